Background: an optimization exercise with open tools, aiming at small area. Do not read the settings as production practice. Where RTL was checked, it was by simulation tests only, not by an equivalence proof against the original. Order is by start time. A run may have started before the one above it ended, and the first run may already hold edits. Not every run is shown, and edits may drop behaviour that the tests do not exercise. For run 11, only the layout was checked, not whether the RTL still works. The clock port is modelled as an ideal driver; clocking choices that lean on that would not hold on a real chip. Power is estimated from default activity; no workload was simulated.

## design/flow/design.v

```verilog
`timescale 1ns / 1ps
module vga(
input clk,
input reset,
input [9:0] l_pos,
input [9:0] r_pos,
input [9:0] x_ball_pos,
input [9:0] y_ball_pos,
output reg hsync,
output reg vsync,
output reg [11:0] out
    );
    reg [20:0] counter;
    always @(posedge clk) begin
        if(reset) begin
            counter <= 0;
            hsync <= 0;
            vsync <= 0;
            out <= 0;
        end else begin
            if(counter[0]==0) begin
                hsync <= counter%(1040*2) >= 1712 && counter%(1040*2) < 1952;
                vsync <= counter >= 1324960 && counter < 1337440;
                if(counter%(1040*2) >= 112 && counter%(1040*2) < 1712
                && counter >= 76960 && counter < 1324960) begin
                    out <=  
                    ((counter%(1040*2)-112)/2 < 20)&&((counter-76960)/(1040*2)>=l_pos)&&
                    ((counter-76960)/(1040*2)<l_pos+150) ||
                    ((counter%(1040*2)-112)/2 >= 780)&&((counter-76960)/(1040*2)>=r_pos)&&
                    ((counter-76960)/(1040*2)<r_pos+150) ||
                    counter%(1040*2) == 912 && ((counter-76960)/(1040*2*8))%2 ||
                    (counter%(1040*2)/2-56 >= x_ball_pos && counter%(1040*2)/2-56 < x_ball_pos + 10 &&
                    (counter-76960)/(1040*2) >= y_ball_pos && (counter-76960)/(1040*2) < y_ball_pos + 10)
                    ?8191:0;
                end else begin
                    out <= 0;
                end
            end
            counter <= (counter + 1)%(1040*666*2);
        end
    end
endmodule
`timescale 1ns / 1ps
module pong(
input clk,
input reset,
input l_up,
input l_down,
input r_up,
input r_down,
output reg [9:0] l_pos,
output reg [9:0] r_pos,
output reg [9:0] x_ball_pos,
output reg [9:0] y_ball_pos
    );
    reg [16:0] l_up_c, l_down_c, r_up_c, r_down_c, ball_c;
    reg move_x, move_y;
    always @(posedge clk) begin
        if(reset) begin
            l_up_c <= 0;
            l_down_c <= 0;
            r_up_c <= 0;
            r_down_c <= 0;
            ball_c <= 0;
            l_pos <= 225;
            r_pos <= 225;
            x_ball_pos <= 395;
            y_ball_pos <= 295;
            move_x <= 0;
            move_y <= 0;
        end else begin
            if(l_down&&~l_up)
                l_down_c <= l_down_c + 1;
            else if(l_up&&~l_down)
                l_up_c <= l_up_c + 1;
            if(r_down&&~r_up)
                r_down_c <= r_down_c + 1;
            else if(r_up&&~r_down)
                r_up_c <= r_up_c + 1;
            if(&l_up_c)
                l_pos <= l_pos == 0 ? 0 : l_pos - 1;
            if(&l_down_c)
                l_pos <= l_pos == 449 ? 449 : l_pos + 1;
            if(&r_up_c)
                r_pos <= r_pos == 0 ? 0 : r_pos - 1;
            if(&r_down_c)
                r_pos <= r_pos == 449 ? 449 : r_pos + 1;
            ball_c = ball_c + 1;
            if(&ball_c) begin
                if(x_ball_pos == 20 || x_ball_pos == 769)
                    move_x=~move_x;
                if(y_ball_pos == 0 || y_ball_pos == 589)
                    move_y=~move_y;
                if(x_ball_pos == 20 && (y_ball_pos >= l_pos + 160 || y_ball_pos + 10 < l_pos)) begin
                    x_ball_pos <= 395;
                    y_ball_pos <= 295;
                end else if(x_ball_pos == 769 && (y_ball_pos >= r_pos + 160 || y_ball_pos + 10 < r_pos)) begin
                    x_ball_pos <= 395;
                    y_ball_pos <= 295;
                end else begin
                    x_ball_pos = x_ball_pos + (move_x ? 1 : -1);
                    y_ball_pos = y_ball_pos + (move_y ? 1 : -1);
                end
            end
        end
    end
endmodule
`timescale 1ns / 1ps
module Top(
input clk,
input reset,
input l_down,
input l_up,
input r_down,
input r_up,
output hsync,
output vsync,
output red0,
output red1,
output red2,
output red3,
output grn0,
output grn1,
output grn2,
output grn3,
output blu0,
output blu1,
output blu2,
output blu3
    );
    wire [11:0] out;
    assign red0=out[0];
    assign red1=out[1];
    assign red2=out[2];
    assign red3=out[3];
    assign grn0=out[4];
    assign grn1=out[5];
    assign grn2=out[6];
    assign grn3=out[7];
    assign blu0=out[8];
    assign blu1=out[9];
    assign blu2=out[10];
    assign blu3=out[11];
    wire [9:0] l_pos, r_pos, x_ball_pos, y_ball_pos;
    vga vga_inst(
    .clk(clk),
    .reset(reset),
    .l_pos(l_pos),
    .r_pos(r_pos),
    .x_ball_pos(x_ball_pos),
    .y_ball_pos(y_ball_pos),
    .hsync(hsync),
    .vsync(vsync),
    .out(out)
    );
    pong pong_inst(
    .clk(clk),
    .reset(reset),
    .l_up(l_up),
    .l_down(l_down),
    .r_up(r_up),
    .r_down(r_down),
    .x_ball_pos(x_ball_pos),
    .y_ball_pos(y_ball_pos),
    .l_pos(l_pos),
    .r_pos(r_pos)
    );
endmodule
```

## design/flow/run.sh

```bash
#!/bin/bash
# synth_recipe.tcl (not shown) runs the flow's synth.tcl, then flattens the netlist and writes it again
# the make line also repeats each setting of config.mk as NAME=value (left out here)
make -C /OpenROAD-flow-scripts/flow DESIGN_CONFIG=/design/flow/config.mk WORK_HOME=/design/flow/orfs CLKGATE_MAP_FILE= SYNTH_SCRIPT=/design/flow/synth_recipe.tcl finish
```

## design/flow/config.mk

```make
export PLATFORM = sky130hd
export DESIGN_NAME = Top
export DESIGN_NICKNAME = Top
export VERILOG_FILES = /design/flow/design.v
export SDC_FILE = /design/flow/constraint.sdc
export NUM_CORES = 4
export LEC_CHECK = 0
export CAP_MARGIN = 20
export CORE_MARGIN = 2
export CORE_UTILIZATION = 40
export SLEW_MARGIN = 20
```

## design/flow/constraint.sdc

```tcl
create_clock -name core_clock -period 12.0 [get_ports {clk}]
set_input_delay 2.4000 -clock core_clock [delete_from_list [all_inputs] [get_ports {clk}]]
set_output_delay 2.4000 -clock core_clock [all_outputs]
set_load 0.01 [all_outputs]
```

==> out/qor.yml, run 1 <==
timing:
  min_period_over_period: 0.9305
  clock_skew_ns: 0.01246
  fin_ws_ns: 0.8338
  setup_violations: 0
  slew_viol_final: 0
  slew_headroom: 0.3910
  period_needed_ns: 11.17
  worst_slew_pin_slew_ns: 0.9134
  fmax_mhz: 89.56
  finalHoldViolations: 0
die:
  die_area_um2: 44580
  start_util: 0.4073
  placeableCoreArea_um2: 42130
  die_x_um: 211.1
  ioPinCount: 20
  fp.dieH_um: 211.1
  row_count: 75
logic_synthesis:
  netlist_area_um2: 17160
  synth_cells: 2294
  async_flop_share: 0
  seq_area_frac_synth: 0.1761
  synth_cell_types: 131
  synth_nets: 2474
  avgSynthCellArea_um2: 7.481
  synth_ff_type: "dfxtp_1"
  yosys_register_bits: 151
  yosysWarnings: 2
  synth_edf_count: 0
route:
  antenna_left: 0
  wl_per_cell_um: 16.35
  wirelength_um: 45980
  vias: 16220
  drc: 0
  drt_first_pass_iters: 9
  drtIter0Drc: 1197
  viasPerCell: 5.764
worst_hold_path:
  min_to: "pong_inst.move_x"
  hp-class: "flop to flop"
  worstHoldPathCells: 2
  hp-start: "pong_inst.move_x"
placement:
  place_congestion: 0.8993
  place_ws_ns: 0.2337
  port-buffer-count: 19
  dpl-instance-area_um2: 17730
  place.detailed.hpwl_um: 34810
clock_tree:
  cts.path.max_buffers: 2
  cts.reportedPaths.clkPinSlew_ns: 0.07
  htree_levels: 4
  insertion_delay_ns: 0.46
  cts_buffers: 17
  root_buffer: "clkbuf_16"
  cts_tree: "built"
  cts_sinks: 151
worst_setup_path:
  r2r.worst_path.cells: 42
  critPathSlowestCell: "or4b_4"
  critPathLaunch: "vga_inst.counter[5]"
  cp.arrival_ns: 11.55
  end_kind: "flop"
  r2r_slack_ns: 0.83
  critPathMaxStageDelay_ns: 0.48
  reg2reg_to: "vga_inst.out[10]"
  crit_type: "flop to flop"
  critPathLaunchType: "flop"
  r2r_start: "vga_inst.counter[5]"
  worstPathRequired_ns: 12.39
  path_max_fanout: 16
global_route:
  grt_overflow: 0
  grt_max_degree: 84
  grt_pass1_wl_um: 76980
  grtUsageTotal: 0.2080
  antenna_found_initial: 0
  grt_pass1_vias: 15490
cells_and_area:
  diodes: 0
  stdcell_area_um2: 18520
  nNetsFinal: 2441
  layout-drive-gt1-share: 0.08135
  area_delta_synth_final_pct: 7.896
flow_run:
  cap_violations: 0
run_status:
  outcome: "no timing/DRC/antenna violations"
## kinds of logic after synthesis
| family | Yosys count | share of synthesized area |
|---|---|---|
| mux | 25 | 0.01589 |
| buf+inv | 203 | 0.04914 |
| fa+ha+maj | 179 | 0.1307 |
| simple gates | 938 | 0.2854 |
| flops | 151 | 0.1761 |
| compound gates | 587 | 0.2311 |
| xor+xnor | 211 | 0.1116 |
## per-stage QoR
stage	utilization	hold WS (ns)	TNS [ns]	std cells
floorplan	-	0.4411	0	2294
global placement	0.4208	0.4523	0	2775
detailed placement	0.4208	0.4650	0	2775
CTS	0.4349	0.4754	0	2807
global route	0.4395	0.5007	-0.1406	2813
finish	0.4395	0.4711	0	2813
## metal layers
layer,track usage,vias to the layer above,part of all wire,wire length (um)
li1,-,8211,-,-
met5,0,-,0,0
met1,0.2797,7570,0.47,21820
met4,0.06387,0,0.020,931
met3,0.03375,65,0.044,2007
met2,0.3405,369,0.46,21230
## how the worst max path moves through the flow
stage                     depth (start not counted)          endpoint
after floorplan                                  53  vga_inst.out[10]
after global placement                           49  vga_inst.out[10]
after detailed placement                         49  vga_inst.out[10]
after CTS                                        49  vga_inst.out[10]
after global routing                             53  vga_inst.out[10]
final                                            42  vga_inst.out[10]
## timing repair
item | in CTS | in global routing
hold buffers | 0 | 0
buffers inserted | 0 | 6
gates resized for setup | 0 | 35
endpoints found under the setup margin | 0 | 1
## critical path, delay by kind of cell, from the launching register on
family          cells  cell delay, ns
buf+inv             3            0.42
flops               1            0.34
compound gates     13            3.58
fa+ha+maj           3            0.82
mux                 2            0.57
simple gates       17            4.29
xor+xnor            4            1.07
## layout make-up
class                      count  area (um2)
sequential                   151        3027
tap                          539       674.4
fill                        4217       23620
multi-input combinational   1940       13440
timing repair buffer          45       382.9
inverter                     106       397.9
clock inverter                14       156.4
clock buffer                  18       439.2
## Yosys cell counts (15+ instances only)
| cell | count | area share |
|---|---|---|
| nand2_1 | 187 | 0.041 |
| a211oi_1 | 15 | 0.0066 |
| dfxtp_1 | 151 | 0.18 |
| nand4_1 | 38 | 0.014 |
| ha_1 | 172 | 0.13 |
| o21ai_0 | 123 | 0.036 |
| xnor2_1 | 127 | 0.065 |
| clkbuf_1 | 62 | 0.014 |
| xor2_1 | 78 | 0.040 |
| nor2b_1 | 53 | 0.019 |
| o21a_1 | 18 | 0.0079 |
| or2_2 | 20 | 0.0073 |
| inv_1 | 100 | 0.022 |
| mux2i_1 | 18 | 0.010 |
| and2_1 | 22 | 0.0080 |
| nor4_1 | 19 | 0.0069 |
| nand3_1 | 93 | 0.027 |
| nor3_1 | 71 | 0.021 |
| o211ai_1 | 15 | 0.0066 |
| and3_1 | 33 | 0.012 |
| nor2_1 | 230 | 0.050 |
| or3_1 | 35 | 0.013 |
| nand2b_1 | 60 | 0.022 |
| a21o_1 | 28 | 0.012 |
| a21oi_1 | 168 | 0.049 |
## placed cells by master, fill, tap and decap left out, types with 21 or more instances in the layout
master	instances
a21o_1	28
a21oi_1	166
and2_1	21
and3_1	33
buf_4	27
dfxtp_1	148
ha_1	172
inv_1	100
nand2_1	187
nand2b_1	60
nand3_1	93
nand4_1	38
nor2_1	229
nor2b_1	53
nor3_1	66
o21ai_0	121
or3_1	35
xnor2_1	125
xor2_1	78
## sequential cells by signal, summed over array words and instances, names as in the netlist, 17 cells and up
signal / count
pong_inst.r_up_c: 17
vga_inst.counter: 21
pong_inst.l_down_c: 17
pong_inst.ball_c: 17
pong_inst.l_up_c: 17
pong_inst.r_down_c: 17
Power of run 1 is not shown: the default activity estimate is doubtful for this run.
==> run 2: changes to the inputs <==
==> design/flow/design.v (replaced) <==
module vga(
input clk,
input reset,
input [8:0] l_pos,
input [8:0] r_pos,
input [9:0] x_ball_n,
input [9:0] y_ball_n,
output step,
output reg hsync,
output reg vsync,
output reg col
    );
    function [10:0] sub;
        input [9:0] a;
        input [9:0] b;
        reg c;
        integer i;
        begin
            c = 1'b1;
            for (i = 0; i < 10; i = i + 1) begin
                sub[i] = a[i] ^ b[i] ^ c;
                c = (a[i] & b[i]) | (a[i] & c) | (b[i] & c);
            end
            sub[10] = c;
        end
    endfunction
    reg [11:0] h;
    reg [9:0] v;
    wire [10:0] h2 = h[11:1];
    wire p = h[0];
    wire hend = h == 12'd2079;
    wire vend = v == 10'd665;
    balltimer bt(.clk(clk), .reset(reset), .step(step));
    wire [8:0] pad_n = h2[9] ? ~r_pos : ~l_pos;
    wire [10:0] dp = sub(v, {1'b1, pad_n});           
    wire on_pad = (h2 < 11'd76 || h2 >= 11'd836) && dp[10] && dp[9:0] < 10'd150;
    wire [10:0] dx = sub(h2[9:0], x_ball_n);           
    wire [10:0] dy = sub(v, y_ball_n);                 
    wire on_ball = dx[10] && dx[9:0] < 10'd10 && dy[10] && dy[9:0] < 10'd10;
    wire [9:0] y = v - 10'd37;
    wire on_line = h2 == 11'd456 && y[3];
    wire visible = h2 >= 11'd56 && h2 < 11'd856 && v >= 10'd37 && v < 10'd637;
    always @(posedge clk) begin
        if (reset || hend)
            h <= 12'd0;
        else
            h <= h + 1'b1;
        if (reset || (hend && vend))
            v <= 10'd0;
        else if (hend)
            v <= v + 1'b1;
        if (reset) begin
            hsync <= 1'b0;
            vsync <= 1'b0;
            col <= 1'b0;
        end else if (!p) begin
            hsync <= h2 >= 11'd856 && h2 < 11'd976;
            vsync <= v >= 10'd637 && v < 10'd643;
            col <= visible && (on_pad || on_line || on_ball);
        end
    end
endmodule
module balltimer(
input clk,
input reset,
output step
    );
    reg [16:0] s;
    wire [16:0] q = s ^ 17'h0aaaa;     
    wire z = ~|q[15:0];
    wire fb = q[16] ^ q[13] ^ z;
    assign step = q[16] & z;
    always @(posedge clk)
        s <= reset ? 17'h0aaaa ^ 17'd1 : ({q[15:0], fb} ^ 17'h0aaaa);
endmodule
module pong(
input clk,
input reset,
input l_up,
input l_down,
input r_up,
input r_down,
input step,
output reg [9:0] x_ball_n,
output reg [9:0] y_ball_n,
output [8:0] l_pos,
output [8:0] r_pos
    );
    wire l_up_f, l_down_f, r_up_f, r_down_f;
    stepc l_down_s(.clk(clk), .reset(reset), .en(l_down && ~l_up), .full(l_down_f));
    stepc l_up_s(.clk(clk), .reset(reset), .en(l_up && ~l_down), .full(l_up_f));
    stepc r_down_s(.clk(clk), .reset(reset), .en(r_down && ~r_up), .full(r_down_f));
    stepc r_up_s(.clk(clk), .reset(reset), .en(r_up && ~r_down), .full(r_up_f));
    paddle l_p(.clk(clk), .reset(reset), .dn(l_down_f), .up(l_up_f), .pos(l_pos));
    paddle r_p(.clk(clk), .reset(reset), .dn(r_down_f), .up(r_up_f), .pos(r_pos));
    function [10:0] sub;
        input [9:0] a;
        input [9:0] b;
        reg c;
        integer i;
        begin
            c = 1'b1;
            for (i = 0; i < 10; i = i + 1) begin
                sub[i] = a[i] ^ b[i] ^ c;
                c = (a[i] & b[i]) | (a[i] & c) | (b[i] & c);
            end
            sub[10] = c;
        end
    endfunction
    reg move_x, move_y;
    wire at_l = x_ball_n == ~10'd76;
    wire at_r = x_ball_n == ~10'd825;
    wire at_x = at_l || at_r;
    wire mx = move_x ^ at_x;
    wire my = move_y ^ (y_ball_n == ~10'd37 || y_ball_n == ~10'd626);
    wire [8:0] pad = at_r ? r_pos : l_pos;
    wire [10:0] e = sub({1'b0, pad}, y_ball_n);
    wire hit = e[10] ? e[9:0] <= 10'd10 : e[9:0] > 10'd864;
    wire miss = at_x && !hit;
    function [9:0] step1;
        input [9:0] a;
        input dn;
        reg t;
        integer i;
        begin
            t = 1'b1;
            for (i = 0; i < 10; i = i + 1) begin
                step1[i] = a[i] ^ t;
                t = t & (a[i] ^ dn);
            end
        end
    endfunction
    always @(posedge clk) begin
        if (reset) begin
            x_ball_n <= ~10'd451;
            y_ball_n <= ~10'd332;
            move_x <= 1'b0;
            move_y <= 1'b0;
        end else if (step) begin
            move_x <= mx;
            move_y <= my;
            if (miss) begin
                x_ball_n <= ~10'd451;
                y_ball_n <= ~10'd332;
            end else begin
                x_ball_n <= step1(x_ball_n, mx);
                y_ball_n <= step1(y_ball_n, my);
            end
        end
    end
endmodule
module paddle(
input clk,
input reset,
input dn,
input up,
output reg [8:0] pos
    );
    wire inc = dn && pos != 9'd486;
    wire dec = !dn && up && pos != 9'd37;
    reg [8:0] nx;
    reg t;
    integer i;
    always @(*) begin
        t = inc | dec;
        for (i = 0; i < 9; i = i + 1) begin
            nx[i] = pos[i] ^ t;
            t = t & (pos[i] ^ dec);
        end
    end
    always @(posedge clk)
        if (reset) pos <= 9'd262;
        else pos <= nx;
endmodule
module stepc(
input clk,
input reset,
input en,
output full
    );
    reg [16:0] q;
    wire z = ~|q[15:0];
    wire fb = q[16] ^ q[13] ^ z;
    assign full = z & ~q[16];
    always @(posedge clk)
        if (reset) q <= 17'd1;
        else if (en) q <= {q[15:0], fb};
endmodule
module Top(
input clk,
input reset,
input l_down,
input l_up,
input r_down,
input r_up,
output hsync,
output vsync,
output red0,
output red1,
output red2,
output red3,
output grn0,
output grn1,
output grn2,
output grn3,
output blu0,
output blu1,
output blu2,
output blu3
    );
    wire col;
    assign red0=col;
    assign red1=col;
    assign red2=col;
    assign red3=col;
    assign grn0=col;
    assign grn1=col;
    assign grn2=col;
    assign grn3=col;
    assign blu0=col;
    assign blu1=col;
    assign blu2=col;
    assign blu3=col;
    wire [8:0] l_pos, r_pos;
    wire [9:0] x_ball_pos, y_ball_pos;
    wire step;
    vga vga_inst(
    .clk(clk),
    .reset(reset),
    .l_pos(l_pos),
    .r_pos(r_pos),
    .x_ball_n(x_ball_pos),
    .y_ball_n(y_ball_pos),
    .step(step),
    .hsync(hsync),
    .vsync(vsync),
    .col(col)
    );
    pong pong_inst(
    .clk(clk),
    .reset(reset),
    .l_up(l_up),
    .l_down(l_down),
    .r_up(r_up),
    .r_down(r_down),
    .step(step),
    .x_ball_n(x_ball_pos),
    .y_ball_n(y_ball_pos),
    .l_pos(l_pos),
    .r_pos(r_pos)
    );
endmodule
==> run 2 against run 1 <==
Compared with the run above:
- still clean on timing, DRC and antenna
- first-iteration DRC count down 71%
- routed wire length down 64%
- fmax up 75%
- count of clock-buffer cells in the layout unchanged
- cell area down 52%
- via count down 62%
- sequential share of layout area up 17 points
- hold slack worse by 0.080 ns
- worst setup slack better by 4.8 ns
- synthesized cell count down 58%
==> out/qor.yml, run 2 <==
worst_setup_path:
  reg2reg_to: "pong_inst.x_ball_n[9]"
  r2r_slack_ns: 5.60  # +4.77 ns
  path_max_fanout: 20  # +4
  crit_type: "flop to flop"
  cp.arrival_ns: 6.71  # -4.84 ns
  r2r_start: "pong_inst.x_ball_n[4]"
  worstPathRequired_ns: 12.32  # -0.07 ns
  critPathLaunch: "pong_inst.x_ball_n[4]"
  r2r.worst_path.cells: 27  # -36%
  end_kind: "flop"
  critPathLaunchType: "flop"
  endpoint: "pong_inst.x_ball_n[9]"
logic_synthesis:
  synth_cells: 962  # -58%
  yosysMostFrequentCell: "nand2_1"
  synth_cell_types: 62  # -53%
  netlist_area_um2: 8045  # -53%
  yosysWarnings: 5  # +3
  synth_ff_type: "dfxtp_1"
  avgSynthCellArea_um2: 8.363  # +12%
  yosys-top-cells-area: "dfxtp_1 (37%), fa_1 (8.5%), nand2_1 (7.8%)"
  seq_area_frac_synth: 0.3733  # +0.1971
  yosys_register_bits: 150  # -0.66%
  synth_nets: 1010  # -59%
  synth_top_cell_by_area: "dfxtp_1"
  synth_edf_count: 0  # unchanged
  async_flop_share: 0  # unchanged
  post-synth-top-area-fraction: 0.3733  # +0.1971
  synth_commonest_cells: "nand2_1 (167), dfxtp_1 (150), a21oi_1 (96), nor2_1 (70), inv_1 (57)"
timing:
  slew_viol_final: 0  # unchanged
  period_needed_ns: 6.397  # -4.769 ns
  final.setup.tns_ns: 0  # unchanged
  hold_ws_ns: 0.3907  # -0.08038 ns
  min_period_over_period: 0.5331  # -0.3974
  fmax_mhz: 156.3  # +75%
  finalHoldViolations: 0  # unchanged
  setup_violations: 0  # unchanged
  slew_headroom: 0.2860  # -0.1051
  rsz0062_at_grt: "no"
  worst_slew_pin_slew_ns: 1.069  # +0.1554 ns
  clock_skew_ns: 0.01275  # +0.0002884 ns
power:
  power_density_nw_per_um2: 127.6
  power.leakage_nw: 3.116
  peakVddDrop_mv: 0.09160
global_route:
  grtUsageTotal: 0.1609  # -0.04710
  grt_pass1_vias: 5808  # -63%
  grt_max_degree: 104  # +24%
  grt_pass1_wl_um: 28320  # -63%
  grt_overflow: 0  # unchanged
  antenna_found_initial: 0  # unchanged
clock_tree:
  cts_sinks: 150  # -0.66%
  insertion_delay_ns: 0.43  # -0.03 ns
  htree_levels: 4  # unchanged
  root_buffer: "clkbuf_16"
  cts.repair_timing.setup_buffer_count: 0  # unchanged
  cts_tree: "built"
  cts_buffers: 17  # unchanged
  cts.path.max_buffers: 2  # unchanged
  holdBufCountCts: 0  # unchanged
  cts.reportedPaths.clkPinSlew_ns: 0.07  # about the same
  cts_resized: 0  # unchanged
die:
  fp.dieH_um: 145.8  # -31%
  row_count: 51  # -32%
  die_x_um: 145.8  # -31%
  placeableCoreArea_um2: 19590  # -54%
  start_util: 0.4107  # +0.003374
  ioPinCount: 20  # unchanged
  die_area_um2: 21260  # -52%
route:
  vias: 6227  # -62%
  drt_first_pass_iters: 5  # -4
  wl_per_cell_um: 13.59  # -17%
  drc: 0  # unchanged
  drtIter0Drc: 345  # -71%
  viasPerCell: 5.125  # -11%
  wirelength_um: 16510  # -64%
  antenna_left: 0  # unchanged
placement:
  port-buffer-count: 19  # unchanged
  place_congestion: 0.8502  # -5.5%
  place.detailed.hpwl_um: 11450  # -67%
cells_and_area:
  layout-drive-gt1-share: 0.06316  # -0.01820
  nNetsFinal: 985  # -60%
  area_delta_synth_final_pct: 10.75
  layout_commonest_cell: "nand2_1"
  diodes: 0  # unchanged
  mostFrequentLayoutCells: "nand2_1 (167), dfxtp_1 (150), a21oi_1 (96)"
worst_hold_path:
  hp-class: "flop to flop"
flow_run:
  cap_violations: 0  # unchanged
run_status:
  outcome: "no timing/DRC/antenna violations"
run 2: cell count changes after synthesis, sizes merged, moves of 67 or more:
cell | previous run | this run
nand3 | 95 | 17
ha | 172 | 8
xnor2 | 131 | 44
a21oi | 173 | 96
xor2 | 80 | 13
o21ai | 137 | 25
nor2 | 233 | 70
run 2: metal layers:
layer / GRT usage / vias up / routed length, um / share of wire
met5: 0 / - / 0 / 0
met4: 0.05245 / 0 / 197 / 0.012
met3: 0.03793 / 12 / 421 / 0.026
met2: 0.2486 / 61 / 7632 / 0.46
met1: 0.2222 / 2961 / 8254 / 0.50
li1: - / 3193 / - / -
run 2: stage by stage:
stage	power, mW	utilization	cell area [um2]	instances	setup slack [ns]
floorplan	0.5703	-	8045	962	5.956
global placement	0.5837	0.4230	8287	1183	5.850
detailed placement	0.5844	0.4230	8287	1183	5.693
CTS	1.151	0.4548	8910	1215	5.660
global route	1.183	0.4548	8910	1215	5.037
finish	1.137	0.4548	8910	1215	5.603
run 2: worst max-delay path, stage by stage, from the launching register on:
cell and delay, ns:
dfxtp_1 0.40, or2_1 0.29, nor3_1 0.24, nand2_1 0.34, mux2i_1 0.26, ha_1 0.17
inv_1 0.05, fa_1 0.39, fa_1 0.40, fa_1 0.36, inv_1 0.07, fa_1 0.15
inv_1 0.05, fa_1 0.35, inv_1 0.07, fa_1 0.15, inv_1 0.05, fa_1 0.38
fa_1 0.41, ha_1 0.33, nor2b_1 0.17, nand2_1 0.08, a21oi_1 0.15, nand4b_1 0.12
a41oi_1 0.24, buf_4 0.28, nand2_1 0.07, mux2_2 0.26
run 2: cell type report:
type | count | area [um2]
fillers | 1955 | 10680
multi-input cells | 687 | 4521
flip-flops and latches | 150 | 3003
clock buffers | 18 | 439.2
well taps | 265 | 331.6
inverters | 59 | 221.5
repair buffers | 22 | 210.2
clock inverters | 14 | 183.9
run 2: where the power goes:
| group | internal [mW] | switching, mW | leakage, nW |
|---|---|---|---|
| logic | 0.0216 | 0.0334 | 1.60 |
| registers | 0.505 | 0.0120 | 1.21 |
| clock network | 0.323 | 0.241 | 0.304 |
| total | 0.850 | 0.287 | 3.12 |
run 2: kinds of logic after synthesis:
| logic type | synth area share |
|---|---|
| DFF | 0.3733 |
| AOI/OAI and AO/OA | 0.1142 |
| and+or+nand+nor | 0.2434 |
| adders and majority gates | 0.09705 |
| muxes | 0.03919 |
| xor gates and xnor gates | 0.06812 |
| buffers and inverters | 0.06485 |
run 2: how the worst min path moves through the flow:
stage,start,endpoint,slack [ns],cells past startpoint
6_report,vga_inst.bt.s[12],vga_inst.bt.s[13],0.39,1
5_1_grt,vga_inst.bt.s[8],vga_inst.bt.s[9],0.41,1
4_1_cts,vga_inst.bt.s[12],vga_inst.bt.s[13],0.39,1
3_5_place_dp,vga_inst.bt.s[12],vga_inst.bt.s[13],0.38,1
3_3_place_gp,vga_inst.bt.s[8],vga_inst.bt.s[9],0.37,1
2_1_floorplan,vga_inst.bt.s[14],vga_inst.bt.s[15],0.36,1
==> run 3: changes to the inputs <==
--- a/design/flow/design.v
+++ b/design/flow/design.v
@@ -6,6 +6,6 @@
 input [9:0] x_ball_n,
-input [9:0] y_ball_n,
+input [9:0] y_ball_pos,
 output step,
-output reg hsync,
-output reg vsync,
+output hsync,
+output vsync,
 output reg col
@@ -19,6 +19,4 @@
             c = 1'b1;
-            for (i = 0; i < 10; i = i + 1) begin
-                sub[i] = a[i] ^ b[i] ^ c;
-                c = (a[i] & b[i]) | (a[i] & c) | (b[i] & c);
-            end
+            for (i = 0; i < 10; i = i + 1)
+                {c, sub[i]} = a[i] + b[i] + c;
             sub[10] = c;
@@ -28,2 +26,3 @@
     reg [9:0] v;
+    reg ball_v;
     wire [10:0] h2 = h[11:1];
@@ -33,8 +32,7 @@
     balltimer bt(.clk(clk), .reset(reset), .step(step));
-    wire [8:0] pad_n = h2[9] ? ~r_pos : ~l_pos;
-    wire [10:0] dp = sub(v, {1'b1, pad_n});           
-    wire on_pad = (h2 < 11'd76 || h2 >= 11'd836) && dp[10] && dp[9:0] < 10'd150;
+    wire [9:0] b = p ? y_ball_pos : {1'b0, h2[9] ? r_pos : l_pos};
+    wire [10:0] d = sub(v, ~b);                        
+    wire on_pad = (h2 < 11'd76 || h2 >= 11'd836) && d[10] && d[9:0] < 10'd150;
     wire [10:0] dx = sub(h2[9:0], x_ball_n);           
-    wire [10:0] dy = sub(v, y_ball_n);                 
-    wire on_ball = dx[10] && dx[9:0] < 10'd10 && dy[10] && dy[9:0] < 10'd10;
+    wire on_ball = dx[10] && dx[9:0] < 10'd10 && ball_v;
     wire [9:0] y = v - 10'd37;
@@ -42,2 +40,5 @@
     wire visible = h2 >= 11'd56 && h2 < 11'd856 && v >= 10'd37 && v < 10'd637;
+    assign hsync = h >= 12'd1713 && h <= 12'd1952;
+    assign vsync = (v >= 10'd637 && v < 10'd643 && !(v == 10'd637 && h == 12'd0)) ||
+                   (v == 10'd643 && h == 12'd0);
     always @(posedge clk) begin
@@ -51,11 +52,7 @@
             v <= v + 1'b1;
-        if (reset) begin
-            hsync <= 1'b0;
-            vsync <= 1'b0;
+        ball_v <= d[10] && d[9:0] < 10'd10;
+        if (reset)
             col <= 1'b0;
-        end else if (!p) begin
-            hsync <= h2 >= 11'd856 && h2 < 11'd976;
-            vsync <= v >= 10'd637 && v < 10'd643;
+        else if (!p)
             col <= visible && (on_pad || on_line || on_ball);
-        end
     end
@@ -84,3 +81,3 @@
 output reg [9:0] x_ball_n,
-output reg [9:0] y_ball_n,
+output reg [9:0] y_ball_pos,
 output [8:0] l_pos,
@@ -102,6 +99,4 @@
             c = 1'b1;
-            for (i = 0; i < 10; i = i + 1) begin
-                sub[i] = a[i] ^ b[i] ^ c;
-                c = (a[i] & b[i]) | (a[i] & c) | (b[i] & c);
-            end
+            for (i = 0; i < 10; i = i + 1)
+                {c, sub[i]} = a[i] + b[i] + c;
             sub[10] = c;
@@ -114,6 +109,6 @@
     wire mx = move_x ^ at_x;
-    wire my = move_y ^ (y_ball_n == ~10'd37 || y_ball_n == ~10'd626);
+    wire my = move_y ^ (y_ball_pos == 10'd37 || y_ball_pos == 10'd626);
     wire [8:0] pad = at_r ? r_pos : l_pos;
-    wire [10:0] e = sub({1'b0, pad}, y_ball_n);
-    wire hit = e[10] ? e[9:0] <= 10'd10 : e[9:0] > 10'd864;
+    wire [10:0] e = sub(y_ball_pos, ~{1'b0, pad});
+    wire hit = e[10] ? e[9:0] < 10'd160 : e[9:0] >= 10'd1014;
     wire miss = at_x && !hit;
@@ -135,3 +130,3 @@
             x_ball_n <= ~10'd451;
-            y_ball_n <= ~10'd332;
+            y_ball_pos <= 10'd332;
             move_x <= 1'b0;
@@ -143,6 +138,6 @@
                 x_ball_n <= ~10'd451;
-                y_ball_n <= ~10'd332;
+                y_ball_pos <= 10'd332;
             end else begin
                 x_ball_n <= step1(x_ball_n, mx);
-                y_ball_n <= step1(y_ball_n, my);
+                y_ball_pos <= step1(y_ball_pos, !my);
             end
@@ -232,3 +227,3 @@
     .x_ball_n(x_ball_pos),
-    .y_ball_n(y_ball_pos),
+    .y_ball_pos(y_ball_pos),
     .step(step),
@@ -247,3 +242,3 @@
     .x_ball_n(x_ball_pos),
-    .y_ball_n(y_ball_pos),
+    .y_ball_pos(y_ball_pos),
     .l_pos(l_pos),
==> design/flow/flow/run.sh (new file) <==
#!/bin/bash
# Own flow: the standard layout (standard.sh), except that ABC maps the
# combinational logic with an area-oriented script (area.abc) instead of
# ORFS's speed script. The synthesis is otherwise ORFS's synth.tcl as
# synth_recipe.tcl runs it, so registers, their names and cell types are the
# standard synthesis's.
set -euo pipefail
here=$(pwd)
mkdir -p "$here/mysynth"
# ORFS's synth.tcl with the ABC script swapped after synth_preamble.tcl
python3 - "$FLOW_HOME/scripts/synth.tcl" "$here/mysynth/synth_mod.tcl" "$here/flow/area.abc" <<'PY'
import sys
src, dst, abc = sys.argv[1:4]
s = open(src).read()
anchor = "source $::env(SCRIPTS_DIR)/synth_preamble.tcl\n"
assert s.count(anchor) == 1
s = s.replace(anchor, anchor + (
    "set abc_args [list -script {%s} {*}$lib_args {*}$lib_dont_use_args"
    " -constr $::env(OBJECTS_DIR)/abc.constr]\n" % abc), 1)
open(dst, "w").write(s)
PY
# synth_recipe.tcl, sourcing the patched synth.tcl
sed "s#source \$::env(SCRIPTS_DIR)/synth.tcl#source $here/mysynth/synth_mod.tcl#" \
    "$here/synth_recipe.tcl" > "$here/mysynth/synth_own.tcl"
grep -q "mysynth/synth_mod.tcl" "$here/mysynth/synth_own.tcl"
bash "$here/standard.sh" SYNTH_SCRIPT="$here/mysynth/synth_own.tcl" finish > "$here/flow_make.log" 2>&1
==> design/flow/flow/area.abc (new file) <==
strash
dch -f
amap
topo
stime -c
==> design/flow/standard.sh (new file) <==
#!/bin/bash
# synth_recipe.tcl (not shown) runs the flow's synth.tcl, then flattens the netlist and writes it again
# the make line also repeats each setting of config.mk as NAME=value (left out here)
make -C /OpenROAD-flow-scripts/flow DESIGN_CONFIG=/design/flow/config.mk WORK_HOME=/design/flow/orfs CLKGATE_MAP_FILE= SYNTH_SCRIPT=/design/flow/synth_recipe.tcl "${@:-finish}"
removed: design/flow/run.sh
==> run 3 against run 2 <==
Compared with the run above:
- still clean
- count of clock-buffer cells in the layout increased by 2
- worst setup slack improved by 0.14 ns
- fmax rose by 2.2%
- cell count is 6.5% lower
- flip-flop and latch count decreased by 1
- synthesized area is 10% lower
- via count is 1.8% higher
- synthesized cell count shrank 10%
- core utilization is 0.47 points higher
- sequential power fell by 1%
- die area is 10% lower
- hold slack worse by 0.015 ns
==> out/qor.yml, run 3 <==
timing:
  fmax_mhz: 159.7  # +2.2%
  finalHoldViolations: 0  # unchanged
  worst_slew_pin_slew_ns: 0.9232  # -0.1456 ns
  slew_viol_final: 0  # unchanged
  clock_skew_ns: 0.008538  # -0.004213 ns
  period_needed_ns: 6.261  # -0.1364 ns
  slew_headroom: 0.3807  # +0.09473
  min_period_over_period: 0.5217  # -0.01137
  rsz0062_at_grt: "no"
  final.setup.tns_ns: 0  # unchanged
  setup_violations: 0  # unchanged
power:
  pwr-share-clk: 0.463  # -0.034
  p_switching_mw: 0.2635  # -8.0%
  power.leakage_nw: 2.788  # -11%
  finalPower_mw: 1.081  # -4.9%
  peakVddDrop_mv: 0.09423  # +2.9%
  swShare: 0.2436  # -0.008460
  power_density_nw_per_um2: 131.9  # +3.4%
  power_frac_seq: 0.473  # +0.018
  comb_power_share: 0.063  # +0.015
  p_int_mw: 0.8179  # -3.8%
logic_synthesis:
  async_flop_share: 0  # unchanged
  yosysWarnings: 5  # unchanged
  post-synth-top-area-fraction: 0.4135  # +0.04021
  synth_edf_count: 0  # unchanged
  synth_nets: 903  # -11%
  seq_area_frac_synth: 0.4135  # +0.04021
  synth_ff_type: "dfxtp_1"
  yosysMostFrequentCell: "dfxtp_1"
  synth_commonest_cells: "dfxtp_1 (149), nor2_1 (143), clkinv_1 (121), a22oi_1 (69), nand2_1 (49)"
  synth_top_cell_by_area: "dfxtp_1"
  yosys-top-cells-area: "dfxtp_1 (41%), nor2_1 (7.4%), fa_1 (7.2%)"
  yosys_register_bits: 149  # -0.67%
  synth_cells: 863  # -10%
  avgSynthCellArea_um2: 8.360  # about the same
  synth_cell_types: 41  # -34%
  netlist_area_um2: 7214  # -10%
clock_tree:
  root_buffer: "clkbuf_16"
  cts_sinks: 149  # -0.67%
  cts_buffers: 17  # unchanged
  cts_resized: 0  # unchanged
  cts.reportedPaths.clkPinSlew_ns: 0.06  # about the same
  cts_tree: "built"
  cts.repair_timing.setup_buffer_count: 0  # unchanged
  htree_levels: 4  # unchanged
  cts.path.max_buffers: 2  # unchanged
  insertion_delay_ns: 0.42  # about the same
  holdBufCountCts: 0  # unchanged
worst_setup_path:
  critPathLaunchType: "flop"
  worstPathRequired_ns: 12.35  # +0.03 ns
  cp.arrival_ns: 6.61  # -0.10 ns
  end_kind: "flop"
  r2r.worst_path.cells: 26  # -3.7%
  crit_type: "flop to flop"
  path_max_fanout: 14  # -30%
placement:
  place_congestion: 0.8469  # -0.39%
  port-buffer-count: 19  # unchanged
  dpl-instance-area_um2: 7641  # -7.8%
  place.detailed.hpwl_um: 11680  # +2.0%
die:
  die_area_um2: 19130  # -10%
  ioPinCount: 20  # unchanged
  row_count: 49  # -3.9%
  placeableCoreArea_um2: 17840  # -8.9%
  start_util: 0.4044  # -0.006303
  die_x_um: 138.3  # -5.2%
  fp.dieH_um: 138.3  # -5.2%
cells_and_area:
  nNetsFinal: 936  # -5.0%
  layout_commonest_cell: "dfxtp_1"
  diodes: 0  # unchanged
  stdcell_area_um2: 8198  # -8.0%
  area_delta_synth_final_pct: 13.63
  layout-drive-gt1-share: 0.03969  # -0.02347
  mostFrequentLayoutCells: "dfxtp_1 (149), nor2_1 (142), clkinv_1 (121)"
route:
  wl_per_cell_um: 14.62  # +7.6%
  viasPerCell: 5.580  # +8.9%
  drt-met1-wl_um: 8080  # -2.1%
  vias: 6339  # +1.8%
  wirelength_um: 16610  # +0.60%
  drtIter0Drc: 434  # +26%
  top_layer: "met4"
  antenna_left: 0  # unchanged
  drc: 0  # unchanged
  wl_met2_um: 7503  # -1.7%
  dr_wl_met3_um: 702  # +67%
  drt_first_pass_iters: 5  # unchanged
worst_hold_path:
  worstHoldPathCells: 1  # unchanged
  hp-class: "flop to flop"
global_route:
  grt_max_degree: 63  # -39%
  grtUsageTotal: 0.1756  # +0.01474
  antenna_found_initial: 0  # unchanged
  grt_pass1_wl_um: 27760  # -2.0%
  grt_pass1_vias: 5691  # -2.0%
  grt_overflow: 0  # unchanged
run_status:
  outcome: "no timing/DRC/antenna violations"
flow_run:
  cap_violations: 0  # unchanged
## run 3: cell types whose count changed after synthesis, moves of 50 or more
cell / change
clkinv_1: +119
nand2_1: -118
nor2_1: +73
a22oi_1: +68
inv_1: -57
a21oi_1: -50
## run 3: per-stage QoR
step | setup WS (ns) | cells | hold WS, ns | utilization
finish | 5.739 | 1136 | 0.3759 | 0.4595
detailed placement | 5.753 | 1105 | 0.3632 | 0.4283
global placement | 5.891 | 1105 | 0.3609 | 0.4283
CTS | 5.710 | 1135 | 0.3804 | 0.4589
floorplan | 5.145 | 863 | 0.3529 | -
global route | 5.246 | 1136 | 0.3905 | 0.4595
## run 3: critical path, cell delays in order, from the launching register on
cell and delay, ns:
dfxtp_1 0.59, clkinv_1 0.42, o221ai_1 0.35, fa_1 0.22
clkinv_1 0.08, fa_1 0.41, fa_1 0.39, clkinv_1 0.07
fa_1 0.16, clkinv_1 0.08, fa_1 0.41, fa_1 0.44
fa_1 0.41, clkinv_1 0.08, fa_1 0.16, clkinv_1 0.08
fa_1 0.45, nand2b_1 0.09, nand2b_1 0.13, nor3_1 0.05
o21ai_0 0.14, a31oi_1 0.09, or4_1 0.41, o311a_1 0.14
nor3_1 0.15, a22oi_1 0.09, nor2_1 0.10
## run 3: path summary, 6_finish.rpt
path | slack [ns] | from | to
max reg2reg | 5.74 | vga_inst.h[0] | vga_inst.col
min | 0.38 | vga_inst.bt.s[0] | vga_inst.bt.s[1]
min reg2reg | 0.38 | vga_inst.bt.s[0] | vga_inst.bt.s[1]
max | 5.74 | vga_inst.h[0] | vga_inst.col
## run 3: cells by family (layout without fill, tap and decap cells)
group                      count (synthesis)  after routing  share of synthesized area
AOI/OAI and AO/OA                        261            261                     0.2432
adders and majority gates                 34             34                    0.08602
and+or+nand+nor                          287            287                     0.1830
buffers and inverters                    132            176                    0.07440
DFF                                      149            149                     0.4135
## run 3: cell type report
cell class / instances / area, um2
well taps: 229 / 286.5
multi-input cells: 582 / 3697
flip-flops and latches: 149 / 2983
repair buffers: 25 / 230.2
inverters: 121 / 454.2
clock buffers: 20 / 446.7
clock inverters: 10 / 100.1
fillers: 1762 / 9643
## run 3: power groups by stage
stage	Sequential, mW	Clock, mW	Combinational, mW
6_report	0.512	0.501	0.0684
5_1_grt	0.513	0.536	0.0783
4_1_cts	0.512	0.514	0.0682
3_5_place_dp	0.523	0	0.0678
3_3_place_gp	0.523	0	0.0671
2_1_floorplan	0.520	0	0.0475
## run 3: layer usage
metal / vias to the layer above / global-route usage
li1: 3218 / -
met1: 2950 / 0.2396
met2: 144 / 0.2762
met3: 27 / 0.03845
met4: 0 / 0.06176
met5: - / 0
==> run 4: changes to the inputs <==
--- a/design/flow/config.mk
+++ b/design/flow/config.mk
@@ -9,3 +9,5 @@
 export CORE_MARGIN = 2
-export CORE_UTILIZATION = 40
+export CORE_UTILIZATION = 60
+export CTS_BUF_LIST = sky130_fd_sc_hd__clkbuf_8
+export CTS_CLUSTER_SIZE = 50
 export SLEW_MARGIN = 20
==> run 4 against run 3 <==
Compared with the run above:
- still clean on timing, DRC and antenna
- sequential share of layout area rose by 0.92 points
- flip-flop and latch count unchanged
- largest power group unchanged
- routed wire length shrank 1.8%
- hold slack better by 0.014 ns
- highest routed layer unchanged
- synthesized cell count unchanged
==> out/qor.yml, run 4 <==
die:
  start_util: 0.6082  # +0.2039
  die_x_um: 113.7  # -18%
  die_area_um2: 12920  # -32%
  row_count: 40  # -18%
  ioPinCount: 20  # unchanged
  fp.dieH_um: 113.7  # -18%
  placeableCoreArea_um2: 11860  # -34%
route:
  viasPerCell: 6.194  # +11%
  wirelength_um: 16300  # -1.8%
  drt_first_pass_iters: 5  # unchanged
  drc: 0  # unchanged
  vias: 6535  # +3.1%
  drtIter0Drc: 626  # +44%
  wl_per_cell_um: 15.45  # +5.7%
  antenna_left: 0  # unchanged
clock_tree:
  cts_resized: 0  # unchanged
  cts_buffers: 17  # unchanged
  cts.repair_timing.setup_buffer_count: 0  # unchanged
  root_buffer: "clkbuf_8"
  htree_levels: 4  # unchanged
  cts_sinks: 149  # unchanged
  cts.path.max_buffers: 2  # unchanged
  holdBufCountCts: 0  # unchanged
  insertion_delay_ns: 0.45  # +0.03 ns
  cts_tree: "built"
  cts.reportedPaths.clkPinSlew_ns: 0.08  # +0.02 ns
logic_synthesis:
  synth_cells: 863  # unchanged
  async_flop_share: 0  # unchanged
  netlist_area_um2: 7214  # unchanged
  synth_ff_type: "dfxtp_1"
  yosysWarnings: 5  # unchanged
  yosysMostFrequentCell: "dfxtp_1"
  yosys-top-cells-area: "dfxtp_1 (41%), nor2_1 (7.4%), fa_1 (7.2%)"
  post-synth-top-area-fraction: 0.4135  # unchanged
  yosys_register_bits: 149  # unchanged
  synth_commonest_cells: "dfxtp_1 (149), nor2_1 (143), clkinv_1 (121), a22oi_1 (69), nand2_1 (49)"
  synth_cell_types: 41  # unchanged
  synth_top_cell_by_area: "dfxtp_1"
  synth_nets: 903  # unchanged
  synth_edf_count: 0  # unchanged
  seq_area_frac_synth: 0.4135  # unchanged
  avgSynthCellArea_um2: 8.360  # unchanged
worst_setup_path:
  critPathLaunchType: "flop"
  reg2reg_to: "vga_inst.col"
  crit_type: "flop to flop"
  r2r_start: "vga_inst.h[0]"
  path_max_fanout: 14  # unchanged
  r2r_slack_ns: 5.65  # -0.09 ns
  end_kind: "flop"
  r2r.worst_path.cells: 26  # unchanged
  worstPathRequired_ns: 12.38  # +0.03 ns
  cp.arrival_ns: 6.74  # +0.13 ns
timing:
  min_period_over_period: 0.5295  # +0.007788
  final.setup.tns_ns: 0  # unchanged
  fmax_mhz: 157.4  # -1.5%
  worst_slew_pin_slew_ns: 0.7161  # -0.2071 ns
  rsz0062_at_grt: "no"
  fin_ws_ns: 5.646  # -0.09345 ns
  clock_skew_ns: 0.01126  # +0.002718 ns
  period_needed_ns: 6.354  # +0.09345 ns
  setup_violations: 0  # unchanged
  slew_viol_final: 0  # unchanged
  finalHoldViolations: 0  # unchanged
  slew_headroom: 0.5175  # +0.1368
global_route:
  grt_max_degree: 64  # +1.6%
  grt_overflow: 0  # unchanged
  grt_pass1_vias: 6111  # +7.4%
  antenna_found_initial: 0  # unchanged
  grtUsageTotal: 0.2640  # +0.08839
  grt_pass1_wl_um: 27640  # -0.42%
placement:
  place_congestion: 0.9658  # +14%
  place.detailed.hpwl_um: 11770  # +0.78%
  place_ws_ns: 5.684  # -0.06895 ns
  port-buffer-count: 19  # unchanged
power:
  peakVddDrop_mv: 0.1266  # +34%
  power.leakage_nw: 2.747  # -1.5%
  power_density_nw_per_um2: 125.8  # -4.6%
cells_and_area:
  layout_commonest_cell: "dfxtp_1"
  final_util: 0.6741  # +0.2146
  mostFrequentLayoutCells: "dfxtp_1 (149), nor2_1 (142), clkinv_1 (121)"
  multiInputGateArea_um2: 3704  # +0.17%
  area_delta_synth_final_pct: 10.82
  nFillCells: 1009  # -43%
  nNetsFinal: 936  # unchanged
  ff_latch_area_um2: 2983  # unchanged
  diodes: 0  # unchanged
  layout-drive-gt1-share: 0.04185  # +0.002159
worst_hold_path:
  hp-start: "vga_inst.bt.s[6]"
  hp-class: "flop to flop"
  min_to: "vga_inst.bt.s[7]"
  worstHoldPathCells: 1  # unchanged
flow_run:
  cap_violations: 0  # unchanged
run_status:
  outcome: "no timing/DRC/antenna violations"
## run 4: changes by cell type in the layout (fill, tap and decap cells not counted)
cell,change
clkbuf_8,+18
clkbuf_16,-17
bufinv_16,+3
clkbuf_1,-2
clkinv_2,-2
inv_1,+2
inv_6,-2
a311oi_1,-1
a311oi_2,+1
clkinv_4,+1
## run 4: worst max-delay path, cell delays in order, from the launching register on
cell and delay (ns):
dfxtp_1 0.61, clkinv_1 0.44, o221ai_1 0.37, fa_1 0.22
clkinv_1 0.09, fa_1 0.42, fa_1 0.40, clkinv_1 0.07
fa_1 0.16, clkinv_1 0.08, fa_1 0.42, fa_1 0.43
fa_1 0.40, clkinv_1 0.07, fa_1 0.17, clkinv_1 0.08
fa_1 0.46, nand2b_1 0.09, nand2b_1 0.13, nor3_1 0.06
o21ai_0 0.15, a31oi_1 0.10, or4_1 0.42, o311a_1 0.14
nor3_1 0.14, a22oi_1 0.09, nor2_1 0.10
## run 4: per-stage QoR
stage | cell area, um2 | power [mW] | cells | hold slack, ns
finish | 7995 | 1.006 | 1055 | 0.3902
global route | 7995 | 1.047 | 1055 | 0.4018
CTS | 7985 | 1.014 | 1054 | 0.3928
detailed placement | 7545 | 0.5902 | 1023 | 0.3692
global placement | 7538 | 0.5865 | 1023 | 0.3655
floorplan | 7214 | 0.5678 | 863 | 0.3529
## run 4: power by group
part / switching, mW / internal, mW
clock: 0.189 / 0.237
sequential: 0.00815 / 0.503
combinational: 0.0450 / 0.0235
total: 0.242 / 0.764
## run 4: cell families (layout without fill, tap and decap cells)
group / Yosys count / count (layout) / share of synthesized area
simple gates: 287 / 287 / 0.1830
compound gates: 261 / 261 / 0.2432
flops: 149 / 149 / 0.4135
buf+inv: 132 / 177 / 0.07440
fa+ha+maj: 34 / 34 / 0.08602
## run 4: cell type report
cell class / instances / share of cell area
clock buffers: 19 / 0.03271
clock inverters: 12 / 0.02238
inverters: 121 / 0.05681
multi-input cells: 582 / 0.4632
flip-flops and latches: 149 / 0.3731
well taps: 147 / 0.02300
repair buffers: 25 / 0.02880
## run 4: how the worst max path moves through the flow
| stage | startpoint | endpoint | slack, ns | cells past startpoint |
|---|---|---|---|---|
| after floorplan | pong_inst.x_ball_n[2] | pong_inst.y_ball_pos[9] | 5.15 | 24 |
| after global placement | vga_inst.h[0] | vga_inst.col | 5.96 | 26 |
| after detailed placement | vga_inst.h[0] | vga_inst.col | 5.68 | 26 |
| after CTS | vga_inst.h[0] | vga_inst.col | 5.66 | 26 |
| after global routing | vga_inst.h[0] | vga_inst.col | 5.20 | 26 |
| final | vga_inst.h[0] | vga_inst.col | 5.65 | 26 |
## run 4: metal layers
layer	track usage	part of all wire	wire length, um
met5	0	0	0
met4	0.1049	0.020	320
met3	0.06323	0.049	791
met2	0.4559	0.50	8117
met1	0.3187	0.43	7072
==> run 5: changes to the inputs <==
--- a/design/flow/config.mk
+++ b/design/flow/config.mk
@@ -10,4 +10,5 @@
 export CORE_UTILIZATION = 60
-export CTS_BUF_LIST = sky130_fd_sc_hd__clkbuf_8
-export CTS_CLUSTER_SIZE = 50
+export CTS_BUF_LIST = sky130_fd_sc_hd__clkbuf_16
+export CTS_CLUSTER_DIAMETER = 300
+export CTS_CLUSTER_SIZE = 80
 export SLEW_MARGIN = 20
==> run 5 against run 4 <==
Compared with the run above:
- critical endpoint unchanged
- global-route usage increased by 0.61 points
- worst setup slack got worse by 0.016 ns
- non-clock buffer count unchanged
- largest power group is now clock
- largest cell class unchanged
- cell count unchanged
- power increased by 12%
- synthesized area unchanged
==> out/qor.yml, run 5 <==
run_status:
  outcome: "no timing/DRC/antenna violations"
power:
  power_density_nw_per_um2: 138.5  # +10%
  power.leakage_nw: 2.823  # +2.8%
  peakVddDrop_mv: 0.1374  # +8.5%
logic_synthesis:
  yosys_register_bits: 149  # unchanged
  synth_cell_types: 41  # unchanged
  synth_nets: 903  # unchanged
  synth_commonest_cells: "dfxtp_1 (149), nor2_1 (143), clkinv_1 (121), a22oi_1 (69), nand2_1 (49)"
  yosysWarnings: 5  # unchanged
  synth_cells: 863  # unchanged
  yosysMostFrequentCell: "dfxtp_1"
  yosys-top-cells-area: "dfxtp_1 (41%), nor2_1 (7.4%), fa_1 (7.2%)"
  synth_top_cell_by_area: "dfxtp_1"
  synth_ff_type: "dfxtp_1"
  async_flop_share: 0  # unchanged
  synth_edf_count: 0  # unchanged
  post-synth-top-area-fraction: 0.4135  # unchanged
  avgSynthCellArea_um2: 8.360  # unchanged
  seq_area_frac_synth: 0.4135  # unchanged
  netlist_area_um2: 7214  # unchanged
worst_setup_path:
  path_max_fanout: 14  # unchanged
  critPathLaunchType: "flop"
  critical_path.top_delay_family: "adder cells"
  r2r_slack_ns: 5.63  # -0.02 ns
  end_kind: "flop"
  cp_common_cell: "fa_1"
  worstPathRequired_ns: 12.36  # -0.02 ns
  r2r_start: "vga_inst.h[0]"
  cp.arrival_ns: 6.73  # about the same
  critPathSlowestCell: "dfxtp_1"
  critPathMaxStageDelay_ns: 0.60  # about the same
  critPathLaunch: "vga_inst.h[0]"
  crit_buf_inv: 6  # unchanged
  crit_type: "flop to flop"
timing:
  fmax_mhz: 157.0  # -0.25%
  fin_ws_ns: 5.630  # -0.01621 ns
  slew_viol_final: 0  # unchanged
  finalHoldViolations: 0  # unchanged
  setup_violations: 0  # unchanged
  final.setup.tns_ns: 0  # unchanged
  min_period_over_period: 0.5309  # +0.001351
  rsz0062_at_grt: "no"
  period_needed_ns: 6.370  # +0.01621 ns
  clock_skew_ns: 0.005936  # -0.005320 ns
  slew_headroom: 0.5024  # -0.01513
  worst_slew_pin_slew_ns: 0.7386  # +0.02246 ns
flow_run:
  cap_violations: 0  # unchanged
clock_tree:
  cts_buffers: 17  # unchanged
  root_buffer: "clkbuf_16"
  cts_tree: "built"
  holdBufCountCts: 0  # unchanged
  cts_sinks: 149  # unchanged
  cts.path.max_buffers: 2  # unchanged
  htree_levels: 4  # unchanged
  cts.repair_timing.setup_buffer_count: 0  # unchanged
  cts.reportedPaths.clkPinSlew_ns: 0.06  # -0.02 ns
  insertion_delay_ns: 0.42  # -0.03 ns
  cts_resized: 0  # unchanged
cells_and_area:
  area_delta_synth_final_pct: 13.20
  ff_latch_area_um2: 2983  # unchanged
  layout_commonest_cell: "dfxtp_1"
  layout-drive-gt1-share: 0.03965  # -0.002203
  nNetsFinal: 936  # unchanged
  mostFrequentLayoutCells: "dfxtp_1 (149), nor2_1 (142), clkinv_1 (123)"
  diodes: 0  # unchanged
  nFillCells: 984  # -2.5%
  multiInputGateArea_um2: 3704  # unchanged
global_route:
  grt_overflow: 0  # unchanged
  antenna_found_initial: 0  # unchanged
  grt_pass1_wl_um: 28250  # +2.2%
  grt_pass1_vias: 6196  # +1.4%
  grtUsageTotal: 0.2701  # +0.006071
  grt_max_degree: 64  # unchanged
die:
  die_area_um2: 12920  # unchanged
  ioPinCount: 20  # unchanged
  die_x_um: 113.7  # unchanged
  start_util: 0.6082  # unchanged
  row_count: 40  # unchanged
  placeableCoreArea_um2: 11860  # unchanged
  fp.dieH_um: 113.7  # unchanged
route:
  viasPerCell: 6.328  # +2.2%
  wirelength_um: 16770  # +2.9%
  vias: 6676  # +2.2%
  drtIter0Drc: 645  # +3.0%
  wl_per_cell_um: 15.90  # +2.9%
  drt_first_pass_iters: 6  # +1
  antenna_left: 0  # unchanged
  drc: 0  # unchanged
placement:
  place.detailed.hpwl_um: 11770  # unchanged
  place_congestion: 0.9658  # unchanged
  port-buffer-count: 19  # unchanged
  place_ws_ns: 5.684  # unchanged
worst_hold_path:
  hp-class: "flop to flop"
  hp-start: "vga_inst.bt.s[2]"
[run 5: per-layer routing]
metal	global-route usage	vias up	routed length [um]
li1	-	3238	-
met1	0.3266	3152	7223
met2	0.4639	240	8233
met3	0.06164	46	864
met4	0.1154	0	448
met5	0	-	0
[run 5: kinds of logic (layout without fill, tap and decap cells)]
kind of cell,Yosys count,after routing,synth area share
and+or+nand+nor,287,287,0.1830
AOI/OAI and AO/OA,261,261,0.2432
DFF,149,149,0.4135
buffers and inverters,132,177,0.07440
adders and majority gates,34,34,0.08602
[run 5: worst reg2reg max path: cells and delay by family (launching register included)]
kind / cells / cell delay (ns)
buf+inv: 6 / 0.83
fa+ha+maj: 9 / 3.10
compound gates: 5 / 0.84
flops: 1 / 0.60
simple gates: 6 / 0.94
[run 5: power breakdown]
| part | total [mW] | switching (mW) | leakage (nW) | internal, mW |
|---|---|---|---|---|
| Sequential | 0.512 | 0.00818 | 1.21 | 0.504 |
| Combinational | 0.0695 | 0.0458 | 1.31 | 0.0237 |
| Clock | 0.550 | 0.204 | 0.301 | 0.346 |
| Total | 1.13 | 0.258 | 2.82 | 0.873 |
[run 5: worst paths after layout]
check | endpoint | cells past startpoint
worst max-delay path | vga_inst.col | 26
worst min-delay path | vga_inst.bt.s[3] | 1
worst max register to register | vga_inst.col | 26
worst min register to register | vga_inst.bt.s[3] | 1
[run 5: final cells by class]
cell class,count,share of cell area
clock buffers,17,0.05209
clock inverters,14,0.02283
inverters,121,0.05562
multi-input cells,582,0.4535
flip-flops and latches,149,0.3653
well taps,147,0.02252
repair buffers,25,0.02819
[run 5: metrics by stage]
step	total power [mW]	instances	util	instance area (um2)	hold WS, ns
after CTS	1.140	1054	0.6877	8157	0.3859
after global placement	0.5865	1023	0.6355	7538	0.3655
after detailed placement	0.5902	1023	0.6361	7545	0.3692
after global routing	1.172	1055	0.6885	8167	0.3928
after floorplan	0.5678	863	-	7214	0.3529
final	1.131	1055	0.6885	8167	0.3839
==> run 6: changes to the inputs <==
--- a/design/flow/config.mk
+++ b/design/flow/config.mk
@@ -10,5 +10,5 @@
 export CORE_UTILIZATION = 60
-export CTS_BUF_LIST = sky130_fd_sc_hd__clkbuf_16
-export CTS_CLUSTER_DIAMETER = 300
-export CTS_CLUSTER_SIZE = 80
+export CTS_BUF_LIST = sky130_fd_sc_hd__clkbuf_8
+export CTS_CLUSTER_DIAMETER = 200
+export CTS_CLUSTER_SIZE = 40
 export SLEW_MARGIN = 20
==> run 6 against run 5 <==
Compared with the run above:
- clock skew up 0.0053 ns
- critical endpoint unchanged
- global-route usage shrank 0.61 points
- synthesized cell count is the same
- critical path depth unchanged
- combinational power is 1% lower
- hold slack better by 0.0063 ns
- fmax rose by 0.25%
==> out/qor.yml, run 6 <==
placement:
  place_congestion: 0.9658  # unchanged
  place.detailed.hpwl_um: 11770  # unchanged
  dpl-instance-area_um2: 7545  # unchanged
  port-buffer-count: 19  # unchanged
global_route:
  grt_overflow: 0  # unchanged
  grt_pass1_vias: 6111  # -1.4%
  grtUsageTotal: 0.2640  # -0.006071
  grt_pass1_wl_um: 27640  # -2.1%
  grt_max_degree: 64  # unchanged
  antenna_found_initial: 0  # unchanged
logic_synthesis:
  netlist_area_um2: 7214  # unchanged
  yosysMostFrequentCell: "dfxtp_1"
  synth_cell_types: 41  # unchanged
  post-synth-top-area-fraction: 0.4135  # unchanged
  seq_area_frac_synth: 0.4135  # unchanged
  yosys-top-cells-area: "dfxtp_1 (41%), nor2_1 (7.4%), fa_1 (7.2%)"
  synth_top_cell_by_area: "dfxtp_1"
  synth_commonest_cells: "dfxtp_1 (149), nor2_1 (143), clkinv_1 (121), a22oi_1 (69), nand2_1 (49)"
  synth_ff_type: "dfxtp_1"
  yosysWarnings: 5  # unchanged
  synth_cells: 863  # unchanged
  avgSynthCellArea_um2: 8.360  # unchanged
  synth_nets: 903  # unchanged
  async_flop_share: 0  # unchanged
  yosys_register_bits: 149  # unchanged
  synth_edf_count: 0  # unchanged
route:
  viasPerCell: 6.194  # -2.1%
  wirelength_um: 16300  # -2.8%
  drtIter0Drc: 626  # -2.9%
  vias: 6535  # -2.1%
  drt_first_pass_iters: 5  # -1
  wl_per_cell_um: 15.45  # -2.8%
  antenna_left: 0  # unchanged
  drc: 0  # unchanged
power:
  p_int_mw: 0.7639  # -13%
  pwr-share-clk: 0.424  # -0.062
  power_frac_seq: 0.508  # +0.055
  finalPower_mw: 1.006  # -11%
  peakVddDrop_mv: 0.1266  # -7.9%
  power_density_nw_per_um2: 125.8  # -9.2%
  comb_power_share: 0.068  # +0.007
  swShare: 0.2406  # +0.01232
  power.leakage_nw: 2.747  # -2.7%
  p_switching_mw: 0.2421  # -6.3%
clock_tree:
  root_buffer: "clkbuf_8"
  holdBufCountCts: 0  # unchanged
  cts.repair_timing.setup_buffer_count: 0  # unchanged
  cts_buffers: 17  # unchanged
  cts.path.max_buffers: 2  # unchanged
  insertion_delay_ns: 0.45  # +0.03 ns
  cts_sinks: 149  # unchanged
  cts_resized: 0  # unchanged
  cts.reportedPaths.clkPinSlew_ns: 0.08  # +0.02 ns
  htree_levels: 4  # unchanged
  cts_tree: "built"
timing:
  rsz0062_at_grt: "no"
  final.setup.tns_ns: 0  # unchanged
  fmax_mhz: 157.4  # +0.25%
  clock_skew_ns: 0.01126  # +0.005320 ns
  min_period_over_period: 0.5295  # -0.001351
  period_needed_ns: 6.354  # -0.01621 ns
  setup_violations: 0  # unchanged
  finalHoldViolations: 0  # unchanged
  slew_headroom: 0.5175  # +0.01513
  slew_viol_final: 0  # unchanged
  worst_slew_pin_slew_ns: 0.7161  # -0.02246 ns
cells_and_area:
  stdcell_area_um2: 7995  # -2.1%
  multiInputGateArea_um2: 3704  # unchanged
  mostFrequentLayoutCells: "dfxtp_1 (149), nor2_1 (142), clkinv_1 (121)"
  layout_commonest_cell: "dfxtp_1"
  area_delta_synth_final_pct: 10.82
  nNetsFinal: 936  # unchanged
  diodes: 0  # unchanged
  ff_latch_area_um2: 2983  # unchanged
  nFillCells: 1009  # +2.5%
  final_util: 0.6741  # -0.01445
  layout-drive-gt1-share: 0.04185  # +0.002203
die:
  die_area_um2: 12920  # unchanged
  placeableCoreArea_um2: 11860  # unchanged
  die_x_um: 113.7  # unchanged
  row_count: 40  # unchanged
  fp.dieH_um: 113.7  # unchanged
  ioPinCount: 20  # unchanged
  start_util: 0.6082  # unchanged
worst_setup_path:
  end_kind: "flop"
  cp.arrival_ns: 6.74  # about the same
  path_max_fanout: 14  # unchanged
  worstPathRequired_ns: 12.38  # +0.02 ns
  crit_type: "flop to flop"
  r2r_slack_ns: 5.65  # +0.02 ns
  critPathLaunchType: "flop"
run_status:
  outcome: "no timing/DRC/antenna violations"
worst_hold_path:
  hp-class: "flop to flop"
flow_run:
  cap_violations: 0  # unchanged
[run 6: logic make-up (layout without fill, tap and decap cells)]
kind of cell,Yosys count,count (layout),share of synthesized area
AND/OR/NAND/NOR,287,287,0.1830
flip-flops,149,149,0.4135
adder cells (fa/ha/maj),34,34,0.08602
buffers and inverters,132,177,0.07440
AO/OA/AOI/OAI,261,261,0.2432
[run 6: final timing paths]
| path | start | endpoint | depth (start not counted) |
|---|---|---|---|
| hold reg to reg | vga_inst.bt.s[6] | vga_inst.bt.s[7] | 1 |
| hold / removal | vga_inst.bt.s[6] | vga_inst.bt.s[7] | 1 |
| setup reg to reg | vga_inst.h[0] | vga_inst.col | 26 |
| setup / recovery | vga_inst.h[0] | vga_inst.col | 26 |
[run 6: power groups by stage]
stage	sequential [mW]	combinational (mW)	clock, mW
2_1_floorplan	0.520	0.0475	0
3_3_place_gp	0.522	0.0643	0
3_5_place_dp	0.522	0.0677	0
4_1_cts	0.511	0.0680	0.435
5_1_grt	0.513	0.0773	0.457
6_report	0.511	0.0685	0.426
[run 6: metal layers]
layer  GRT usage  up-vias  routed length, um
met5           0        -                  0
met4      0.1049        0                320
met3     0.06323       25                791
met2      0.4559      212               8117
met1      0.3187     3068               7072
li1            -     3230                  -
[run 6: through the flow]
step	hold slack, ns	setup slack (ns)	cells
2_1_floorplan	0.3529	5.145	863
3_3_place_gp	0.3655	5.958	1023
3_5_place_dp	0.3692	5.684	1023
4_1_cts	0.3928	5.656	1054
5_1_grt	0.4018	5.202	1055
6_report	0.3902	5.646	1055
[run 6: critical path: stages, from the launching register on]
cell and delay (ns):
dfxtp_1 0.61, clkinv_1 0.44, o221ai_1 0.37, fa_1 0.22, clkinv_1 0.09, fa_1 0.42
fa_1 0.40, clkinv_1 0.07, fa_1 0.16, clkinv_1 0.08, fa_1 0.42, fa_1 0.43
fa_1 0.40, clkinv_1 0.07, fa_1 0.17, clkinv_1 0.08, fa_1 0.46, nand2b_1 0.09
nand2b_1 0.13, nor3_1 0.06, o21ai_0 0.15, a31oi_1 0.10, or4_1 0.42, o311a_1 0.14
nor3_1 0.14, a22oi_1 0.09, nor2_1 0.10
[run 6: layout make-up]
class / count / area share
Multi-Input combinational cell: 582 / 0.4632
Sequential cell: 149 / 0.3731
Inverter: 121 / 0.05681
Clock buffer: 19 / 0.03271
Timing Repair Buffer: 25 / 0.02880
Tap cell: 147 / 0.02300
Clock inverter: 12 / 0.02238
==> run 7: changes to the inputs <==
--- a/design/flow/flow/run.sh
+++ b/design/flow/flow/run.sh
@@ -25,2 +25,6 @@
 grep -q "mysynth/synth_mod.tcl" "$here/mysynth/synth_own.tcl"
-bash "$here/standard.sh" SYNTH_SCRIPT="$here/mysynth/synth_own.tcl" finish > "$here/flow_make.log" 2>&1
+# CTS without dummy balancing loads; port buffers of the smallest buffer
+bash "$here/standard.sh" SYNTH_SCRIPT="$here/mysynth/synth_own.tcl" \
+    "CTS_ARGS=-sink_clustering_enable -repair_clock_nets -buf_list sky130_fd_sc_hd__clkbuf_8 -dont_use_dummy_load" \
+    "BUFFER_PORTS_ARGS=-buffer_cell sky130_fd_sc_hd__buf_1" \
+    finish > "$here/flow_make.log" 2>&1
--- a/design/flow/config.mk
+++ b/design/flow/config.mk
@@ -11,4 +11,3 @@
 export CTS_BUF_LIST = sky130_fd_sc_hd__clkbuf_8
-export CTS_CLUSTER_DIAMETER = 200
-export CTS_CLUSTER_SIZE = 40
+export CTS_CLUSTER_SIZE = 50
 export SLEW_MARGIN = 20
==> run 7 against run 6 <==
Compared with the run above:
- die area unchanged
- register-to-register slack worse by 0.32 ns
- cell count is 1.3% lower
- synthesized area stayed put
- hold slack worse by 0.0022 ns
- non-clock buffer count did not move
- worst setup slack lost 0.32 ns
- largest cell class unchanged
- cell area fell by 4.1%
- sequential power hardly changed
- first-iteration DRC count down 8.0%
- routed wire length grew 0.91%
==> out/qor.yml, run 7 <==
run_status:
  outcome: "no timing/DRC/antenna violations"
cells_and_area:
  nFillCells: 1035  # +2.6%
  layout-drive-gt1-share: 0.02796  # -0.01389
  multiInputGateArea_um2: 3697  # -0.17%
  final_util: 0.6466  # -0.02743
  nNetsFinal: 936  # unchanged
  diodes: 0  # unchanged
  layout_commonest_cell: "dfxtp_1"
  area_delta_synth_final_pct: 6.313
  ff_latch_area_um2: 2983  # unchanged
  mostFrequentLayoutCells: "dfxtp_1 (149), nor2_1 (142), clkinv_1 (121)"
placement:
  port-buffer-count: 19  # unchanged
  place_ws_ns: 5.399  # -0.2845 ns
  place_congestion: 0.9727  # +0.71%
  place.detailed.hpwl_um: 11830  # +0.48%
global_route:
  grt_overflow: 0  # unchanged
  grt_pass1_vias: 6063  # -0.79%
  grtUsageTotal: 0.2683  # +0.004310
  grt_max_degree: 60  # -6.3%
  grt_pass1_wl_um: 28190  # +2.0%
  antenna_found_initial: 0  # unchanged
power:
  power.leakage_nw: 2.601  # -5.3%
  power_density_nw_per_um2: 112.3  # -11%
  peakVddDrop_mv: 0.1200  # -5.2%
worst_setup_path:
  r2r.worst_path.cells: 26  # unchanged
  crit_type: "flop to flop"
  r2r_start: "pong_inst.x_ball_n[2]"
  reg2reg_to: "pong_inst.y_ball_pos[9]"
  crit_buf_inv: 10  # +4
  crit_cells: 26  # unchanged
  critPathSlowestCell: "o31ai_1"
  critPathLaunchType: "flop"
  end_kind: "flop"
  path_max_fanout: 10  # -4
  worstPathRequired_ns: 12.31  # -0.07 ns
  r2r_slack_ns: 5.33  # -0.32 ns
  cp.arrival_ns: 6.98  # +0.24 ns
  critical_path.top_delay_family: "adder cells"
  critPathMaxStageDelay_ns: 0.67  # +0.06 ns
timing:
  fin_ws_ns: 5.330  # -0.3164 ns
  clock_skew_ns: 0.02146  # +0.01021 ns
  min_period_over_period: 0.5559  # +0.02636
  setup_violations: 0  # unchanged
  rsz0062_at_grt: "no"
  worst_slew_pin_slew_ns: 1.010  # +0.2938 ns
  final.setup.tns_ns: 0  # unchanged
  finalHoldViolations: 0  # unchanged
  slew_viol_final: 0  # unchanged
  fmax_mhz: 149.9  # -4.7%
  period_needed_ns: 6.670  # +0.3164 ns
  slew_headroom: 0.3242  # -0.1933
logic_synthesis:
  yosys-top-cells-area: "dfxtp_1 (41%), nor2_1 (7.4%), fa_1 (7.2%)"
  async_flop_share: 0  # unchanged
  synth_cells: 863  # unchanged
  synth_ff_type: "dfxtp_1"
  yosysWarnings: 5  # unchanged
  post-synth-top-area-fraction: 0.4135  # unchanged
  seq_area_frac_synth: 0.4135  # unchanged
  synth_nets: 903  # unchanged
  netlist_area_um2: 7214  # unchanged
  synth_top_cell_by_area: "dfxtp_1"
  synth_commonest_cells: "dfxtp_1 (149), nor2_1 (143), clkinv_1 (121), a22oi_1 (69), nand2_1 (49)"
  synth_cell_types: 41  # unchanged
  yosysMostFrequentCell: "dfxtp_1"
  avgSynthCellArea_um2: 8.360  # unchanged
  synth_edf_count: 0  # unchanged
  yosys_register_bits: 149  # unchanged
route:
  viasPerCell: 6.264  # +1.1%
  drt_first_pass_iters: 5  # unchanged
  wl_per_cell_um: 15.80  # +2.3%
  vias: 6521  # -0.21%
  drc: 0  # unchanged
  wirelength_um: 16450  # +0.91%
  antenna_left: 0  # unchanged
  drtIter0Drc: 576  # -8.0%
clock_tree:
  cts_sinks: 149  # unchanged
  cts_resized: 0  # unchanged
  cts_buffers: 17  # unchanged
  cts.repair_timing.setup_buffer_count: 0  # unchanged
  insertion_delay_ns: 0.45  # about the same
  cts_tree: "built"
  cts.path.max_buffers: 2  # unchanged
  cts.reportedPaths.clkPinSlew_ns: 0.06  # -0.02 ns
  htree_levels: 4  # unchanged
  holdBufCountCts: 0  # unchanged
  root_buffer: "clkbuf_8"
die:
  start_util: 0.6082  # unchanged
  fp.dieH_um: 113.7  # unchanged
  die_area_um2: 12920  # unchanged
  placeableCoreArea_um2: 11860  # unchanged
  die_x_um: 113.7  # unchanged
  ioPinCount: 20  # unchanged
  row_count: 40  # unchanged
worst_hold_path:
  hp-class: "flop to flop"
  worstHoldPathCells: 1  # unchanged
  hp-start: "vga_inst.bt.s[14]"
  min_to: "vga_inst.bt.s[15]"
flow_run:
  cap_violations: 0  # unchanged
## run 7: report_power, final
part	leakage, nW	internal, mW	switching (mW)
logic	1.27	0.0224	0.0448
registers	1.21	0.503	0.00845
clock network	0.122	0.125	0.157
total	2.60	0.651	0.210
## run 7: layout make-up
| class | instances | share of cell area |
|---|---|---|
| Multi-Input combinational cell | 582 | 0.4821 |
| Tap cell | 147 | 0.02398 |
| Sequential cell | 149 | 0.3889 |
| Timing Repair Buffer | 25 | 0.01533 |
| Clock buffer | 17 | 0.03051 |
| Inverter | 121 | 0.05922 |
## run 7: logic make-up (layout without fill, tap and decap cells)
family	after synthesis	count (layout)	share of synthesized area
buffers and inverters	132	163	0.07440
flip-flops	149	149	0.4135
AO/OA/AOI/OAI	261	261	0.2432
adder cells (fa/ha/maj)	34	34	0.08602
AND/OR/NAND/NOR	287	287	0.1830
## run 7: stage by stage
stage | instance area, um2 | total power [mW] | cells | hold WS (ns)
floorplan | 7214 | 0.5678 | 863 | 0.3529
global placement | 7433 | 0.5865 | 1024 | 0.3648
detailed placement | 7433 | 0.5897 | 1024 | 0.3719
CTS | 7667 | 0.8677 | 1041 | 0.3908
global route | 7670 | 0.9006 | 1041 | 0.4099
finish | 7670 | 0.8610 | 1041 | 0.3879
## run 7: worst max path at each step
stage          slack, ns                 endpoint                  start
2_1_floorplan       5.15  pong_inst.y_ball_pos[9]  pong_inst.x_ball_n[2]
3_3_place_gp        5.69  pong_inst.y_ball_pos[9]  pong_inst.x_ball_n[6]
3_5_place_dp        5.40  pong_inst.y_ball_pos[9]  pong_inst.x_ball_n[6]
4_1_cts             5.41  pong_inst.y_ball_pos[9]  pong_inst.x_ball_n[6]
5_1_grt             4.80  pong_inst.y_ball_pos[9]  pong_inst.x_ball_n[6]
6_report            5.33  pong_inst.y_ball_pos[9]  pong_inst.x_ball_n[2]
## run 7: routing by layer
metal  routed length (um)  vias up  global-route usage
li1                     -     3199                   -
met1                 7174     3090              0.3363
met2                 8079      193              0.4555
met3                  789       39             0.06270
met4                  406        0             0.09593
met5                    0        -                   0
==> run 8: changes to the inputs <==
==> design/flow/flow/area.abc (replaced) <==
strash
&get -n
&deepsyn -T 60
&put
dch -f
amap
topo
stime -c
--- a/design/flow/config.mk
+++ b/design/flow/config.mk
@@ -10,4 +10,2 @@
 export CORE_UTILIZATION = 60
-export CTS_BUF_LIST = sky130_fd_sc_hd__clkbuf_8
-export CTS_CLUSTER_SIZE = 50
 export SLEW_MARGIN = 20
==> run 8 against run 7 <==
Compared with the run above:
- synthesized cell count decreased by 1.9%
- worst setup slack got worse by 0.70 ns
- highest routed layer unchanged
- synthesized area decreased by 3.0%
- power increased by 0.26%
- sequential share of layout area increased by 1.2 points
- global-route usage decreased by 1.2 points
- flip-flop and latch count unchanged
- register-to-register slack got worse by 0.70 ns
- via count decreased by 5.9%
- largest power group unchanged
- clock skew increased by 0.011 ns
==> out/qor.yml, run 8 <==
timing:
  min_period_over_period: 0.6139  # +0.05806
  slew_headroom: 0.4322  # +0.1080
  finalHoldViolations: 0  # unchanged
  clock_skew_ns: 0.03199  # +0.01052 ns
  fmax_mhz: 135.7  # -9.5%
  setup_violations: 0  # unchanged
  worst_slew_pin_slew_ns: 0.8410  # -0.1689 ns
  final.setup.tns_ns: 0  # unchanged
  rsz0062_at_grt: "no"
  period_needed_ns: 7.367  # +0.6968 ns
  hold_ws_ns: 0.3813  # -0.006671 ns
  slew_viol_final: 0  # unchanged
route:
  antenna_left: 0  # unchanged
  wirelength_um: 15270  # -7.2%
  dr_wl_met3_um: 650  # -18%
  wl_per_cell_um: 14.99  # -5.2%
  top_layer: "met4"
  wl_met2_um: 7311  # -9.5%
  drc: 0  # unchanged
  drtIter0Drc: 439  # -24%
  viasPerCell: 6.024  # -3.8%
  vias: 6138  # -5.9%
  drt_first_pass_iters: 6  # +1
  drt-met1-wl_um: 6885  # -4.0%
logic_synthesis:
  netlist_area_um2: 6997  # -3.0%
  yosys_register_bits: 149  # unchanged
  synth_nets: 887  # -1.8%
  synth_cell_types: 43  # +4.9%
  avgSynthCellArea_um2: 8.261  # -1.2%
  synth_edf_count: 0  # unchanged
  yosysWarnings: 5  # unchanged
  synth_ff_type: "dfxtp_1"
  yosysMostFrequentCell: "clkinv_1"
  yosys-top-cells-area: "dfxtp_1 (43%), clkinv_1 (9.2%), fa_1 (7.4%)"
  post-synth-top-area-fraction: 0.4263  # +0.01287
  synth_top_cell_by_area: "dfxtp_1"
  seq_area_frac_synth: 0.4263  # +0.01287
  synth_cells: 847  # -1.9%
  synth_commonest_cells: "clkinv_1 (172), dfxtp_1 (149), nor2_1 (104), o22ai_1 (80), nand2_1 (43)"
  async_flop_share: 0  # unchanged
worst_setup_path:
  critical_path.top_delay_family: "adder cells"
  crit_buf_inv: 9  # -1
  cp.arrival_ns: 7.70  # +0.72 ns
  crit_type: "flop to flop"
  critPathLaunchType: "flop"
  critPathSlowestCell: "nor3_2"
  end_kind: "flop"
  path_max_fanout: 11  # +1
  cp_common_cell: "clkinv_1"
  worstPathRequired_ns: 12.34  # +0.03 ns
  critPathMaxStageDelay_ns: 0.54  # -0.13 ns
cells_and_area:
  area_delta_synth_final_pct: 6.241  # about the same
  diodes: 0  # unchanged
  nNetsFinal: 918  # -1.9%
  mostFrequentLayoutCells: "clkinv_1 (172), dfxtp_1 (149), nor2_1 (104)"
  final_util: 0.6510  # +0.004373
  layout-drive-gt1-share: 0.02511  # -0.002850
  layout.cells.non_filler: 1019  # -2.1%
  layout_commonest_cell: "clkinv_1"
  stdcell_area_um2: 7433  # -3.1%
clock_tree:
  cts_resized: 0  # unchanged
  htree_levels: 4  # unchanged
  cts_buffers: 17  # unchanged
  cts.path.max_buffers: 2  # unchanged
  cts.reportedPaths.clkPinSlew_ns: 0.07  # about the same
  cts_sinks: 149  # unchanged
  root_buffer: "clkbuf_8"
  cts.repair_timing.setup_buffer_count: 0  # unchanged
  insertion_delay_ns: 0.46  # about the same
  holdBufCountCts: 0  # unchanged
  cts_tree: "built"
flow_run:
  cap_violations: 0  # unchanged
global_route:
  grt_max_degree: 38  # -37%
  grtUsageTotal: 0.2563  # -0.01206
  grt_overflow: 0  # unchanged
  antenna_found_initial: 0  # unchanged
  grt_pass1_vias: 5939  # -2.0%
  grt_pass1_wl_um: 26140  # -7.3%
power:
  power_density_nw_per_um2: 116.1  # +3.5%
  peakVddDrop_mv: 0.1000  # -17%
  power.leakage_nw: 2.446  # -6.0%
die:
  row_count: 39  # -2.5%
  start_util: 0.6128  # +0.004527
  die_x_um: 112.0  # -1.5%
  die_area_um2: 12540  # -2.9%
  ioPinCount: 20  # unchanged
  fp.dieH_um: 112.0  # -1.5%
  placeableCoreArea_um2: 11420  # -3.7%
worst_hold_path:
  hp-class: "flop to flop"
placement:
  port-buffer-count: 19  # unchanged
  place.detailed.hpwl_um: 11460  # -3.1%
  dpl-instance-area_um2: 7194  # -3.2%
  dp.cells: 1002  # -2.1%
  place_congestion: 0.9321  # -4.2%
run_status:
  outcome: "no timing/DRC/antenna violations"
run 8: worst paths after layout:
kind / cells past startpoint / startpoint / to / slack, ns
worst max-delay path: 29 / pong_inst.x_ball_n[1] / pong_inst.x_ball_n[2] / 4.63
worst min-delay path: 1 / vga_inst.bt.s[6] / vga_inst.bt.s[7] / 0.38
worst max register to register: 29 / pong_inst.x_ball_n[1] / pong_inst.x_ball_n[2] / 4.63
worst min register to register: 1 / vga_inst.bt.s[6] / vga_inst.bt.s[7] / 0.38
run 8: layout make-up:
class / count / area, um2
Clock buffer: 17 / 234.0
Fill cell: 1012 / 3985
Inverter: 172 / 645.6
Multi-Input combinational cell: 515 / 3291
Sequential cell: 149 / 2983
Tap cell: 143 / 178.9
Timing Repair Buffer: 23 / 101.3
run 8: kinds of logic after synthesis:
group | after synthesis | share of synthesized area
DFF | 149 | 0.4263
buffers and inverters | 183 | 0.1041
adders and majority gates | 34 | 0.08870
AOI/OAI and AO/OA | 227 | 0.2126
and+or+nand+nor | 254 | 0.1683
run 8: per-layer routing:
metal | track usage | up-vias
met5 | 0 | -
met4 | 0.1187 | 0
met3 | 0.05444 | 39
met2 | 0.4287 | 186
met1 | 0.3189 | 2863
li1 | - | 3050
run 8: per-stage QoR:
stage	setup WS [ns]	power, mW
6_report	4.633	0.8632
5_1_grt	4.119	0.8960
4_1_cts	4.246	0.8703
3_5_place_dp	4.229	0.5937
3_3_place_gp	4.800	0.5901
2_1_floorplan	5.511	0.5741
run 8: where the power goes:
part           internal, mW  switching [mW]  leakage [nW]
Combinational        0.0249          0.0468          1.12
Sequential            0.503         0.00876          1.21
Clock                 0.124           0.155         0.122
Total                 0.652           0.211          2.45
==> run 9: changes to the inputs <==
--- a/design/flow/flow/run.sh
+++ b/design/flow/flow/run.sh
@@ -25,6 +25,8 @@
 grep -q "mysynth/synth_mod.tcl" "$here/mysynth/synth_own.tcl"
-# CTS without dummy balancing loads; port buffers of the smallest buffer
+# CTS without dummy balancing loads; port buffers of the smallest buffer;
+# no pass-through buffers from synthesis (placement is not timing driven, so
+# nothing would remove them)
 bash "$here/standard.sh" SYNTH_SCRIPT="$here/mysynth/synth_own.tcl" \
     "CTS_ARGS=-sink_clustering_enable -repair_clock_nets -buf_list sky130_fd_sc_hd__clkbuf_8 -dont_use_dummy_load" \
-    "BUFFER_PORTS_ARGS=-buffer_cell sky130_fd_sc_hd__buf_1" \
+    "BUFFER_PORTS_ARGS=-buffer_cell sky130_fd_sc_hd__buf_1" SYNTH_INSBUF=0 \
     finish > "$here/flow_make.log" 2>&1
--- a/design/flow/config.mk
+++ b/design/flow/config.mk
@@ -10,2 +10,3 @@
 export CORE_UTILIZATION = 60
+export GPL_TIMING_DRIVEN = 0
 export SLEW_MARGIN = 20
==> run 9 against run 8 <==
Compared with the run above:
- cell count down 0.98%
- global-route usage down 1.1 points
- largest power group unchanged
- critical path depth down 1
- sequential share of layout area about the same
- synthesized area down 1.4%
- highest routed layer unchanged
- die area down 1.4%
- critical path type unchanged
- still clean
- power up 0.40%
- hold slack worse by 0.0034 ns
==> out/qor.yml, run 9 <==
run_status:
  outcome: "no timing/DRC/antenna violations"
global_route:
  grt_overflow: 0  # unchanged
  grtUsageTotal: 0.2449  # -0.01141
  antenna_found_initial: 0  # unchanged
  grt_pass1_wl_um: 24720  # -5.4%
  grt_pass1_vias: 5420  # -8.7%
  grt_max_degree: 29  # -24%
logic_synthesis:
  avgSynthCellArea_um2: 8.348  # +1.1%
  synth_commonest_cells: "clkinv_1 (174), dfxtp_1 (149), nor2_1 (94), o22ai_1 (78), o21ai_0 (42)"
  yosys_register_bits: 149  # unchanged
  synth_cell_types: 41  # -4.7%
  yosysWarnings: 5  # unchanged
  async_flop_share: 0  # unchanged
  synth_edf_count: 0  # unchanged
  yosys-top-cells-area: "dfxtp_1 (43%), clkinv_1 (9.5%), fa_1 (7.5%)"
  synth_cells: 826  # -2.5%
  synth_nets: 866  # -2.4%
  synth_top_cell_by_area: "dfxtp_1"
  synth_ff_type: "dfxtp_1"
  seq_area_frac_synth: 0.4326  # +0.006266
  post-synth-top-area-fraction: 0.4326  # +0.006266
  netlist_area_um2: 6895  # -1.4%
  yosysMostFrequentCell: "clkinv_1"
worst_setup_path:
  crit_type: "flop to flop"
  r2r_start: "pong_inst.x_ball_n[1]"
  critPathMaxStageDelay_ns: 0.70  # +0.16 ns
  worstPathRequired_ns: 12.37  # +0.03 ns
  end_kind: "flop"
  critPathLaunch: "pong_inst.x_ball_n[1]"
  critical_path.top_delay_family: "adder cells"
  critPathLaunchType: "flop"
  path_max_fanout: 12  # +1
  crit_buf_inv: 9  # unchanged
  cp_common_cell: "clkinv_1"
  critPathSlowestCell: "nor2_1"
  cp.arrival_ns: 8.08  # +0.38 ns
clock_tree:
  cts_resized: 0  # unchanged
  cts.repair_timing.setup_buffer_count: 0  # unchanged
  cts_sinks: 149  # unchanged
  holdBufCountCts: 0  # unchanged
  htree_levels: 4  # unchanged
  cts_tree: "built"
  cts.path.max_buffers: 2  # unchanged
  insertion_delay_ns: 0.45  # about the same
  cts.reportedPaths.clkPinSlew_ns: 0.07  # about the same
  cts_buffers: 17  # unchanged
  root_buffer: "clkbuf_8"
cells_and_area:
  stdcell_area_um2: 7436  # about the same
  layout.cells.non_filler: 1009  # -0.98%
  layout-drive-gt1-share: 0.02656  # +0.001445
  layout_commonest_cell: "clkinv_1"
  mostFrequentLayoutCells: "clkinv_1 (174), dfxtp_1 (149), nor2_1 (94)"
  diodes: 0  # unchanged
  nNetsFinal: 908  # -1.1%
  area_delta_synth_final_pct: 7.839
timing:
  rsz0062_at_grt: "no"
  min_period_over_period: 0.6423  # +0.02839
  period_needed_ns: 7.708  # +0.3407 ns
  hold_ws_ns: 0.3779  # -0.003406 ns
  finalHoldViolations: 0  # unchanged
  slew_headroom: 0.4033  # -0.02896
  slew_viol_final: 0  # unchanged
  setup_violations: 0  # unchanged
  clock_skew_ns: 0.03157  # -0.0004122 ns
  final.setup.tns_ns: 0  # unchanged
  worst_slew_pin_slew_ns: 0.8918  # +0.05083 ns
  fmax_mhz: 129.7  # -4.4%
placement:
  place.detailed.hpwl_um: 11100  # -3.2%
  dp.cells: 992  # -1.0%
  dpl-instance-area_um2: 7202  # +0.10%
  port-buffer-count: 19  # unchanged
  place_congestion: 0.9324  # about the same
power:
  peakVddDrop_mv: 0.1079  # +7.9%
  power_density_nw_per_um2: 116.6  # +0.37%
  power.leakage_nw: 2.456  # +0.39%
die:
  ioPinCount: 20  # unchanged
  fp.dieH_um: 111.2  # -0.70%
  start_util: 0.6091  # -0.003670
  row_count: 39  # unchanged
  die_x_um: 111.2  # -0.70%
  die_area_um2: 12370  # -1.4%
  placeableCoreArea_um2: 11320  # -0.85%
worst_hold_path:
  hp-class: "flop to flop"
  hp-start: "vga_inst.bt.s[8]"
route:
  antenna_left: 0  # unchanged
  drtIter0Drc: 483  # +10%
  drc: 0  # unchanged
  drt_first_pass_iters: 8  # +2
  wl_per_cell_um: 14.50  # -3.3%
  wirelength_um: 14630  # -4.2%
  viasPerCell: 5.974  # -0.82%
  vias: 6028  # -1.8%
flow_run:
  cap_violations: 0  # unchanged
-- run 9: per-stage QoR --
stage	worst slack (ns)	power, mW	util
finish	4.292	0.8667	0.6568
global route	3.692	0.9058	0.6568
CTS	4.348	0.8760	0.6568
detailed placement	4.346	0.5984	0.6362
global placement	3.988	0.5932	0.6312
floorplan	5.396	0.5757	-
-- run 9: worst register-to-register path, delay by kind of cell, from the launching register on --
kind	cells	cell delay (ns)
adder cells (fa/ha/maj)	9	2.85
buffers and inverters	9	1.69
AND/OR/NAND/NOR	5	1.66
AO/OA/AOI/OAI	5	1.01
flip-flops	1	0.46
-- run 9: final cells by class --
class | instances | area, um2
sequential | 149 | 2983
inverter | 174 | 653.1
multi-input combinational | 503 | 3264
tap | 143 | 178.9
timing repair buffer | 23 | 122.6
fill | 971 | 3885
clock buffer | 17 | 234.0
-- run 9: cell families (layout without fill, tap and decap cells) --
family                   count (synthesis)  after routing  share of synthesized area
AND/OR/NAND/NOR                        235            235                     0.1586
buffers and inverters                  174            214                    0.09472
adder cells (fa/ha/maj)                 34             34                    0.09000
flip-flops                             149            149                     0.4326
AO/OA/AOI/OAI                          234            234                     0.2241
-- run 9: path summary, 6_finish.rpt --
| check | end | slack, ns | depth (start not counted) |
|---|---|---|---|
| worst min register to register | vga_inst.bt.s[9] | 0.38 | 1 |
| worst max-delay path | pong_inst.x_ball_n[4] | 4.29 | 28 |
| worst max register to register | pong_inst.x_ball_n[4] | 4.29 | 28 |
| worst min-delay path | vga_inst.bt.s[9] | 0.38 | 1 |
-- run 9: report_power, final --
| group | switching (mW) | total (mW) | internal [mW] |
|---|---|---|---|
| combinational | 0.0471 | 0.0750 | 0.0278 |
| sequential | 0.0103 | 0.513 | 0.503 |
| clock | 0.154 | 0.279 | 0.125 |
-- run 9: per-layer routing --
metal  vias to the layer above  global-route usage  share of wire
met1                      2787              0.3262           0.48
met3                        28             0.04811          0.044
met2                       164              0.3898           0.45
met5                         -                   0              0
met4                         0              0.1070          0.027
li1                       3049                   -              -
==> run 10: changes to the inputs <==
--- a/design/flow/flow/run.sh
+++ b/design/flow/flow/run.sh
@@ -27,6 +27,7 @@
 # no pass-through buffers from synthesis (placement is not timing driven, so
-# nothing would remove them)
+# nothing would remove them); adders left to ABC rather than mapped to
+# full-adder cells first
 bash "$here/standard.sh" SYNTH_SCRIPT="$here/mysynth/synth_own.tcl" \
     "CTS_ARGS=-sink_clustering_enable -repair_clock_nets -buf_list sky130_fd_sc_hd__clkbuf_8 -dont_use_dummy_load" \
-    "BUFFER_PORTS_ARGS=-buffer_cell sky130_fd_sc_hd__buf_1" SYNTH_INSBUF=0 \
+    "BUFFER_PORTS_ARGS=-buffer_cell sky130_fd_sc_hd__buf_1" SYNTH_INSBUF=0 ADDER_MAP_FILE= \
     finish > "$here/flow_make.log" 2>&1
==> run 10 against run 9 <==
Compared with the run above:
- still clean
- hold slack worse by 0.0011 ns
- first-iteration DRC count down 6.4%
- fmax up 32%
- via count up 6.7%
- clock skew up 0.0024 ns
- largest power group unchanged
==> out/qor.yml, run 10 <==
run_status:
  outcome: "no timing/DRC/antenna violations"
worst_setup_path:
  critPathLaunch: "pong_inst.x_ball_n[4]"
  path_max_fanout: 13  # +1
  worstPathRequired_ns: 12.35  # -0.02 ns
  end_kind: "flop"
  r2r_slack_ns: 6.18  # +1.89 ns
  critPathSlowestCell: "a31oi_1"
  reg2reg_to: "pong_inst.x_ball_n[0]"
  cp.arrival_ns: 6.17  # -1.91 ns
  critPathLaunchType: "flop"
  r2r.worst_path.cells: 19  # -32%
  cp_cell_sequence: "clkinv_1, o22ai_1, nor2_1, a21oi_1, nand2_1, nor3_1, nor3_1, o22ai_1, nand2_1, o21ai_0, nor2b_1, o22ai_1, nand2_1, a211oi_1, a31o_1, or4_1, a31oi_1, clkinv_1, a221oi_1"
  r2r_start: "pong_inst.x_ball_n[4]"
  crit_type: "flop to flop"
  critPathMaxStageDelay_ns: 0.78  # +0.08 ns
  endpoint: "pong_inst.x_ball_n[0]"
cells_and_area:
  diodes: 0  # unchanged
  layout-drive-gt1-share: 0.02447  # -0.002087
  layout_commonest_cell: "clkinv_1"
  layout.cells.non_filler: 1039  # +3.0%
  area_delta_synth_final_pct: 7.662
  nNetsFinal: 907  # -0.11%
  mostFrequentLayoutCells: "clkinv_1 (159), dfxtp_1 (149), nor2_1 (119)"
route:
  wl_met2_um: 7258  # +9.9%
  wirelength_um: 15620  # +6.7%
  drt_first_pass_iters: 6  # -2
  top_layer: "met4"
  wl_per_cell_um: 15.03  # +3.7%
  drtIter0Drc: 452  # -6.4%
  viasPerCell: 6.192  # +3.7%
  antenna_left: 0  # unchanged
  drt-met1-wl_um: 7298  # +4.5%
  dr_wl_met3_um: 739  # +14%
  vias: 6434  # +6.7%
  drc: 0  # unchanged
die:
  ioPinCount: 20  # unchanged
  die_area_um2: 11990  # -3.0%
  fp.dieH_um: 109.5  # -1.5%
  die_x_um: 109.5  # -1.5%
  start_util: 0.6161  # +0.007028
  placeableCoreArea_um2: 10840  # -4.2%
  row_count: 38  # -2.6%
timing:
  worst_slew_pin_slew_ns: 1.010  # +0.1179 ns
  slew_viol_final: 0  # unchanged
  min_period_over_period: 0.4850  # -0.1573
  slew_headroom: 0.3237  # -0.07953
  clock_skew_ns: 0.03398  # +0.002410 ns
  final.setup.tns_ns: 0  # unchanged
  finalHoldViolations: 0  # unchanged
  fmax_mhz: 171.8  # +32%
  period_needed_ns: 5.820  # -1.887 ns
  rsz0062_at_grt: "no"
  setup_violations: 0  # unchanged
clock_tree:
  cts_tree: "built"
  cts.path.max_buffers: 2  # unchanged
  root_buffer: "clkbuf_8"
  cts_resized: 0  # unchanged
  cts.reportedPaths.clkPinSlew_ns: 0.08  # about the same
  insertion_delay_ns: 0.46  # about the same
  cts_buffers: 17  # unchanged
  cts_sinks: 149  # unchanged
  holdBufCountCts: 0  # unchanged
  cts.repair_timing.setup_buffer_count: 0  # unchanged
  htree_levels: 4  # unchanged
logic_synthesis:
  synth_edf_count: 0  # unchanged
  synth_commonest_cells: "clkinv_1 (159), dfxtp_1 (149), nor2_1 (119), o22ai_1 (83), nand2_1 (59)"
  synth_ff_type: "dfxtp_1"
  synth_top_cell_by_area: "dfxtp_1"
  seq_area_frac_synth: 0.4466  # +0.01402
  post-synth-top-area-fraction: 0.4466  # +0.01402
  synth_nets: 866  # unchanged
  synth_cell_types: 47  # +15%
  netlist_area_um2: 6679  # -3.1%
  async_flop_share: 0  # unchanged
  yosys_register_bits: 149  # unchanged
  yosysMostFrequentCell: "clkinv_1"
  yosys-top-cells-area: "dfxtp_1 (45%), clkinv_1 (8.9%), o22ai_1 (7.8%)"
  yosysWarnings: 5  # unchanged
  synth_cells: 860  # +4.1%
  avgSynthCellArea_um2: 7.766  # -7.0%
global_route:
  grt_overflow: 0  # unchanged
  grtUsageTotal: 0.2738  # +0.02894
  antenna_found_initial: 0  # unchanged
  grt_pass1_vias: 5755  # +6.2%
  grt_max_degree: 34  # +17%
  grt_pass1_wl_um: 25880  # +4.7%
worst_hold_path:
  hp-class: "flop to flop"
placement:
  place.detailed.hpwl_um: 11570  # +4.3%
  port-buffer-count: 19  # unchanged
  place_congestion: 0.9418  # +1.0%
  dp.cells: 1022  # +3.0%
power:
  power_density_nw_per_um2: 120.3  # +3.2%
  peakVddDrop_mv: 0.1078  # -0.14%
  power.leakage_nw: 2.392  # -2.6%
flow_run:
  cap_violations: 0  # unchanged
run 10: critical path, delay by kind of cell (launching register included):
family                 cells  cell delay (ns)
AO/OA/AOI/OAI              9             2.45
AND/OR/NAND/NOR            8             1.46
buffers and inverters      2             1.16
flip-flops                 1             0.65
run 10: power by group:
group          internal (mW)  switching (mW)  leakage, nW
registers              0.503         0.00872         1.21
logic                 0.0259          0.0486         1.06
clock network          0.124           0.155        0.122
total                  0.653           0.212         2.39
run 10: per-stage QoR:
| step | power, mW | utilization | hold WS [ns] | setup slack [ns] | instance area [um2] |
|---|---|---|---|---|---|
| floorplan | 0.5740 | - | 0.3524 | 7.825 | 6679 |
| global placement | 0.5902 | 0.6389 | 0.3568 | 5.909 | 6925 |
| detailed placement | 0.5950 | 0.6417 | 0.3626 | 6.390 | 6957 |
| CTS | 0.8711 | 0.6633 | 0.3783 | 6.386 | 7191 |
| global route | 0.9025 | 0.6633 | 0.3951 | 5.602 | 7191 |
| finish | 0.8651 | 0.6633 | 0.3768 | 6.180 | 7191 |
run 10: worst min-delay path by stage:
stage | startpoint | end | cells past startpoint
global route | vga_inst.bt.s[2] | vga_inst.bt.s[3] | 1
detailed placement | vga_inst.bt.s[2] | vga_inst.bt.s[3] | 1
CTS | vga_inst.bt.s[2] | vga_inst.bt.s[3] | 1
global placement | vga_inst.bt.s[6] | vga_inst.bt.s[7] | 1
finish | vga_inst.bt.s[2] | vga_inst.bt.s[3] | 1
floorplan | vga_inst.bt.s[4] | vga_inst.bt.s[5] | 1
run 10: cell families after synthesis:
group | after synthesis | synth area share
AO/OA/AOI/OAI | 277 | 0.2782
XOR/XNOR | 1 | 0.001312
buffers and inverters | 159 | 0.08936
flip-flops | 149 | 0.4466
AND/OR/NAND/NOR | 274 | 0.1845
run 10: layout make-up:
type                       instances  area (um2)
clock buffer                      17       234.0
fill                             942        3650
inverter                         159       596.8
timing repair buffer              22       95.09
sequential                       149        2983
tap                              140       175.2
multi-input combinational        552        3107
run 10: layer usage:
| layer | GRT usage | vias up |
|---|---|---|
| li1 | - | 3224 |
| met1 | 0.3508 | 2996 |
| met2 | 0.4405 | 182 |
| met3 | 0.06580 | 32 |
| met4 | 0.1184 | 0 |
| met5 | 0 | - |
==> run 11: changes to the inputs <==
--- a/design/flow/design.v
+++ b/design/flow/design.v
@@ -175,9 +175,9 @@
     );
-    reg [16:0] q;
-    wire z = ~|q[15:0];
-    wire fb = q[16] ^ q[13] ^ z;
-    assign full = z & ~q[16];
+    reg [16:0] s;
+    wire z = &s[15:0];                   
+    wire fb_n = ~(s[16] ^ s[13] ^ z);     
+    assign full = z & s[16];
     always @(posedge clk)
-        if (reset) q <= 17'd1;
-        else if (en) q <= {q[15:0], fb};
+        if (reset) s <= ~17'd1;
+        else if (en) s <= {s[15:0], fb_n};
 endmodule
==> run 11 against run 10 <==
Compared with the run above:
- clock power hardly changed
- register-to-register slack better by 0.63 ns
- critical path type unchanged
- critical endpoint is now pong_inst.y_ball_pos[1]
- clock skew grew 0.0031 ns
==> out/qor.yml, run 11 <==
run_status:
  outcome: "no timing/DRC/antenna violations"
cells_and_area:
  area_delta_synth_final_pct: 7.514
  mostFrequentLayoutCells: "dfxtp_1 (149), nor2_1 (131), clkinv_1 (101)"
  layout-drive-gt1-share: 0.02453  # +0.00006108
  layout_commonest_cell: "dfxtp_1"
  nFillCells: 932  # -1.1%
  ff_latch_area_um2: 2983  # unchanged
  nNetsFinal: 864  # -4.7%
  stdcell_area_um2: 7214  # +0.33%
  diodes: 0  # unchanged
  multiInputGateArea_um2: 3348  # +7.8%
clock_tree:
  cts.reportedPaths.clkPinSlew_ns: 0.08  # about the same
  cts_buffers: 17  # unchanged
  holdBufCountCts: 0  # unchanged
  cts_sinks: 149  # unchanged
  cts.repair_timing.setup_buffer_count: 0  # unchanged
  insertion_delay_ns: 0.45  # about the same
  cts_tree: "built"
  cts_resized: 0  # unchanged
  cts.path.max_buffers: 2  # unchanged
  htree_levels: 4  # unchanged
  root_buffer: "clkbuf_8"
power:
  power_frac_seq: 0.604  # +0.013
  comb_power_share: 0.069  # -0.017
  p_switching_mw: 0.2004  # -5.5%
  peakVddDrop_mv: 0.1028  # -4.6%
  power.leakage_nw: 2.398  # +0.22%
  pwr-share-clk: 0.327  # +0.004
  finalPower_mw: 0.8480  # -2.0%
  p_int_mw: 0.6476  # -0.81%
  swShare: 0.2363  # -0.008936
  power_density_nw_per_um2: 117.5  # -2.3%
logic_synthesis:
  synth_cells: 817  # -5.0%
  yosys-top-cells-area: "dfxtp_1 (44%), o22a_1 (8.5%), nor2_1 (7.3%)"
  synth_commonest_cells: "dfxtp_1 (149), nor2_1 (131), clkinv_1 (101), o22a_1 (65), o21ai_0 (49)"
  async_flop_share: 0  # unchanged
  netlist_area_um2: 6710  # +0.47%
  yosys_register_bits: 149  # unchanged
  yosysWarnings: 5  # unchanged
  avgSynthCellArea_um2: 8.213  # +5.8%
  synth_nets: 823  # -5.0%
  synth_edf_count: 0  # unchanged
  seq_area_frac_synth: 0.4445  # -0.002082
  yosysMostFrequentCell: "dfxtp_1"
  synth_top_cell_by_area: "dfxtp_1"
  synth_cell_types: 42  # -11%
  post-synth-top-area-fraction: 0.4445  # -0.002082
  synth_ff_type: "dfxtp_1"
worst_setup_path:
  cp_cell_sequence: "clkinv_1, o22ai_1, clkinv_1, o22ai_1, a211o_1, o21a_1, and2_0, nor2_1, nand2_1, o21ai_0, nor2_1, nor2_1, nor2_1, nor2_1, clkinv_1, nor3_1, nor3b_1, a2111oi_0, nor2_1, clkinv_1, a221oi_1"
  cp.arrival_ns: 5.53  # -0.64 ns
  cp_common_cell: "nor2_1"
  critPathLaunchType: "flop"
  critPathSlowestCell: "dfxtp_1"
  critPathMaxStageDelay_ns: 0.70  # -0.08 ns
  crit_buf_inv: 4  # +2
  worstPathRequired_ns: 12.35  # about the same
  critical_path.top_delay_family: "simple AND/OR/NAND/NOR gates"
  end_kind: "flop"
  path_max_fanout: 15  # +2
  crit_type: "flop to flop"
timing:
  finalHoldViolations: 0  # unchanged
  fin_ws_ns: 6.812  # +0.6322 ns
  rsz0062_at_grt: "no"
  setup_violations: 0  # unchanged
  slew_viol_final: 0  # unchanged
  final.setup.tns_ns: 0  # unchanged
  min_period_over_period: 0.4324  # -0.05268
  slew_headroom: 0.4215  # +0.09773
  hold_ws_ns: 0.3708  # -0.006012 ns
  clock_skew_ns: 0.03712  # +0.003134 ns
  worst_slew_pin_slew_ns: 0.8625  # -0.1472 ns
  period_needed_ns: 5.188  # -0.6322 ns
  fmax_mhz: 192.7  # +12%
die:
  die_x_um: 109.8  # +0.22%
  fp.dieH_um: 109.8  # +0.22%
  ioPinCount: 20  # unchanged
  placeableCoreArea_um2: 10890  # +0.44%
  die_area_um2: 12050  # +0.45%
  row_count: 38  # unchanged
  start_util: 0.6163  # about the same
route:
  drc: 0  # unchanged
  drt_first_pass_iters: 9  # +3
  wl_per_cell_um: 15.55  # +3.4%
  viasPerCell: 6.353  # +2.6%
  antenna_left: 0  # unchanged
  vias: 6328  # -1.6%
  wirelength_um: 15490  # -0.84%
  drtIter0Drc: 637  # +41%
global_route:
  grt_overflow: 0  # unchanged
  grt_pass1_wl_um: 26130  # +0.99%
  grt_max_degree: 30  # -12%
  grtUsageTotal: 0.2762  # +0.002433
  grt_pass1_vias: 5740  # -0.26%
  antenna_found_initial: 0  # unchanged
placement:
  port-buffer-count: 19  # unchanged
  place_congestion: 0.9436  # +0.19%
  dpl-instance-area_um2: 6980  # +0.34%
  place_ws_ns: 6.891  # +0.5011 ns
  place.detailed.hpwl_um: 11300  # -2.4%
worst_hold_path:
  hp-class: "flop to flop"
flow_run:
  cap_violations: 0  # unchanged
run 11: changes by cell type after synthesis, moves of 4 or more:
cell | before | now
nor4_1 | 10 | 15
a22oi_1 | 6 | 10
a2111oi_0 | 1 | 5
o22a_1 | 3 | 65
o22ai_1 | 83 | 16
nor2_1 | 119 | 131
nand2_1 | 59 | 47
nor2b_1 | 6 | 16
o32a_1 | 4 | 0
clkinv_1 | 159 | 101
o32ai_1 | 1 | 6
a21oi_1 | 32 | 40
a211oi_1 | 22 | 18
run 11: path summary, 6_finish.rpt:
path | startpoint | endpoint | slack (ns) | depth (start not counted)
setup / recovery | pong_inst.x_ball_n[2] | pong_inst.y_ball_pos[1] | 6.81 | 21
hold / removal | vga_inst.bt.s[6] | vga_inst.bt.s[7] | 0.37 | 1
setup reg to reg | pong_inst.x_ball_n[2] | pong_inst.y_ball_pos[1] | 6.81 | 21
hold reg to reg | vga_inst.bt.s[6] | vga_inst.bt.s[7] | 0.37 | 1
run 11: logic make-up (layout without fill, tap and decap cells):
kind of cell | after synthesis | in the layout | share of synthesized area
compound gates | 272 | 272 | 0.2931
buf+inv | 101 | 140 | 0.05650
flops | 149 | 149 | 0.4445
simple gates | 295 | 295 | 0.2059
run 11: power groups by stage:
stage               clock network (mW)  registers [mW]  logic, mW
floorplan                            0           0.520     0.0433
global placement                     0           0.523     0.0548
detailed placement                   0           0.523     0.0577
CTS                              0.285           0.512     0.0581
global route                     0.305           0.513     0.0664
finish                           0.277           0.512     0.0588
run 11: through the flow:
| stage | utilization | cells |
|---|---|---|
| CTS | 0.6626 | 996 |
| global placement | 0.6389 | 976 |
| finish | 0.6626 | 996 |
| detailed placement | 0.6411 | 979 |
| global route | 0.6626 | 996 |
| floorplan | - | 817 |
run 11: routing by layer:
layer	up-vias	track usage	share of wire
met3	26	0.06283	0.060
li1	3158	-	-
met2	224	0.4506	0.46
met4	0	0.1067	0.018
met1	2920	0.3554	0.46
met5	-	0	0
run 11: worst register-to-register path, cell delays in order (launching register included):
cell and delay, ns:
dfxtp_1 0.70, clkinv_1 0.55, o22ai_1 0.40, clkinv_1 0.14
o22ai_1 0.26, a211o_1 0.17, o21a_1 0.15, and2_0 0.16
nor2_1 0.06, nand2_1 0.08, o21ai_0 0.11, nor2_1 0.14
nor2_1 0.08, nor2_1 0.13, nor2_1 0.08, clkinv_1 0.06
nor3_1 0.04, nor3b_1 0.19, a2111oi_0 0.12, nor2_1 0.64
clkinv_1 0.54, a221oi_1 0.33
run 11: cell type report:
type | count | share of cell area
Clock buffer | 17 | 0.03243
Inverter | 101 | 0.05255
Multi-Input combinational cell | 567 | 0.4641
Sequential cell | 149 | 0.4135
Tap cell | 140 | 0.02428
Timing Repair Buffer | 22 | 0.01318
==> run 12: changes to the inputs <==
--- a/design/flow/design.v
+++ b/design/flow/design.v
@@ -175,9 +175,9 @@
     );
-    reg [16:0] s;
-    wire z = &s[15:0];                   
-    wire fb_n = ~(s[16] ^ s[13] ^ z);     
-    assign full = z & s[16];
+    reg [16:0] q;
+    wire z = ~|q[15:0];
+    wire fb = q[16] ^ q[13] ^ z;
+    assign full = z & ~q[16];
     always @(posedge clk)
-        if (reset) s <= ~17'd1;
-        else if (en) s <= {s[15:0], fb_n};
+        if (reset) q <= 17'd1;
+        else if (en) q <= {q[15:0], fb};
 endmodule
--- a/design/flow/flow/run.sh
+++ b/design/flow/flow/run.sh
@@ -25,9 +25,18 @@
 grep -q "mysynth/synth_mod.tcl" "$here/mysynth/synth_own.tcl"
-# CTS without dummy balancing loads; port buffers of the smallest buffer;
-# no pass-through buffers from synthesis (placement is not timing driven, so
-# nothing would remove them); adders left to ABC rather than mapped to
-# full-adder cells first
-bash "$here/standard.sh" SYNTH_SCRIPT="$here/mysynth/synth_own.tcl" \
-    "CTS_ARGS=-sink_clustering_enable -repair_clock_nets -buf_list sky130_fd_sc_hd__clkbuf_8 -dont_use_dummy_load" \
-    "BUFFER_PORTS_ARGS=-buffer_cell sky130_fd_sc_hd__buf_1" SYNTH_INSBUF=0 ADDER_MAP_FILE= \
-    finish > "$here/flow_make.log" 2>&1
+# CTS without dummy balancing loads, with small leaf buffers; port buffers
+# of the smallest buffer; no pass-through buffers from synthesis (placement
+# is not timing driven, so nothing would remove them); adders left to ABC
+# rather than mapped to full-adder cells first.
+args=(SYNTH_SCRIPT="$here/mysynth/synth_own.tcl"
+    "CTS_ARGS=-sink_clustering_enable -repair_clock_nets -buf_list sky130_fd_sc_hd__clkbuf_4 -root_buf sky130_fd_sc_hd__clkbuf_8 -dont_use_dummy_load"
+    "BUFFER_PORTS_ARGS=-buffer_cell sky130_fd_sc_hd__buf_1" SYNTH_INSBUF=0 ADDER_MAP_FILE=)
+bash "$here/standard.sh" "${args[@]}" cts > "$here/flow_make_cts.log" 2>&1
+# Leaf buffers whose flip-flops would see a clock slew over 110 ps become
+# clkbuf_8 (fixclk.tcl), then the standard flow goes on from the clock tree.
+res="$here/orfs/results/sky130hd/Top/base"
+FIX_ODB="$res/4_cts.odb" FIX_SDC="$res/4_cts.sdc" \
+FIX_PLATFORM_DIR="$FLOW_HOME/platforms/sky130hd" FIX_SLEW_PS=110 \
+FIX_BIG=sky130_fd_sc_hd__clkbuf_8 \
+    openroad -no_init -exit "$here/flow/fixclk.tcl" > "$here/fixclk.log" 2>&1
+touch "$res/4_cts.sdc"
+bash "$here/standard.sh" "${args[@]}" finish > "$here/flow_make.log" 2>&1
==> design/flow/flow/fixclk.tcl (new file) <==
# Upsize the clock tree's leaf buffers whose flip-flop clock pins see too
# slow a slew (estimated from placement) to the next larger clock buffer.
set odb $::env(FIX_ODB)
set sdc $::env(FIX_SDC)
set plat $::env(FIX_PLATFORM_DIR)
read_db $odb
foreach lib [glob $plat/lib/sky130_fd_sc_hd__tt_025C_1v80.lib] { read_liberty $lib }
read_sdc $sdc
source $plat/setRC.tcl
set_propagated_clock [all_clocks]
estimate_parasitics -placement
set limit $::env(FIX_SLEW_PS)
set big $::env(FIX_BIG)
set n 0
foreach inst [get_cells *] {
  set m [get_property $inst ref_name]
  if { ![string match sky130_fd_sc_hd__clkbuf_* $m] || $m eq $big } { continue }
  set out [get_pins -of_objects $inst -filter "direction == output"]
  set worst 0
  foreach pin [get_pins -of_objects [get_nets -of_objects $out] -filter "direction == input"] {
    if { [string match */CLK [get_full_name $pin]] } {
      set s [get_property $pin slew_max]
      if { $s > $worst } { set worst $s }
    }
  }
  if { $worst * 1000.0 > $limit } {
    puts "upsize [get_full_name $inst] $m worst clock slew $worst"
    replace_cell $inst $big
    incr n
  }
}
puts "upsized $n clock buffers"
detailed_placement
estimate_parasitics -placement
set worst 0
foreach pin [get_pins -hierarchical */CLK] { set s [get_property $pin slew_max]; if {$s > $worst} {set worst $s} }
puts "WORST_CLK_SLEW $worst"
write_db $odb
==> run 12 against run 11 <==
Compared with the run above:
- register-to-register slack worse by 0.60 ns
- critical path depth fell by 2
- combinational power is 27% higher
- count of clock-buffer cells in the layout is the same
- largest cell class unchanged
- hold slack worse by 0.0011 ns
- cell area decreased by 1.3%
- still clean on timing, DRC and antenna
==> out/qor.yml, run 12 <==
flow_run:
  cap_violations: 0  # unchanged
global_route:
  grt_pass1_wl_um: 26000  # -0.50%
  grt.met2_usage: 0.4427  # -0.007937
  top_usage_layer: "met2"
  grtUsageTotal: 0.2740  # -0.002216
  grt.met3_usage: 0.06165  # -0.001186
  met1_usage: 0.3518  # -0.003669
  grt_overflow: 0  # unchanged
  grt_max_degree: 34  # +13%
  grt_pass1_vias: 5760  # +0.35%
  antenna_found_initial: 0  # unchanged
run_status:
  outcome: "no timing/DRC/antenna violations"
logic_synthesis:
  yosysWarnings: 5  # unchanged
  async_flop_share: 0  # unchanged
  synth_commonest_cells: "clkinv_1 (159), dfxtp_1 (149), nor2_1 (119), o22ai_1 (83), nand2_1 (59)"
  synth_nets: 866  # +5.2%
  synth_mux_area_frac: 0  # unchanged
  synth-simple-area-share: 0.1845  # -0.02133
  avgSynthCellArea_um2: 7.766  # -5.4%
  yosys-top-cells-area: "dfxtp_1 (45%), clkinv_1 (8.9%), o22ai_1 (7.8%)"
  synth-xor-area-share: 0.001311  # +0.001311
  synth_top_cell_by_area: "dfxtp_1"
  netlist_area_um2: 6679  # -0.47%
  synth_cells: 860  # +5.3%
  synth_top_family_by_area: "compound AO/OA/AOI/OAI gates"
  yosysMostFrequentCell: "clkinv_1"
  yosys_register_bits: 149  # unchanged
  post-synth-top-area-fraction: 0.4466  # +0.002082
  synth_ff_type: "dfxtp_1"
  synth_edf_count: 0  # unchanged
  synth_fa_ha_area_frac: 0  # unchanged
  synth_compound_area_frac: 0.2782  # -0.01493
  seq_area_frac_synth: 0.4466  # +0.002082
  synth_cell_types: 47  # +12%
cells_and_area:
  layout_commonest_cell: "clkinv_1"
  mostFrequentLayoutCells: "clkinv_1 (159), dfxtp_1 (149), nor2_1 (119)"
  area_delta_synth_final_pct: 6.632
  diodes: 0  # unchanged
  nFillCells: 949  # +1.8%
  nNetsFinal: 907  # +5.0%
  layout-drive-gt1-share: 0.02447  # -0.00006108
route:
  viasPerCell: 6.149  # -3.2%
  drc: 0  # unchanged
  antenna_left: 0  # unchanged
  wirelength_um: 15520  # +0.19%
  vias: 6389  # +0.96%
  wl_per_cell_um: 14.93  # -4.0%
  drt_first_pass_iters: 5  # -4
  drtIter0Drc: 517  # -19%
timing:
  hold_ws_ns: 0.3697  # -0.001101 ns
  slew_viol_final: 0  # unchanged
  rsz0062_at_grt: "no"
  period_needed_ns: 5.792  # +0.6036 ns
  setup_violations: 0  # unchanged
  min_period_over_period: 0.4827  # +0.05030
  fmax_mhz: 172.7  # -10%
  clock_skew_ns: 0.03345  # -0.003670 ns
  fin_ws_ns: 6.208  # -0.6036 ns
  finalHoldViolations: 0  # unchanged
  final.setup.tns_ns: 0  # unchanged
  slew_headroom: 0.3647  # -0.05673
  worst_slew_pin_slew_ns: 0.9485  # +0.08600 ns
clock_tree:
  cts_sinks: 149  # unchanged
  cts.path.max_buffers: 2  # unchanged
  cts_tree: "built"
  htree_levels: 4  # unchanged
  cts.reportedPaths.clkPinSlew_ns: 0.09  # about the same
  cts_resized: 0  # unchanged
  cts_buffers: 17  # unchanged
  root_buffer: "clkbuf_8"
  cts.repair_timing.setup_buffer_count: 0  # unchanged
  insertion_delay_ns: 0.44  # about the same
  holdBufCountCts: 0  # unchanged
placement:
  place.detailed.hpwl_um: 11570  # +2.4%
  place_congestion: 0.9418  # -0.19%
  port-buffer-count: 19  # unchanged
  place_ws_ns: 6.390  # -0.5011 ns
worst_setup_path:
  end_kind: "flop"
  critPathLaunchType: "flop"
  worstPathRequired_ns: 12.31  # -0.04 ns
  crit_type: "flop to flop"
  cp.arrival_ns: 6.11  # +0.58 ns
  path_max_fanout: 13  # -2
  r2r_slack_ns: 6.21  # -0.60 ns
power:
  comb_power_share: 0.091  # +0.022
  peakVddDrop_mv: 0.1054  # +2.5%
  power_frac_seq: 0.623  # +0.019
  finalPower_mw: 0.8204  # -3.3%
  p_switching_mw: 0.2055  # +2.5%
  p_int_mw: 0.6150  # -5.0%
  power.leakage_nw: 2.364  # -1.4%
  power_density_nw_per_um2: 115.2  # -2.0%
  pwr-share-clk: 0.287  # -0.040
  swShare: 0.2504  # +0.01410
die:
  ioPinCount: 20  # unchanged
  row_count: 38  # unchanged
  fp.dieH_um: 109.5  # -0.22%
  start_util: 0.6161  # about the same
  placeableCoreArea_um2: 10840  # -0.44%
  die_x_um: 109.5  # -0.22%
  die_area_um2: 11990  # -0.45%
worst_hold_path:
  hp-class: "flop to flop"
## run 12: cell count changes in the layout (fill, tap and decap cells not counted), sizes merged, moves of 8 or more
| cell | change |
|---|---|
| o22ai | +67 |
| o22a | -62 |
| clkinv | +58 |
| nand2 | +12 |
| nor2 | -12 |
| nor2b | -10 |
| a21oi | -8 |
## run 12: power by group through the flow
| stage | sequential (mW) | combinational [mW] | clock (mW) |
|---|---|---|---|
| 6_report | 0.511 | 0.0744 | 0.235 |
| 2_1_floorplan | 0.519 | 0.0547 | 0 |
| 4_1_cts | 0.511 | 0.0732 | 0.224 |
| 3_3_place_gp | 0.522 | 0.0684 | 0 |
| 3_5_place_dp | 0.522 | 0.0730 | 0 |
| 5_1_grt | 0.512 | 0.0838 | 0.262 |
## run 12: final cells by class
class | instances | area [um2] | area share
inverter | 159 | 596.8 | 0.08380
clock buffer | 17 | 165.2 | 0.02319
multi-input combinational | 552 | 3107 | 0.4362
tap | 140 | 175.2 | 0.02460
timing repair buffer | 22 | 95.09 | 0.01335
sequential | 149 | 2983 | 0.4188
## run 12: through the flow
stage	cells	instance area (um2)	util
after floorplan	860	6679	-
after detailed placement	1022	6957	0.6417
final	1039	7122	0.6570
after global routing	1039	7122	0.6570
after CTS	1039	7091	0.6541
after global placement	1019	6925	0.6389
## run 12: worst paths after layout
path | startpoint | to | cells past startpoint
worst max-delay path | pong_inst.x_ball_n[4] | pong_inst.x_ball_n[0] | 19
worst min-delay path | vga_inst.bt.s[8] | vga_inst.bt.s[9] | 1
worst max register to register | pong_inst.x_ball_n[4] | pong_inst.x_ball_n[0] | 19
worst min register to register | vga_inst.bt.s[8] | vga_inst.bt.s[9] | 1
## run 12: critical path, stage by stage, from the launching register on
cell	delay (ns)
dfxtp_1	0.65
clkinv_1	0.54
o22ai_1	0.36
nor2_1	0.08
a21oi_1	0.24
nand2_1	0.12
nor3_1	0.26
nor3_1	0.12
o22ai_1	0.16
nand2_1	0.09
o21ai_0	0.13
nor2b_1	0.28
o22ai_1	0.12
nand2_1	0.12
a211oi_1	0.06
a31o_1	0.22
or4_1	0.41
a31oi_1	0.74
clkinv_1	0.60
a221oi_1	0.37
## run 12: metal layers
metal  vias to the layer above  wire length (um)
li1                       3229                 -
met1                      2951              7154
met2                       177              7256
met3                        32               755
met4                         0               349
met5                         -                 0
## run 12: kinds of logic after synthesis
logic type             count (synthesis)
AND/OR/NAND/NOR                      274
XOR/XNOR                               1
buffers and inverters                159
flip-flops                           149
AO/OA/AOI/OAI                        277

==> static timing again, ports no longer ideal <==
The results above use ideal ports. As a check the final layouts listed here were re-extracted and re-timed, cells and wires unchanged.
Step 1 assumes that a clkbuf_16 drives the clock port and a buf_2 every other input.
Step 2 moves the port delays by t, midway between the first and last clock arrival at a register: inputs arrive t later, outputs are due t later. That takes back most of the time a late clock gives input paths.
Slacks: ideal ports / drivers / drivers and shift; pairs: ideal ports / drivers.
| run | t, ns | slack for setup (ns) | worst hold slack (ns) | clock arrival spread, ns |
|---|---|---|---|---|
| run 1 | 0.503 | 0.834 / 0.834 / 0.834 | 0.471 / 0.471 / 0.471 | 0.015 / 0.016 |
| run 2 | 0.471 | 5.603 / 5.603 / 5.603 | 0.391 / 0.391 / 0.391 | 0.013 / 0.013 |
| run 3 | 0.459 | 5.739 / 5.739 / 5.739 | 0.376 / 0.376 / 0.376 | 0.010 / 0.010 |
| run 4 | 0.483 | 5.646 / 5.646 / 5.646 | 0.390 / 0.390 / 0.390 | 0.012 / 0.012 |
| run 5 | 0.464 | 5.630 / 5.630 / 5.630 | 0.384 / 0.384 / 0.384 | 0.007 / 0.007 |
| run 6 | 0.483 | 5.646 / 5.646 / 5.646 | 0.390 / 0.390 / 0.390 | 0.012 / 0.012 |
| run 7 | 0.471 | 5.330 / 5.330 / 5.330 | 0.388 / 0.388 / 0.388 | 0.028 / 0.028 |
| run 8 | 0.477 | 4.633 / 4.633 / 4.633 | 0.381 / 0.381 / 0.381 | 0.032 / 0.033 |
| run 9 | 0.470 | 4.292 / 4.292 / 4.292 | 0.378 / 0.378 / 0.378 | 0.032 / 0.032 |
| run 10 | 0.476 | 6.180 / 6.180 / 6.180 | 0.377 / 0.377 / 0.377 | 0.034 / 0.034 |
| run 11 | 0.471 | 6.812 / 6.812 / 6.812 | 0.371 / 0.371 / 0.371 | 0.037 / 0.038 |
| run 12 | 0.459 | 6.208 / 6.208 / 6.208 | 0.370 / 0.370 / 0.370 | 0.034 / 0.033 |
After both steps setup and hold are still met in every run listed.
